This design comes from an exercise in tuning for small area on the open sky130 flow, not from production work.
The RTL was checked by simulation tests, not by an equivalence proof against the original design.
Order is by start time. A run may have started before the one above it ended, and the first run may already hold edits.
Not every run is shown, and edits may drop behaviour that the tests do not exercise.
Power is estimated from default activity; no workload was simulated.

==> flow/design.v <==
module key( key_num, clk, rst, signal );
	input key_num;
	input clk;
	input rst;
	output signal;
	reg flag;
	reg signal;
	always @ ( posedge clk ) begin
		if ( rst ) begin
			signal <= 1'b0;
			flag <= 1'b0;
		end
		else if ( key_num == 1'b0 ) begin
			signal <= ~flag;
			flag <= 1'b1;
		end
		else begin
			flag <= 1'b0;
		end
	end
endmodule
module Audio( oAUD_LRCK, oAUD_BCK, oLRCK_RISE, oBCK_RISE, oPHASE, oSTART, iCLK, iRST );
	input iCLK;
	input iRST;
	output oAUD_LRCK;
	output oAUD_BCK;
	output oLRCK_RISE;	 
	output oBCK_RISE;	 
	output [4:0] oPHASE;
	output oSTART;		 
	reg [4:0] d;
	reg [5:0] h;
	wire wrap = d[4] & d[0];
	always @ ( posedge iCLK ) begin
		if (iRST) begin
			d <= 5'd0;
			h <= 6'd0;
		end
		else if (wrap) begin
			d <= 5'd0;
			h <= h + 6'd1;
		end
		else begin
			d <= d + 5'd1;
		end
	end
	assign oAUD_BCK = h[0];
	assign oAUD_LRCK = h[5];
	assign oPHASE = h[4:0];
	assign oBCK_RISE = ~iRST & wrap & ~h[0];
	assign oLRCK_RISE = ~iRST & wrap & ( &h[4:0] ) & ~h[5];
	assign oSTART = ( d == 5'd0 ) & ( h[4:0] == 5'd0 );
endmodule
module xpt3( CLK, RST, KEY, SW, I2C_RDY,
				  AUD_ADCDAT, AUD_DACDAT, AUD_BCLK, AUD_LRCK,
				  SRAM_DQ_IN, SRAM_DQ_OUT, SRAM_DQ_OE, SRAM_ADDR, SRAM_WE_N,
				  MODE, PLAY_SPEED, PLAY_SECONDS, PLAY_FRAMES
				  );
	input CLK;
	input RST;
	input [3:0] KEY;
	input [1:0] SW;
	input I2C_RDY;
	input AUD_ADCDAT;
	output AUD_DACDAT;
	output AUD_BCLK;
	output AUD_LRCK;
	input [15:0] SRAM_DQ_IN;
	output [15:0] SRAM_DQ_OUT;
	output SRAM_DQ_OE;
	output [19:0] SRAM_ADDR;
	output SRAM_WE_N;
	output [2:0] MODE;
	output [3:0] PLAY_SPEED;
	output [6:0] PLAY_SECONDS;
	output [13:0] PLAY_FRAMES;
	parameter IDLE = 3'd0;
	parameter PLAY = 3'd1;
	parameter REC = 3'd2;
	parameter REC_PAUSE = 3'd3;
	parameter PLAY_PAUSE = 3'd4;
	parameter x1    = 4'd8 ;
	parameter x2    = 4'd9 ;
	parameter x3    = 4'd10;
	parameter x4    = 4'd11;
	parameter x5    = 4'd12;
	parameter x6    = 4'd13;
	parameter x7    = 4'd14;
	parameter x8    = 4'd15;
	parameter x1_2  = 4'd1;
	parameter x1_3  = 4'd2;
	parameter x1_4  = 4'd3;
	parameter x1_5  = 4'd4;
	parameter x1_6  = 4'd5;
	parameter x1_7  = 4'd6;
	parameter x1_8  = 4'd7;
	wire reset = RST;
	wire play, rec, stop, spdctrl;
	wire lrck_rise, bclk_rise, start;
	wire [4:0] phase;
	reg [2:0] state;
	reg [2:0] state_next;
	reg [3:0] speed;
	reg [3:0] speed_next;
	reg [2:0] counter;
	reg [13:0] time_div;
	reg [6:0] time_sec;
	reg [19:0] SRAM_ADDR;
	reg [19:0] full_addr;
	reg full_r;
	reg [1:0] op;		 
	reg [3:0] op_step;
	reg [15:0] sdata_now;
	reg [15:0] sdata_past;
	reg [15:0] tsd;		 
	reg tsd_zero;
	reg [15:0] sdata;
	reg dq_valid;		 
	reg SRAM_DQ_OE;
	reg AUD_DACDAT;
	wire [2:0] counter_limit = speed[2:0];
	wire lrck = AUD_LRCK;
	wire win = ( phase == 5'd0 );	 
	assign SRAM_WE_N = ~( ( state == REC ) | reset );
	assign MODE = state;
	assign PLAY_SPEED = speed;
	assign PLAY_SECONDS = time_sec;
	assign PLAY_FRAMES = time_div;
	assign SRAM_DQ_OUT = tsd & {16{dq_valid}};
	key key_0( KEY[0], CLK, reset, play );
	key key_1( KEY[1], CLK, reset, rec );
	key key_2( KEY[2], CLK, reset, stop );
	key key_3( KEY[3], CLK, reset, spdctrl );
	Audio Audio_setting( .oAUD_LRCK(AUD_LRCK), .oAUD_BCK(AUD_BCLK), .oLRCK_RISE(lrck_rise), .oBCK_RISE(bclk_rise),
	                     .oPHASE(phase), .oSTART(start), .iCLK(CLK), .iRST(reset) );
	wire tdiv_end = &{ time_div[13:10], time_div[7:6], time_div[4:3] };
	always @ ( posedge CLK ) begin
		if (reset) begin
			time_div <= 14'b0;
			time_sec <= 7'b0;
		end
		else if (lrck_rise) begin
			case(state)
				PLAY, REC: begin
					if ( ~tdiv_end ) time_div <= time_div + 14'd1;
					else begin
						time_div <= 14'b0;
						time_sec <= time_sec + 7'b1;
					end
				end
				PLAY_PAUSE, REC_PAUSE: ;
				default: begin
					time_div <= 14'b0;
					time_sec <= 7'b0;
				end
			endcase
		end
	end
	wire pend = start & ( lrck | ( op == 2'd0 ) );
	wire [3:0] inc = reset ? 4'd1 : ( pend ? op_step : 4'd0 );
	wire [19:0] addr_sum = SRAM_ADDR + {16'd0, inc};
	wire [19:0] temp_addr = ( pend & ( op == 2'd0 ) ) ? 20'd0 : addr_sum;
	wire full_new = ( op == 2'd1 ) ? ( ( &temp_addr ) | ( temp_addr >= full_addr ) ) :
	                ( op == 2'd2 ) ? ( &temp_addr ) : 1'b0;
	wire full = pend ? full_new : full_r;
	wire [3:0] play_step = speed[3] ? ( {1'b0, speed[2:0]} + 4'd1 ) : { 3'd0, ( counter == counter_limit ) };
	always @ ( posedge CLK ) begin
		SRAM_ADDR <= reset ? addr_sum : temp_addr;
		full_r <= ~reset & full;
		if (reset) full_addr <= 20'd0;
		else if ( ( state == REC ) & lrck ) full_addr <= temp_addr;
		if (reset) begin
			op <= 2'd0;
			counter <= 3'd0;
		end
		else if (lrck_rise) begin
			case(state)
				PLAY: begin op <= 2'd1; op_step <= play_step; counter <= ( counter == counter_limit ) ? 3'd0 : counter + 3'd1; end
				REC: begin op <= 2'd2; op_step <= 4'd1; end
				PLAY_PAUSE, REC_PAUSE: begin op <= 2'd3; op_step <= 4'd0; end
				default: op <= 2'd0;
			endcase
		end
	end
	always @ ( posedge CLK ) begin
		state <= ( reset || ( I2C_RDY == 0 ) ) ? IDLE : state_next;
	end
	always @ (*) begin
		case(state)
			IDLE: begin
				if ( play & ~rec & ~stop ) state_next = PLAY;
				else if ( ~play & rec & ~stop ) state_next = REC;
				else state_next = IDLE;
			end
			PLAY: begin
				if ( play & ~rec & ~stop ) state_next = PLAY_PAUSE;
				else if ( ( ~play & ~rec & stop ) | full ) state_next = IDLE;
				else state_next = PLAY;
			end
			REC: begin
				if ( ~play & rec & ~stop ) state_next = REC_PAUSE;
				else if ( ( ~play & ~rec & stop ) | full ) state_next = IDLE;
				else state_next = REC;
			end
			PLAY_PAUSE: begin
				if ( play & ~rec & ~stop ) state_next = PLAY;
				else if ( ~play & ~rec & stop ) state_next = IDLE;
				else state_next = PLAY_PAUSE;
			end
			REC_PAUSE: begin
				if ( ~play & rec & ~stop ) state_next = REC;
				else if ( ~play & ~rec & stop ) state_next = IDLE;
				else state_next = REC_PAUSE;
			end
			default: state_next = IDLE;
		endcase
	end
	always @ ( posedge CLK ) begin
		speed <= (reset) ? x1 : speed_next;
	end
	wire up = ~SW[1] & spdctrl;
	wire dn = SW[1] & spdctrl;
	always @ (*) begin
		if (~SW[0]) speed_next = x1;
		else begin
			case(speed)
				x1: speed_next = up ? x2 : dn ? x1_2 : x1;
				x2: speed_next = up ? x3 : dn ? x1 : x2;
				x3: speed_next = up ? x4 : dn ? x2 : x3;
				x4: speed_next = up ? x5 : dn ? x3 : x4;
				x5: speed_next = up ? x6 : dn ? x4 : x5;
				x6: speed_next = up ? x7 : dn ? x5 : x6;
				x7: speed_next = up ? x8 : dn ? x6 : x7;
				x8: speed_next = up ? x1 : dn ? x7 : x8;
				x1_2: speed_next = up ? x1 : dn ? x1_3 : x1_2;
				x1_3: speed_next = up ? x1_2 : dn ? x1_4 : x1_3;
				x1_4: speed_next = up ? x1_3 : dn ? x1_5 : x1_4;
				x1_5: speed_next = up ? x1_4 : dn ? x1_6 : x1_5;
				x1_6: speed_next = up ? x1_5 : dn ? x1_7 : x1_6;
				x1_7: speed_next = up ? x1_6 : dn ? x1_8 : x1_7;
				x1_8: speed_next = up ? x1_7 : dn ? x1 : x1_8;
				default: speed_next = x1;
			endcase
		end
	end
	wire c_zero = ( counter == 3'd0 );
	wire c_lim = ( counter == counter_limit );
	wire [15:0] n_now = c_zero ? SRAM_DQ_IN : sdata_now;
	wire [15:0] n_past = c_lim ? n_now : sdata_past;
	wire [15:0] interp;
	interp u_interp( .p(n_past), .n(sdata_now), .c(counter), .s(speed[2:0]), .q(interp) );
	wire [15:0] play_data = win ? ( speed[3] ? SRAM_DQ_IN : interp ) : { sdata[14:0], 1'b0 };
	wire [3:0] rpos = 4'd15 - ( ( phase - 5'd1 ) >> 1 );
	reg [15:0] rec_data;
	integer i;
	always @ (*) begin
		for ( i = 0; i < 16; i = i + 1 )
			rec_data[i] = ( ~win && ( rpos == i ) ) ? AUD_ADCDAT : sdata[i];
	end
	always @ ( posedge CLK ) begin
		if (reset) begin
			sdata_now <= 16'd0;
			sdata_past <= 16'd0;
		end
		else if ( ( state == PLAY ) & win ) begin
			sdata_now <= n_now;
			sdata_past <= n_past;
		end
	end
	always @ ( posedge CLK ) begin
		if (reset) sdata <= 16'd0;
		else if (bclk_rise) sdata <= tsd_zero ? 16'd0 : tsd;
	end
	always @ ( posedge CLK ) begin
		if (reset) begin
			tsd_zero <= 1'b1;
			dq_valid <= 1'b0;
			SRAM_DQ_OE <= 1'b1;
			AUD_DACDAT <= 1'b0;
		end
		else begin
			case(state)
				PLAY: begin
					tsd <= play_data;
					tsd_zero <= 1'b0;
					SRAM_DQ_OE <= 1'b0;
					AUD_DACDAT <= play_data[15];
				end
				REC: begin
					if (lrck) begin
						tsd <= rec_data;
						tsd_zero <= 1'b0;
						dq_valid <= ( phase == 5'd31 );
						SRAM_DQ_OE <= 1'b1;
					end
					AUD_DACDAT <= 1'b0;
				end
				PLAY_PAUSE, REC_PAUSE: ;
				default: begin
					tsd_zero <= 1'b1;
					AUD_DACDAT <= 1'b0;
				end
			endcase
		end
	end
endmodule
module interp( p, n, c, s, q );
	input [15:0] p;
	input [15:0] n;
	input [2:0] c;
	input [2:0] s;
	output [15:0] q;
	wire [3:0] k = {1'b0, s} + 4'd1;
	wire [16:0] dl = {1'b0, n} - {1'b0, p};
	wire [19:0] P = ( {20{c[0]}} & {{3{dl[16]}}, dl} ) + ( {20{c[1]}} & {{2{dl[16]}}, dl, 1'b0} ) + ( {20{c[2]}} & {dl[16], dl, 2'b0} );
	wire sg = P[19];
	reg [18:0] qq;
	reg [3:0] r;
	reg [4:0] v;
	integer i;
	always @ (*) begin
		r = sg ? k - 4'd1 : 4'd0;
		for ( i = 18; i >= 0; i = i - 1 ) begin
			v = {r, P[i]};
			if ( v >= {1'b0, k} ) begin qq[i] = 1'b1; r = v - {1'b0, k}; end
			else begin qq[i] = 1'b0; r = v[3:0]; end
		end
	end
	wire [19:0] sum = {4'b0, p} + {1'b0, qq};
	wire neg = sg & ~sum[19];
	reg [15:0] qk;
	reg cy;
	always @ (*) begin
		case(s)
			3'd2: begin qk = 16'h5555; cy = ( r == 4'd2 ); end
			3'd4: begin qk = 16'h3333; cy = ( r == 4'd4 ); end
			3'd5: begin qk = 16'hAAAA; cy = ( r >= 4'd2 ); end
			3'd6: begin qk = 16'h4924; cy = ( r >= 4'd3 ); end
			default: begin qk = 16'd0; cy = 1'b0; end
		endcase
	end
	assign q = sum[15:0] + ( neg ? qk + {15'd0, cy} : 16'd0 );
endmodule
==> flow/run.sh <==
#!/bin/bash
# synth_recipe.tcl (not shown) runs the flow's synth.tcl, then flattens the netlist and writes it again
# the make line also repeats each setting of config.mk as NAME=value (left out here)
make -C /OpenROAD-flow-scripts/flow DESIGN_CONFIG=/design/flow/config.mk WORK_HOME=/design/flow/orfs CLKGATE_MAP_FILE= SYNTH_SCRIPT=/design/flow/synth_recipe.tcl finish
==> flow/config.mk <==
export PLATFORM = sky130hd
export DESIGN_NAME = xpt3
export DESIGN_NICKNAME = xpt3
export VERILOG_FILES = /design/flow/design.v
export SDC_FILE = /design/flow/constraint.sdc
export NUM_CORES = 4
export LEC_CHECK = 0
export ABC_AREA = 1
export CAP_MARGIN = 20
export CORE_MARGIN = 2
export CORE_UTILIZATION = 40
export SLEW_MARGIN = 20
==> flow/constraint.sdc <==
create_clock -name core_clock -period 120.0 [get_ports {CLK}]
set_input_delay 24.0000 -clock core_clock [delete_from_list [all_inputs] [get_ports {CLK}]]
set_output_delay 24.0000 -clock core_clock [all_outputs]
set_load 0.01 [all_outputs]
==> results of run 1 <==
-- final cells by class --
cell class	count	area (sq um)	share of cell area, %
Clock inverter	14	144	0.764
Sequential cell	165	3500	18.6
Tap cell	532	666	3.53
Clock buffer	18	429	2.28
Multi-Input combinational cell	1810	11300	59.9
Timing Repair Buffer	109	1050	5.56
Inverter	471	1770	9.38
-- per-layer routing --
| metal | vias to the layer above | global-route usage, % | wire length (um) |
|---|---|---|---|
| met4 | 0 | 7.61 | 1340 |
| met2 | 366 | 36.7 | 21500 |
| li1 | 8261 | - | - |
| met1 | 7363 | 27.6 | 21400 |
| met5 | - | 0 | 0 |
| met3 | 75 | 2.43 | 1810 |
-- state kept, by name (all words and copies together) (netlist names), 2 cells and up --
| register | cells |
|---|---|
| Audio_setting.d | 5 |
| Audio_setting.h | 6 |
| SRAM_ADDR | 20 |
| counter | 3 |
| full_addr | 20 |
| op | 2 |
| op_step | 4 |
| sdata | 16 |
| sdata_now | 16 |
| sdata_past | 16 |
| speed | 4 |
| state | 3 |
| time_div | 14 |
| time_sec | 7 |
| tsd | 16 |
-- placed cells by master, fill, tap and decap left out, types with 24 or more instances in the layout --
cell type,n
nand2_1,478
inv_1,462
nor2_1,281
ha_1,180
a21oi_1,169
dfxtp_1,145
o21ai_0,120
nand3_1,117
clkdlybuf4s50_1,93
xor2_1,71
nor3_1,69
fa_1,40
a211oi_1,33
xnor2_1,30
nand4_1,24
-- path summary, 6_finish.rpt --
path	slack (ns)	start	to	cells past startpoint
worst max-delay path	55.18	SRAM_DQ_IN[0]	tsd[15]	256
worst max register to register	77.09	counter[2]	tsd[15]	257
worst min-delay path	0.47	full_addr[7]	full_addr[7]	2
worst min register to register	0.47	full_addr[7]	full_addr[7]	2
-- logic make-up (layout without fill, tap and decap cells) --
kind of cell / Yosys count / in the layout / synth area share (%)
AND/OR/NAND/NOR: 1056 / 1056 / 28.5
buffers and inverters: 524 / 612 / 11.8
AO/OA/AOI/OAI: 419 / 419 / 14.4
adder cells (fa/ha/maj): 220 / 220 / 18.2
flip-flops: 165 / 165 / 20.9
XOR/XNOR: 101 / 101 / 5.28
multiplexers: 14 / 14 / 0.844
-- metrics by stage --
stage          hold WS (ns)  utilization, %  cells  worst slack (ns)  cell area (sq um)
2_1_floorplan         0.445               -   2499             60.77              16700
3_3_place_gp          0.455            44.4   3087             56.44              18300
3_5_place_dp          0.456            44.4   3087             55.06              18300
4_1_cts               0.468            45.8   3119             55.48              18800
5_1_grt               0.495            45.8   3119             50.23              18800
6_report              0.469            45.8   3119             55.18              18800
-- critical path, delay by kind of cell --
kind	cells	cell delay, ns
AND/OR/NAND/NOR	135	20.12
AO/OA/AOI/OAI	58	9.86
adder cells (fa/ha/maj)	25	7.42
buffers and inverters	36	3.18
XOR/XNOR	2	0.41
==> impl_metrics.json, run 1 <==
{
  "status": "timing/DRC/antenna clean",
  "synth_edf_count": 20,
  "worstPathArrival_ns": 65.03,
  "wl_mm": 46.1,
  "wl_per_cell_um": 14.8,
  "nets": 2820,
  "fin_skew_ns": 0.0154,
  "hold_viol": 0,
  "postCtsSetupBuffers": 0,
  "ioPinCount": 95,
  "clock_latency_ns": 0.46,
  "start_kind": "input port",
  "cts_root_buf": "clkbuf_16",
  "holdCritPathClass": "reg -> reg",
  "worst-setup-path-type": "in -> reg",
  "grt_pass1_wl_mm": 76.0,
  "fin_setup_tns_ns": 0,
  "synth.most_common_cell": "nand2_1",
  "antenna_found_initial": 0,
  "slew_headroom_pct": 31.4,
  "synth_top_cell_by_area": "dfxtp_1",
  "yosysTopAreaCellShare_pct": 17.3,
  "synth_nets": 2745,
  "synth.distinct_cells": 57,
  "period_share_pct": 54.0,
  "cts_buffers": 17,
  "dieHeight_um": 209,
  "vias": 16100,
  "crit_path_end_kind": "flip-flop",
  "core-area_sq_mm": 0.0411,
  "postSynth.asyncResetShare_pct": 0,
  "clk_pin_slew_ns": 0.07,
  "worst_slew_pin_slew_ns": 1.03,
  "hpwlAfterDp_mm": 37.0,
  "drive_gt1_share_pct": 4.48,
  "cts.path.max_buffers": 2,
  "ys_seq_area_share_pct": 20.9,
  "min_period_ns": 64.82,
  "syn_to_final_growth_pct": 12.6,
  "setup-violations-final": 0,
  "die_width_um": 209,
  "synth_seq_cells": 165,
  "rsz0062_at_grt": "no",
  "slowest_delay_ns": 0.61,
  "synth_flop_cell": "dfxtp_1",
  "post_cts_resized": 0,
  "initialDrtViolationCount": 1064,
  "syn-cell-area_sq_mm": 0.0167,
  "yosysWarnings": 4,
  "grt_usage_pct": 21.3,
  "grt_max_degree": 62,
  "num-fill-cells": 4220,
  "rows": 74,
  "place_congestion": 0.949,
  "fmax_mhz": 15.4,
  "avgSynthCellArea_sq_um": 6.70,
  "first_pass_iters": 6,
  "grt-ovfl-total": 0,
  "portBuffers": 94,
  "cap_violations": 0,
  "ant_nets": 0,
  "cp_max_fo": 14,
  "num_antenna_cells": 0,
  "cts_sinks": 165,
  "syn_inst": 2499,
  "start_util_pct": 40.7,
  "worstPathRequired_ns": 120.21,
  "htreeDepth": 4,
  "drv_slew": 0,
  "cp_slowest_cell": "nor3_1",
  "dieArea_sq_mm": 0.0435,
  "vias_per_cell": 5.15,
  "synth.area.top_cells": "dfxtp_1, ha_1, nand2_1",
  "tritoncts": "yes",
  "synth_commonest_cells": "nand2_1, inv_1, nor2_1",
  "ctsHoldBuffers": 0,
  "crit_path_frequent_cell": "nor2_1",
  "drc": 0,
  "grt_pass1_vias": 15600
}
Power of run 1 is not shown: default switching activity piles up to over one toggle a cycle in this logic, so the estimate is an artifact.
==> run 2, diff against run 1 <==
==> flow/flow/run.sh (new file) <==
#!/bin/bash
# Layout flow: the standard flow, except that synthesis maps the logic with
# a stronger ABC area script and without the full/half-adder extraction, and the
# port buffers use the smallest buffer cell.
set -euo pipefail
rm -rf scripts_custom
cp -r "$FLOW_HOME/scripts" scripts_custom
cp flow/abc_area.script scripts_custom/abc_area.script
bash standard.sh SCRIPTS_DIR="$PWD/scripts_custom" ADDER_MAP_FILE= synth > synth.log 2>&1
bash standard.sh "BUFFER_PORTS_ARGS=-buffer_cell sky130_fd_sc_hd__buf_1" finish > finish.log 2>&1
==> flow/flow/abc_area.script (new file) <==
strash
&get -n
&fraig -x
&put
dc2
strash
&get -n
&dch -f
&nf -R 1000
&put
==> flow/standard.sh (new file) <==
#!/bin/bash
# synth_recipe.tcl (not shown) runs the flow's synth.tcl, then flattens the netlist and writes it again
# the make line also repeats each setting of config.mk as NAME=value (left out here)
make -C /OpenROAD-flow-scripts/flow DESIGN_CONFIG=/design/flow/config.mk WORK_HOME=/design/flow/orfs CLKGATE_MAP_FILE= SYNTH_SCRIPT=/design/flow/synth_recipe.tcl "${@:-finish}"
removed: flow/run.sh
==> run 2 against run 1 <==
Against the previous run: first-iteration DRC count shrank 22%; maximum frequency increased by 6.6%; area after synthesis decreased by 27%; largest cell class unchanged.
==> impl_metrics.json, run 2 <==
{
  "synth.area.top_cells": "dfxtp_1, xnor2_1, nor2_1",
  "fin_setup_tns_ns": 0,
  "drc": 0,
  "grt_usage_pct": 21.2,
  "start_util_pct": 40.4,
  "synth.distinct_cells": 54,
  "seqCellArea_sq_mm": 0.00350,
  "cts_buffers": 17,
  "cap_violations": 0,
  "cp_max_fo": 9,
  "multi_input_area_sq_mm": 0.00864,
  "hp-start": "sdata[15]",
  "rows": 64,
  "synth.most_common_cell": "nor2_1",
  "worst_slew_pin_slew_ns": 0.992,
  "ctsHoldBuffers": 0,
  "slowest_delay_ns": 0.84,
  "slew_headroom_pct": 33.3,
  "core-area_sq_mm": 0.0304,
  "status": "timing/DRC/antenna clean",
  "synth_commonest_cells": "nor2_1, nand2_1, xnor2_1",
  "crit_path_frequent_cell": "maj3_1",
  "antenna_found_initial": 0,
  "grt_pass1_vias": 10600,
  "synth_nets": 1649,
  "cts_sinks": 165,
  "portBuffers": 94,
  "vias_per_cell": 5.41,
  "hold-worst-slack_ns": 0.477,
  "grt_pass1_wl_mm": 54.4,
  "nets": 1783,
  "yosysWarnings": 4,
  "ioPinCount": 95,
  "start_kind": "input port",
  "worstPathRequired_ns": 120.17,
  "clock_latency_ns": 0.44,
  "synth_top_cell_by_area": "dfxtp_1",
  "fin_skew_ns": 0.0107,
  "dieArea_sq_mm": 0.0322,
  "syn_to_final_growth_pct": 13.6,
  "place_congestion": 0.890,
  "worstPathArrival_ns": 60.96,
  "cts.path.max_buffers": 2,
  "htreeDepth": 4,
  "wl_mm": 34.1,
  "reg2reg_slack_ns": 81.41,
  "min_period_ns": 60.79,
  "hold_viol": 0,
  "synth_edf_count": 20,
  "drive_gt1_share_pct": 3.28,
  "grt-ovfl-total": 0,
  "syn-cell-area_sq_mm": 0.0123,
  "initialDrtViolationCount": 834,
  "tritoncts": "yes",
  "rsz0062_at_grt": "no",
  "clk_pin_slew_ns": 0.06,
  "avgSynthCellArea_sq_um": 7.58,
  "holdPathEnd": "sdata[15]",
  "wl_per_cell_um": 15.8,
  "holdCritPathClass": "reg -> reg",
  "grt_max_degree": 66,
  "worst-setup-path-type": "in -> reg",
  "cp_slowest_cell": "o31ai_1",
  "final_common_cell": "nor2_1",
  "period_share_pct": 50.7,
  "ant_nets": 0,
  "post_cts_resized": 0,
  "ys_seq_area_share_pct": 28.5,
  "drv_slew": 0,
  "layout_common_cells": "nor2_1, nand2_1, xnor2_1",
  "synth_flop_cell": "dfxtp_1",
  "rr_worst_depth": 171,
  "setup-violations-final": 0,
  "hpwlAfterDp_mm": 25.1,
  "syn_inst": 1623,
  "cts_root_buf": "clkbuf_16",
  "vias": 11700,
  "num-fill-cells": 3071,
  "die_width_um": 179,
  "yosysTopAreaCellShare_pct": 23.6,
  "fmax_mhz": 16.5,
  "postCtsSetupBuffers": 0,
  "postSynth.asyncResetShare_pct": 0,
  "reg_top3": "SRAM_ADDR: 20 flops, full_addr: 20 flops",
  "num_antenna_cells": 0,
  "dieHeight_um": 179,
  "synth_seq_cells": 165,
  "first_pass_iters": 5,
  "r2r_end": "tsd[15]",
  "holdPathStages": 2,
  "crit_path_end_kind": "flip-flop",
  "regToRegStartpoint": "counter[2]"
}
run 2: changes by cell type after synthesis, sizes merged, moves of 57 or more:
cell	previous run	this run
xnor2	30	170
ha	180	0
inv	465	0
a21oi	171	114
nand2	501	170
nand3	143	22
run 2: routing by layer:
| metal | up-vias | wire [um] | GRT usage (%) |
|---|---|---|---|
| li1 | 6037 | - | - |
| met1 | 5423 | 16300 | 28.8 |
| met2 | 219 | 15900 | 35.3 |
| met3 | 41 | 1360 | 3.04 |
| met4 | 0 | 591 | 5.44 |
| met5 | - | 0 | 0 |
run 2: layout make-up:
cell class,instances,area share (%)
multi-input cells,1402,61.8
flip-flops and latches,165,25.1
repair buffers,115,3.68
well taps,396,3.55
clock buffers,22,3.40
inverters,56,1.50
clock inverters,10,0.949
run 2: through the flow:
| step | utilization (%) | setup WS [ns] | cells | cell area, sq um |
|---|---|---|---|---|
| 2_1_floorplan | - | 63.12 | 1623 | 12300 |
| 6_report | 45.9 | 59.21 | 2166 | 14000 |
| 3_5_place_dp | 43.9 | 59.24 | 2134 | 13400 |
| 4_1_cts | 45.9 | 59.53 | 2166 | 14000 |
| 5_1_grt | 45.9 | 55.78 | 2166 | 14000 |
| 3_3_place_gp | 43.9 | 60.44 | 2134 | 13400 |
run 2: cells by family (layout without fill, tap and decap cells):
logic type / Yosys count / count (layout) / share of synthesized area, %
buffers and inverters: 56 / 203 / 1.71
AO/OA/AOI/OAI: 411 / 411 / 21.3
flip-flops: 165 / 165 / 28.5
XOR/XNOR: 237 / 237 / 17.2
adder cells (fa/ha/maj): 51 / 51 / 4.15
multiplexers: 31 / 31 / 2.55
AND/OR/NAND/NOR: 672 / 672 / 24.6
run 2: worst max path at each step:
stage | slack (ns) | endpoint | start | depth (start not counted)
floorplan | 63.12 | tsd[15] | SRAM_DQ_IN[0] | 171
global placement | 60.44 | tsd[15] | SRAM_DQ_IN[2] | 171
detailed placement | 59.24 | tsd[15] | SRAM_DQ_IN[2] | 171
CTS | 59.53 | tsd[15] | SRAM_DQ_IN[2] | 171
global route | 55.78 | tsd[15] | SRAM_DQ_IN[2] | 171
finish | 59.21 | tsd[15] | SRAM_DQ_IN[2] | 171
run 2: critical path, delay by kind of cell:
kind | cells | cell delay, ns
buffers and inverters | 10 | 1.26
AO/OA/AOI/OAI | 63 | 14.23
adder cells (fa/ha/maj) | 30 | 10.85
XOR/XNOR | 19 | 3.80
AND/OR/NAND/NOR | 48 | 6.52
multiplexers | 1 | 0.20
Power of run 2 is left out for the same reason.
==> run 3, diff against run 2 <==
--- a/flow/design.v
+++ b/flow/design.v
@@ -107,6 +107,7 @@
 	reg [6:0] time_sec;
 	reg [19:0] SRAM_ADDR;
 	reg [19:0] full_addr;
+	reg fa_zero;
 	reg full_r;
 	reg [1:0] op;		 
 	reg [3:0] op_step;
@@ -134,6 +135,22 @@
 	Audio Audio_setting( .oAUD_LRCK(AUD_LRCK), .oAUD_BCK(AUD_BCLK), .oLRCK_RISE(lrck_rise), .oBCK_RISE(bclk_rise),
 	                     .oPHASE(phase), .oSTART(start), .iCLK(CLK), .iRST(reset) );
 	wire tdiv_end = &{ time_div[13:10], time_div[7:6], time_div[4:3] };
+	reg [13:0] tdiv_inc;
+	reg [6:0] tsec_inc;
+	reg tc;
+	integer m;
+	always @ (*) begin
+		tc = 1'b1;
+		for ( m = 0; m < 14; m = m + 1 ) begin
+			tdiv_inc[m] = time_div[m] ^ tc;
+			tc = time_div[m] & tc;
+		end
+		tc = 1'b1;
+		for ( m = 0; m < 7; m = m + 1 ) begin
+			tsec_inc[m] = time_sec[m] ^ tc;
+			tc = time_sec[m] & tc;
+		end
+	end
 	always @ ( posedge CLK ) begin
 		if (reset) begin
 			time_div <= 14'b0;
@@ -142,10 +159,10 @@
 		else if (lrck_rise) begin
 			case(state)
 				PLAY, REC: begin
-					if ( ~tdiv_end ) time_div <= time_div + 14'd1;
+					if ( ~tdiv_end ) time_div <= tdiv_inc;
 					else begin
 						time_div <= 14'b0;
-						time_sec <= time_sec + 7'b1;
+						time_sec <= tsec_inc;
 					end
 				end
 				PLAY_PAUSE, REC_PAUSE: ;
@@ -158,17 +175,41 @@
 	end
 	wire pend = start & ( lrck | ( op == 2'd0 ) );
 	wire [3:0] inc = reset ? 4'd1 : ( pend ? op_step : 4'd0 );
-	wire [19:0] addr_sum = SRAM_ADDR + {16'd0, inc};
+	reg [19:0] addr_sum;
+	reg ac;
+	integer j;
+	always @ (*) begin
+		ac = 1'b0;
+		for ( j = 0; j < 20; j = j + 1 ) begin
+			if ( j < 4 ) begin
+				addr_sum[j] = SRAM_ADDR[j] ^ inc[j] ^ ac;
+				ac = ( SRAM_ADDR[j] & inc[j] ) | ( SRAM_ADDR[j] & ac ) | ( inc[j] & ac );
+			end
+			else begin
+				addr_sum[j] = SRAM_ADDR[j] ^ ac;
+				ac = SRAM_ADDR[j] & ac;
+			end
+		end
+	end
 	wire [19:0] temp_addr = ( pend & ( op == 2'd0 ) ) ? 20'd0 : addr_sum;
-	wire full_new = ( op == 2'd1 ) ? ( ( &temp_addr ) | ( temp_addr >= full_addr ) ) :
+	reg ge;
+	always @ (*) begin
+		ge = 1'b1;
+		for ( j = 0; j < 20; j = j + 1 )
+			ge = ( temp_addr[j] & ~full_addr[j] ) | ( temp_addr[j] & ge ) | ( ~full_addr[j] & ge );
+	end
+	wire full_new = ( op == 2'd1 ) ? ( ( &temp_addr ) | ge | fa_zero ) :
 	                ( op == 2'd2 ) ? ( &temp_addr ) : 1'b0;
 	wire full = pend ? full_new : full_r;
 	wire [3:0] play_step = speed[3] ? ( {1'b0, speed[2:0]} + 4'd1 ) : { 3'd0, ( counter == counter_limit ) };
 	always @ ( posedge CLK ) begin
 		SRAM_ADDR <= reset ? addr_sum : temp_addr;
-		full_r <= ~reset & full;
-		if (reset) full_addr <= 20'd0;
-		else if ( ( state == REC ) & lrck ) full_addr <= temp_addr;
+		full_r <= full;
+		if (reset) fa_zero <= 1'b1;
+		else if ( ( state == REC ) & lrck ) begin
+			full_addr <= temp_addr;
+			fa_zero <= 1'b0;
+		end
 		if (reset) begin
 			op <= 2'd0;
 			counter <= 3'd0;
@@ -268,8 +309,7 @@
 		end
 	end
 	always @ ( posedge CLK ) begin
-		if (reset) sdata <= 16'd0;
-		else if (bclk_rise) sdata <= tsd_zero ? 16'd0 : tsd;
+		if (bclk_rise) sdata <= tsd_zero ? 16'd0 : tsd;
 	end
 	always @ ( posedge CLK ) begin
 		if (reset) begin
@@ -310,23 +350,63 @@
 	input [2:0] c;
 	input [2:0] s;
 	output [15:0] q;
-	wire [3:0] k = {1'b0, s} + 4'd1;
-	wire [16:0] dl = {1'b0, n} - {1'b0, p};
-	wire [19:0] P = ( {20{c[0]}} & {{3{dl[16]}}, dl} ) + ( {20{c[1]}} & {{2{dl[16]}}, dl, 1'b0} ) + ( {20{c[2]}} & {dl[16], dl, 2'b0} );
+	integer i;
+	reg [16:0] dl;
+	reg cr;
+	always @ (*) begin
+		cr = 1'b1;
+		for ( i = 0; i < 16; i = i + 1 ) begin
+			dl[i] = n[i] ^ ~p[i] ^ cr;
+			cr = ( n[i] & ~p[i] ) | ( n[i] & cr ) | ( ~p[i] & cr );
+		end
+		dl[16] = ~cr;
+	end
+	reg [19:0] a0, a1, a2, s1, c1, P;
+	reg cc;
+	always @ (*) begin
+		a0 = {20{c[0]}} & {{3{dl[16]}}, dl};
+		a1 = {20{c[1]}} & {{2{dl[16]}}, dl, 1'b0};
+		a2 = {20{c[2]}} & {dl[16], dl, 2'b0};
+		for ( i = 0; i < 20; i = i + 1 ) begin
+			s1[i] = a0[i] ^ a1[i] ^ a2[i];
+			c1[i] = ( a0[i] & a1[i] ) | ( a0[i] & a2[i] ) | ( a1[i] & a2[i] );
+		end
+		P[0] = s1[0];
+		cc = 1'b0;
+		for ( i = 1; i < 20; i = i + 1 ) begin
+			P[i] = s1[i] ^ c1[i-1] ^ cc;
+			cc = ( s1[i] & c1[i-1] ) | ( s1[i] & cc ) | ( c1[i-1] & cc );
+		end
+	end
 	wire sg = P[19];
+	wire [3:0] k = {1'b0, s} + 4'd1;
 	reg [18:0] qq;
 	reg [3:0] r;
 	reg [4:0] v;
-	integer i;
 	always @ (*) begin
-		r = sg ? k - 4'd1 : 4'd0;
+		r = sg ? {1'b0, s} : 4'd0;
 		for ( i = 18; i >= 0; i = i - 1 ) begin
 			v = {r, P[i]};
 			if ( v >= {1'b0, k} ) begin qq[i] = 1'b1; r = v - {1'b0, k}; end
 			else begin qq[i] = 1'b0; r = v[3:0]; end
 		end
 	end
-	wire [19:0] sum = {4'b0, p} + {1'b0, qq};
+	reg [19:0] sum;
+	reg cs;
+	always @ (*) begin
+		cs = 1'b0;
+		for ( i = 0; i < 19; i = i + 1 ) begin
+			if ( i < 16 ) begin
+				sum[i] = p[i] ^ qq[i] ^ cs;
+				cs = ( p[i] & qq[i] ) | ( p[i] & cs ) | ( qq[i] & cs );
+			end
+			else begin
+				sum[i] = qq[i] ^ cs;
+				cs = qq[i] & cs;
+			end
+		end
+		sum[19] = cs;
+	end
 	wire neg = sg & ~sum[19];
 	reg [15:0] qk;
 	reg cy;
@@ -335,9 +415,18 @@
 			3'd2: begin qk = 16'h5555; cy = ( r == 4'd2 ); end
 			3'd4: begin qk = 16'h3333; cy = ( r == 4'd4 ); end
 			3'd5: begin qk = 16'hAAAA; cy = ( r >= 4'd2 ); end
-			3'd6: begin qk = 16'h4924; cy = ( r >= 4'd3 ); end
 			default: begin qk = 16'd0; cy = 1'b0; end
 		endcase
 	end
-	assign q = sum[15:0] + ( neg ? qk + {15'd0, cy} : 16'd0 );
+	reg [15:0] qo;
+	reg co, ai;
+	always @ (*) begin
+		co = neg & cy;
+		for ( i = 0; i < 16; i = i + 1 ) begin
+			ai = neg & qk[i];
+			qo[i] = sum[i] ^ ai ^ co;
+			co = ( sum[i] & ai ) | ( sum[i] & co ) | ( ai & co );
+		end
+	end
+	assign q = qo;
 endmodule
==> flow/flow/run.sh (replaced) <==
#!/bin/bash
# Layout flow: the standard flow, except that synthesis maps the logic with
# a stronger ABC area script and without the full/half-adder extraction, the
# port buffers use the smallest buffer cell, and the clock tree uses small
# clock buffers without dummy loads.
set -euo pipefail
rm -rf scripts_custom
cp -r "$FLOW_HOME/scripts" scripts_custom
cp flow/abc_area.script scripts_custom/abc_area.script
bash standard.sh SCRIPTS_DIR="$PWD/scripts_custom" ADDER_MAP_FILE= synth > synth.log 2>&1
bash standard.sh "BUFFER_PORTS_ARGS=-buffer_cell sky130_fd_sc_hd__buf_1" \
  "CTS_ARGS=-sink_clustering_enable -repair_clock_nets -dont_use_dummy_load -buf_list sky130_fd_sc_hd__clkbuf_8 -root_buf sky130_fd_sc_hd__clkbuf_16 -sink_clustering_size 20 -sink_clustering_max_diameter 60" \
  finish > finish.log 2>&1
==> flow/flow/abc_area.script (replaced) <==
strash
&get -n
&fraig -x
&put
dc2
strash
&get -n
&deepsyn -T 30
&put
strash
&get -n
&dch -f
&nf -R 1000 -p
&put
==> run 3 against run 2 <==
Against the previous run: sequential share of layout area is 5.9 points higher; critical path depth is 1 higher; maximum frequency is 0.60% lower; die area is 8.1% lower; via count is 7.9% lower; global-route usage is 1.6 points higher; flip-flop and latch count is 1 higher; worst setup slack worse by 0.36 ns; wire length is 2.4% lower; synthesized cell count is 12% lower; final cell count is 11% lower; clock-buffer cell count is 5 lower; critical path type unchanged; highest routed layer unchanged.
==> impl_metrics.json, run 3 <==
{
  "num-fill-cells": 2856,
  "period_share_pct": 51.0,
  "power_w": 0.000183,
  "worst-setup-path-type": "in -> reg",
  "drive_gt1_share_pct": 2.95,
  "worst_slew_pin_slew_ns": 1.03,
  "clock_latency_ns": 0.41,
  "synth_edf_count": 56,
  "synth_flop_cell": "dfxtp_1",
  "tritoncts": "yes",
  "yosysTopAreaCellShare_pct": 19.5,
  "portBuffers": 94,
  "rows": 61,
  "die_width_um": 172,
  "grt_max_degree": 39,
  "htreeDepth": 4,
  "synth.most_common_cell": "nor2_1",
  "antenna_found_initial": 0,
  "clk_pin_slew_ns": 0.07,
  "fin_skew_ns": 0.0504,
  "synth_top_cell_by_area": "dfxtp_1",
  "rsz0062_at_grt": "no",
  "postSynth.asyncResetShare_pct": 0,
  "avgSynthCellArea_sq_um": 7.92,
  "cts_sinks": 166,
  "grt_pass1_vias": 9987,
  "cts.path.max_buffers": 2,
  "path_buf_inv": 4,
  "reg_top3": "SRAM_ADDR: 20 flops, full_addr: 20 flops",
  "place_ws_ns": 58.74,
  "syn-cell-area_sq_mm": 0.0113,
  "setup-violations-final": 0,
  "slew_headroom_pct": 31.5,
  "dieHeight_um": 172,
  "syn_to_final_growth_pct": 11.3,
  "start_kind": "input port",
  "cap_violations": 0,
  "wl_mm": 33.3,
  "postCtsSetupBuffers": 0,
  "cts_buffers": 17,
  "vias": 10800,
  "cp_top_family": "compound AO/OA/AOI/OAI gates",
  "initialDrtViolationCount": 781,
  "worstPathArrival_ns": 61.27,
  "cts_root_buf": "clkbuf_16",
  "p_leak_nw": 4.26,
  "slowest_delay_ns": 0.80,
  "ctsHoldBuffers": 0,
  "synth.area.top_cells": "dfxtp_1, edfxtp_1, xnor2_1",
  "ant_nets": 0,
  "core-area_sq_mm": 0.0278,
  "place_congestion": 0.855,
  "cp_slowest_cell": "nor3_1",
  "first_pass_iters": 5,
  "grt_pass1_wl_mm": 52.6,
  "final_common_cell": "nor2_1",
  "synth_nets": 1450,
  "post_cts_resized": 0,
  "worstPathRequired_ns": 120.12,
  "layout_common_cells": "nor2_1, nand2_1, a21oi_1",
  "crit_path_end_kind": "flip-flop",
  "yosysWarnings": 4,
  "drv_slew": 0,
  "grt_usage_pct": 22.8,
  "dieArea_sq_mm": 0.0296,
  "grt-ovfl-total": 0,
  "fin_area_sq_mm": 0.0126,
  "synth_seq_cells": 166,
  "synth.distinct_cells": 52,
  "synth_commonest_cells": "nor2_1, nand2_1, a21oi_1",
  "vias_per_cell": 5.57,
  "fmax_mhz": 16.4,
  "cp_max_fo": 7,
  "start_util_pct": 40.6,
  "hpwlAfterDp_mm": 25.4,
  "ioPinCount": 95,
  "nets": 1588,
  "ys_seq_area_share_pct": 34.4,
  "hold_viol": 0,
  "crit_path_frequent_cell": "maj3_1",
  "syn_inst": 1424,
  "holdCritPathClass": "reg -> reg",
  "ir_drop_mv": 0.00802,
  "drc": 0,
  "place_area_sq_mm": 0.0123,
  "fin_setup_tns_ns": 0,
  "status": "timing/DRC/antenna clean",
  "pwr_density_cell_mw_per_mm2": 14.5,
  "num_antenna_cells": 0,
  "wl_per_cell_um": 17.2,
  "setup_slack_ns": 58.85,
  "min_period_ns": 61.15
}
## run 3: cell count changes after synthesis, moves of 16 or more
cell	delta
a211oi_1	-46
a22o_1	+16
dfxtp_1	-35
edfxtp_1	+36
mux2i_1	-25
nor2_1	-81
o221ai_1	+20
o32ai_1	-18
xnor2_1	-55
## run 3: logic make-up after synthesis
group           share of synthesized area (%)
buf+inv                                  1.40
flops                                    34.4
compound gates                           20.7
simple gates                             25.0
mux                                     0.566
fa+ha+maj                                4.08
xor+xnor                                 13.8
## run 3: layer usage
layer  GRT usage (%)  part of all wire [%]  vias up
li1                -                     -     5369
met1            31.0                    47     5088
met2            37.0                    46      285
met3            3.59                   5.7       50
met4            7.27                   2.3        0
met5               0                     0        -
## run 3: layout make-up
class                      instances  area (sq um)  share of cell area, %
tap                              378           473                   3.77
clock buffer                      17           245                   1.95
multi-input combinational       1216          7250                   57.8
inverter                          42           158                   1.26
sequential                       166          3880                   30.9
timing repair buffer             119           542                   4.32
## run 3: tightest hold or removal path: cells and delay by family, from the launching register on
| family | cells | cell delay, ns |
|---|---|---|
| compound gates | 1 | 0.06 |
| flops | 1 | 0.34 |
| simple gates | 1 | 0.05 |
## run 3: worst paths after layout
check	startpoint	to	slack, ns	cells after the start
min reg2reg	sdata_past[3]	sdata_past[3]	0.47	2
max	SRAM_DQ_IN[3]	tsd[15]	58.85	172
min	sdata_past[3]	sdata_past[3]	0.47	2
max reg2reg	speed[0]	tsd[15]	81.06	176
## run 3: stage by stage
step / hold WS, ns / util [%] / std cells
after floorplan: 0.425 / - / 1424
after global placement: 0.440 / 44.3 / 1921
after detailed placement: 0.451 / 44.3 / 1921
after CTS: 0.472 / 45.2 / 1938
after global routing: 0.498 / 45.2 / 1938
final: 0.472 / 45.2 / 1938
## run 3: power breakdown
part	total (W)	internal [W]	switching, W
clock	0.0000315	0.0000134	0.0000181
sequential	0.0000623	0.0000604	0.00000194
combinational	0.0000887	0.0000347	0.0000540
==> run 4, diff against run 3 <==
--- a/flow/flow/run.sh
+++ b/flow/flow/run.sh
@@ -9,5 +9,5 @@
 cp flow/abc_area.script scripts_custom/abc_area.script
 bash standard.sh SCRIPTS_DIR="$PWD/scripts_custom" ADDER_MAP_FILE= synth > synth.log 2>&1
 bash standard.sh "BUFFER_PORTS_ARGS=-buffer_cell sky130_fd_sc_hd__buf_1" \
-  "CTS_ARGS=-sink_clustering_enable -repair_clock_nets -dont_use_dummy_load -buf_list sky130_fd_sc_hd__clkbuf_8 -root_buf sky130_fd_sc_hd__clkbuf_16 -sink_clustering_size 20 -sink_clustering_max_diameter 60" \
+  "CTS_ARGS=-sink_clustering_enable -repair_clock_nets -dont_use_dummy_load -buf_list sky130_fd_sc_hd__clkbuf_16 -root_buf sky130_fd_sc_hd__clkbuf_16 -sink_clustering_size 20 -sink_clustering_max_diameter 60" \
   finish > finish.log 2>&1
==> flow/flow/abc_area.script (replaced) <==
strash
&get -n
&fraig -x
&put
dc2
strash
&get -n
&deepsyn -T 120
&put
strash
&get -n
&dch -f
&nf -R 1000 -p
&put
--- a/flow/config.mk
+++ b/flow/config.mk
@@ -8,5 +8,5 @@
 export ABC_AREA = 1
 export CAP_MARGIN = 20
 export CORE_MARGIN = 2
-export CORE_UTILIZATION = 40
+export CORE_UTILIZATION = 65
 export SLEW_MARGIN = 20
==> run 4 against run 3 <==
Against the previous run: still clean on timing, DRC and antenna; total power rose by 1.4%; area after synthesis fell by 0.89%; sequential share of layout area rose by 0.38 points; critical endpoint unchanged; largest power group unchanged; highest routed layer unchanged.
==> impl_metrics.json, run 4 <==
{
  "status": "timing/DRC/antenna clean",
  "grt_pass1_vias": 10100,
  "postCtsSetupBuffers": 0,
  "place_ws_ns": 67.18,
  "slowest_delay_ns": 0.50,
  "synth.area.top_cells": "dfxtp_1, edfxtp_1, xnor2_1",
  "grt_usage_pct": 34.4,
  "place_area_sq_mm": 0.0120,
  "cp_slowest_cell": "a211oi_1",
  "grt_pass1_wl_mm": 50.2,
  "ir_drop_mv": 0.0112,
  "drc": 0,
  "worst_slew_pin_slew_ns": 0.808,
  "setup-violations-final": 0,
  "worstPathRequired_ns": 120.15,
  "drt-met1-wl_mm": 12.9,
  "hold_viol": 0,
  "post_cts_resized": 0,
  "dieHeight_um": 135,
  "top_layer_used": "met4",
  "syn_inst": 1398,
  "dieArea_sq_mm": 0.0183,
  "vias": 10900,
  "core-area_sq_mm": 0.0167,
  "synth_edf_count": 56,
  "pwr_density_cell_mw_per_mm2": 14.9,
  "rows": 47,
  "cts_sinks": 166,
  "wl_met3_mm": 2.20,
  "synth_commonest_cells": "nor2_1, nand2_1, xnor2_1",
  "clock_latency_ns": 0.43,
  "syn-cell-area_sq_mm": 0.0112,
  "htreeDepth": 4,
  "avgSynthCellArea_sq_um": 8.00,
  "start_util_pct": 66.9,
  "worst-setup-path-type": "in -> reg",
  "ioPinCount": 95,
  "hpwlAfterDp_mm": 22.4,
  "postSynth.asyncResetShare_pct": 0,
  "place_congestion": 0.978,
  "num_antenna_cells": 0,
  "fin_skew_ns": 0.0217,
  "cp_max_fo": 8,
  "first_pass_iters": 6,
  "power_w": 0.000185,
  "min_period_ns": 53.18,
  "reg_top3": "SRAM_ADDR: 20 flops, full_addr: 20 flops",
  "cts_buffers": 17,
  "syn_to_final_growth_pct": 10.9,
  "synth_nets": 1424,
  "synth.most_common_cell": "nor2_1",
  "synth_top_cell_by_area": "dfxtp_1",
  "worstPathArrival_ns": 53.33,
  "cap_violations": 0,
  "dp_cells": 1731,
  "holdCritPathClass": "reg -> reg",
  "synth_flop_cell": "dfxtp_1",
  "antenna_found_initial": 0,
  "vias_per_cell": 6.23,
  "instances_no_fill": 1748,
  "grt_max_degree": 52,
  "yosysTopAreaCellShare_pct": 19.7,
  "portBuffers": 94,
  "cts.path.max_buffers": 2,
  "slew_headroom_pct": 45.7,
  "tritoncts": "yes",
  "yosysWarnings": 4,
  "fin_area_sq_mm": 0.0124,
  "grt-ovfl-total": 0,
  "layout_common_cells": "nor2_1, nand2_1, xnor2_1",
  "rsz0062_at_grt": "no",
  "ys_seq_area_share_pct": 34.7,
  "fmax_mhz": 18.8,
  "ant_nets": 0,
  "synth_seq_cells": 166,
  "start_kind": "input port",
  "nets": 1556,
  "ctsHoldBuffers": 0,
  "die_width_um": 135,
  "wl_mm": 30.8,
  "drv_slew": 0,
  "initialDrtViolationCount": 1111,
  "wl_per_cell_um": 17.6,
  "final_common_cell": "nor2_1",
  "synth.distinct_cells": 60,
  "clk_pin_slew_ns": 0.06,
  "setup_slack_ns": 66.82,
  "drive_gt1_share_pct": 2.62,
  "p_leak_nw": 4.22,
  "crit_path_frequent_cell": "nor2_1",
  "crit_path_end_kind": "flip-flop",
  "period_share_pct": 44.3,
  "fin_setup_tns_ns": 0,
  "met2_length_mm": 14.7,
  "cts_root_buf": "clkbuf_16"
}
## run 4: through the flow
step           util, %  hold WS, ns
3_5_place_dp      71.7        0.434
4_1_cts           74.2        0.444
2_1_floorplan        -        0.423
3_3_place_gp      71.7        0.433
6_report          74.2        0.442
5_1_grt           74.2        0.482
## run 4: worst max-delay path, delay by kind of cell
kind            cells  cell delay, ns
buf+inv             3            0.35
simple gates       51            7.84
fa+ha+maj          10            3.59
compound gates     66           13.63
xor+xnor           19            3.88
## run 4: metal layers
| metal | up-vias | track usage, % |
|---|---|---|
| met4 | 0 | 12.0 |
| met5 | - | 0 |
| met2 | 467 | 59.1 |
| li1 | 5240 | - |
| met1 | 5110 | 44.0 |
| met3 | 78 | 5.61 |
## run 4: layout make-up
class / instances / area, sq um
clock buffers: 17 / 425
fillers: 1369 / 4300
inverters: 52 / 195
multi-input cells: 1180 / 7120
flip-flops and latches: 166 / 3880
well taps: 220 / 275
repair buffers: 113 / 495
## run 4: path summary, 6_finish.rpt
| path | start | slack (ns) | endpoint | depth (start not counted) |
|---|---|---|---|---|
| min reg2reg | fa_zero | 0.44 | fa_zero | 2 |
| min | fa_zero | 0.44 | fa_zero | 2 |
| max reg2reg | speed[2] | 84.64 | tsd[15] | 166 |
| max | SRAM_DQ_IN[15] | 66.82 | tsd[15] | 149 |
## run 4: logic make-up after synthesis
| kind of cell | Yosys count | synth area share, % |
|---|---|---|
| AND/OR/NAND/NOR | 616 | 26.5 |
| AO/OA/AOI/OAI | 349 | 19.8 |
| XOR/XNOR | 179 | 14.0 |
| flip-flops | 166 | 34.7 |
| buffers and inverters | 52 | 1.75 |
| adder cells (fa/ha/maj) | 34 | 3.04 |
| multiplexers | 2 | 0.190 |
## run 4: power breakdown
part / total, W / internal (W) / switching (W)
registers: 0.0000615 / 0.0000597 / 0.00000179
logic: 0.0000788 / 0.0000312 / 0.0000476
clock network: 0.0000448 / 0.0000246 / 0.0000202
==> run 5, diff against run 4 <==
--- a/flow/flow/run.sh
+++ b/flow/flow/run.sh
@@ -9,5 +9,5 @@
 cp flow/abc_area.script scripts_custom/abc_area.script
 bash standard.sh SCRIPTS_DIR="$PWD/scripts_custom" ADDER_MAP_FILE= synth > synth.log 2>&1
 bash standard.sh "BUFFER_PORTS_ARGS=-buffer_cell sky130_fd_sc_hd__buf_1" \
-  "CTS_ARGS=-sink_clustering_enable -repair_clock_nets -dont_use_dummy_load -buf_list sky130_fd_sc_hd__clkbuf_16 -root_buf sky130_fd_sc_hd__clkbuf_16 -sink_clustering_size 20 -sink_clustering_max_diameter 60" \
+  "CTS_ARGS=-sink_clustering_enable -repair_clock_nets -dont_use_dummy_load -buf_list sky130_fd_sc_hd__clkbuf_8 -root_buf sky130_fd_sc_hd__clkbuf_16 -sink_clustering_size 20 -sink_clustering_max_diameter 60" \
   finish > finish.log 2>&1
==> run 5 against run 4 <==
Against the previous run: still clean; non-clock buffer count is the same; worst setup slack gained 0.046 ns; clock skew grew 0.018 ns; clock power shrank 29%; sequential share of layout area grew 0.46 points; wire length is essentially flat; register-to-register slack gained 0.09 ns; first-iteration DRC count shrank 11%; final cell count is the same; cell area shrank 1.5%; combinational power shrank 0.6%; critical endpoint unchanged.
==> impl_metrics.json, run 5 <==
{
  "initialDrtViolationCount": 992,
  "pwr-share-comb_pct": 45.6,
  "vias_per_cell": 6.20,
  "grt_pass1_vias": 10100,
  "synth_top_cell_by_area": "dfxtp_1",
  "synth.distinct_cells": 60,
  "syn_to_final_growth_pct": 9.28,
  "cts.path.max_buffers": 2,
  "place_area_sq_mm": 0.0120,
  "hold-worst-slack_ns": 0.445,
  "setup-violations-final": 0,
  "ir_drop_mv": 0.00978,
  "num_antenna_cells": 0,
  "p_leak_nw": 4.14,
  "ioPinCount": 95,
  "pwr-share-clk_pct": 18.6,
  "slowest_delay_ns": 0.51,
  "fin_skew_ns": 0.0392,
  "final_common_cell": "nor2_1",
  "crit_path_frequent_cell": "nor2_1",
  "cp_max_fo": 8,
  "fmax_mhz": 18.8,
  "post_cts_resized": 0,
  "crit_path_end_kind": "flip-flop",
  "postCtsSetupBuffers": 0,
  "ant_nets": 0,
  "clk_pin_slew_ns": 0.08,
  "drv_slew": 0,
  "synth_flop_cell": "dfxtp_1",
  "place_congestion": 0.978,
  "synth_edf_count": 56,
  "avgSynthCellArea_sq_um": 8.00,
  "synth_seq_cells": 166,
  "start_util_pct": 66.9,
  "synth.most_common_cell": "nor2_1",
  "yosysTopAreaCellShare_pct": 19.7,
  "swShare_pct": 39.3,
  "drive_gt1_share_pct": 2.62,
  "syn-cell-area_sq_mm": 0.0112,
  "min_period_ns": 53.13,
  "pwr_density_cell_mw_per_mm2": 14.1,
  "yosysWarnings": 4,
  "fin_setup_tns_ns": 0,
  "portBuffers": 94,
  "vias": 10800,
  "syn_inst": 1398,
  "ys_seq_area_share_pct": 34.7,
  "wl_mm": 30.8,
  "use_met2_pct": 58.2,
  "period_share_pct": 44.3,
  "layout_common_cells": "nor2_1, nand2_1, xnor2_1",
  "nets": 1556,
  "seqPwrFrac_pct": 35.8,
  "die_width_um": 135,
  "fin_area_sq_mm": 0.0122,
  "synth_nets": 1424,
  "postSynth.asyncResetShare_pct": 0,
  "tritoncts": "yes",
  "start_kind": "input port",
  "drc": 0,
  "cts_root_buf": "clkbuf_16",
  "synth.area.top_cells": "dfxtp_1, edfxtp_1, xnor2_1",
  "grt_usage_pct": 34.3,
  "worstPathRequired_ns": 120.11,
  "p_sw_w": 0.0000675,
  "place_ws_ns": 67.18,
  "dieHeight_um": 135,
  "grt_use_met3_pct": 5.39,
  "holdCritPathClass": "reg -> reg",
  "grt_max_degree": 52,
  "worst_slew_pin_slew_ns": 0.917,
  "internal_power_w": 0.000104,
  "grt-busiest-layer": "met2",
  "synth_commonest_cells": "nor2_1, nand2_1, xnor2_1",
  "rsz0062_at_grt": "no",
  "gr-usage-met1_pct": 43.8,
  "rows": 47,
  "grt_pass1_wl_mm": 50.1,
  "first_pass_iters": 6,
  "worstPathArrival_ns": 53.24,
  "slew_headroom_pct": 38.4,
  "wl_per_cell_um": 17.6,
  "status": "timing/DRC/antenna clean",
  "clock_latency_ns": 0.40,
  "hold_viol": 0,
  "dieArea_sq_mm": 0.0183,
  "grt-ovfl-total": 0,
  "cts_sinks": 166,
  "core-area_sq_mm": 0.0167,
  "cp_slowest_cell": "a211oi_1",
  "hpwlAfterDp_mm": 22.4,
  "cap_violations": 0,
  "ctsHoldBuffers": 0,
  "setup_slack_ns": 66.87,
  "cts_buffers": 17,
  "antenna_found_initial": 0,
  "htreeDepth": 4,
  "worst-setup-path-type": "in -> reg",
  "reg_top3": "SRAM_ADDR: 20 flops, full_addr: 20 flops"
}
## run 5: stage by stage
stage	power, W	std cells	utilization [%]
6_report	0.000172	1748	73.2
5_1_grt	0.000182	1748	73.2
4_1_cts	0.000171	1748	73.2
3_5_place_dp	0.000139	1731	71.7
3_3_place_gp	0.000137	1731	71.7
2_1_floorplan	0.000124	1398	-
## run 5: kinds of logic after synthesis
family / synth area share [%]
buf+inv: 1.75
xor+xnor: 14.0
simple gates: 26.5
flops: 34.7
compound gates: 19.8
fa+ha+maj: 3.04
mux: 0.190
## run 5: cell type report
type	instances	area, sq um
repair buffers	113	495
well taps	220	275
clock buffers	17	245
fillers	1411	4480
inverters	52	195
multi-input cells	1180	7120
flip-flops and latches	166	3880
## run 5: critical path: cells and delay by family
kind / cells / cell delay [ns]
xor+xnor: 19 / 3.80
fa+ha+maj: 10 / 3.56
buf+inv: 3 / 0.35
compound gates: 67 / 13.87
simple gates: 51 / 7.66
## run 5: power by group through the flow
stage	clock, W	combinational [W]	sequential, W
6_report	0.0000319	0.0000783	0.0000614
5_1_grt	0.0000341	0.0000864	0.0000616
4_1_cts	0.0000320	0.0000774	0.0000613
3_5_place_dp	0	0.0000765	0.0000626
3_3_place_gp	0	0.0000748	0.0000625
2_1_floorplan	0	0.0000613	0.0000626
## run 5: worst paths after layout
kind	start	endpoint	slack, ns	cells past startpoint
worst max-delay path	SRAM_DQ_IN[15]	tsd[15]	66.87	150
worst min-delay path	fa_zero	fa_zero	0.45	2
worst max register to register	speed[2]	tsd[15]	84.73	167
worst min register to register	fa_zero	fa_zero	0.45	2
## run 5: layer usage
layer	routed length [um]	vias to the layer above
met2	14500	477
met1	12700	5050
li1	-	5229
met3	2500	76
met4	1050	0
met5	0	-
==> run 6, diff against run 5 <==
==> flow/flow/abc_area.script (replaced) <==
strash
&get -n
&fraig -x
&put
dc2
strash
&get -n
&deepsyn -T 240
&put
strash
&get -n
&dch -f
&nf -R 1000 -p
&put
--- a/flow/config.mk
+++ b/flow/config.mk
@@ -8,5 +8,5 @@
 export ABC_AREA = 1
 export CAP_MARGIN = 20
 export CORE_MARGIN = 2
-export CORE_UTILIZATION = 65
+export CORE_UTILIZATION = 75
 export SLEW_MARGIN = 20
==> run 6 against run 5 <==
Against the previous run: critical path type unchanged; total power down 10%; clock-buffer cell count unchanged; register-to-register slack worse by 0.51 ns; critical path depth up 1; via count up 0.14%; core utilization up 11 points; combinational power down 21%; wire length down 5.0%; highest routed layer unchanged; still clean on timing, DRC and antenna; flip-flop and latch count unchanged; synthesized cell count down 0.57%.
==> impl_metrics.json, run 6 <==
{
  "pwr-share-clk_pct": 20.4,
  "setup-violations-final": 0,
  "cts_sinks": 166,
  "cap_violations": 0,
  "crit_cells": 151,
  "syn_to_final_growth_pct": 8.95,
  "cp_slowest_cell": "nor2b_1",
  "cp_top_family": "compound AO/OA/AOI/OAI gates",
  "grt_max_degree": 57,
  "final_common_cell": "nor2_1",
  "slowest_delay_ns": 0.61,
  "internal_power_w": 0.0000977,
  "crit_path_end_kind": "flip-flop",
  "fin_skew_ns": 0.0361,
  "clk_pin_slew_ns": 0.07,
  "hold_viol": 0,
  "hpwlAfterDp_mm": 21.1,
  "tritoncts": "yes",
  "wl_mm": 29.2,
  "ctsHoldBuffers": 0,
  "grt_usage_pct": 36.1,
  "period_share_pct": 45.0,
  "synth.most_common_cell": "nor2_1",
  "wl_per_cell_um": 17.2,
  "synth_commonest_cells": "nor2_1, nand2_1, xnor2_1",
  "synth_edf_count": 56,
  "yosysTopAreaCellShare_pct": 19.6,
  "cts.path.max_buffers": 2,
  "drv_slew": 0,
  "synth_nets": 1416,
  "start_util_pct": 76.9,
  "drc": 0,
  "ant_nets": 0,
  "worstPathArrival_ns": 54.18,
  "p_leak_nw": 4.06,
  "reg2reg_slack_ns": 84.22,
  "reg_top3": "SRAM_ADDR: 20 flops, full_addr: 20 flops",
  "dieArea_sq_mm": 0.0160,
  "holdCritPathClass": "reg -> reg",
  "status": "timing/DRC/antenna clean",
  "postCtsSetupBuffers": 0,
  "worst-setup-path-type": "in -> reg",
  "syn_inst": 1390,
  "core-area_sq_mm": 0.0146,
  "min_period_ns": 53.97,
  "swShare_pct": 36.7,
  "grt_pass1_wl_mm": 47.3,
  "fin_setup_tns_ns": 0,
  "syn-cell-area_sq_mm": 0.0112,
  "synth_seq_cells": 166,
  "synth_top_cell_by_area": "dfxtp_1",
  "pwr-share-comb_pct": 40.1,
  "layout_common_cells": "nor2_1, nand2_1, xnor2_1",
  "avgSynthCellArea_sq_um": 8.07,
  "vias_per_cell": 6.37,
  "rows": 44,
  "worstPathRequired_ns": 120.21,
  "grt-ovfl-total": 0,
  "postSynth.asyncResetShare_pct": 0,
  "dieHeight_um": 126,
  "portBuffers": 94,
  "p_sw_w": 0.0000565,
  "cts_buffers": 17,
  "instances_no_fill": 1704,
  "num_antenna_cells": 0,
  "rsz0062_at_grt": "no",
  "ys_seq_area_share_pct": 34.6,
  "synth.area.top_cells": "dfxtp_1, edfxtp_1, xnor2_1",
  "initialDrtViolationCount": 1079,
  "cp_max_fo": 10,
  "ioPinCount": 95,
  "yosysWarnings": 4,
  "seqPwrFrac_pct": 39.5,
  "worst_slew_pin_slew_ns": 0.954,
  "pwr_density_cell_mw_per_mm2": 12.6,
  "antenna_found_initial": 0,
  "clock_latency_ns": 0.38,
  "htreeDepth": 4,
  "post_cts_resized": 0,
  "place_congestion": 0.956,
  "dp_cells": 1687,
  "nets": 1548,
  "start_kind": "input port",
  "cts_root_buf": "clkbuf_16",
  "fmax_mhz": 18.5,
  "slew_headroom_pct": 36.1,
  "drive_gt1_share_pct": 2.70,
  "die_width_um": 126,
  "vias": 10800,
  "first_pass_iters": 9,
  "holdPathStages": 2,
  "rr_worst_depth": 165,
  "ir_drop_mv": 0.0101,
  "crit_path_frequent_cell": "nor2_1",
  "path_buf_inv": 5,
  "grt_pass1_vias": 9905,
  "synth.distinct_cells": 60,
  "synth_flop_cell": "dfxtp_1"
}
[run 6: area by class of cell]
class / instances / area, sq um
Multi-Input combinational cell: 1165 / 7150
Sequential cell: 166 / 3880
Fill cell: 978 / 2360
Timing Repair Buffer: 113 / 495
Clock buffer: 17 / 245
Tap cell: 184 / 230
Inverter: 59 / 221
[run 6: cells by family after synthesis]
group | count (synthesis) | share of synthesized area, %
simple gates | 600 | 26.0
compound gates | 340 | 19.3
xor+xnor | 183 | 14.3
flops | 166 | 34.6
buf+inv | 59 | 1.97
fa+ha+maj | 40 | 3.57
mux | 2 | 0.190
[run 6: final timing paths]
kind / from / end
min: fa_zero / fa_zero
min reg2reg: fa_zero / fa_zero
max: SRAM_DQ_IN[15] / tsd[15]
max reg2reg: speed[0] / tsd[15]
[run 6: power by group through the flow]
stage               registers, W  clock network [W]   logic, W
floorplan              0.0000623                  0  0.0000469
global placement       0.0000621                  0  0.0000578
detailed placement     0.0000622                  0  0.0000589
CTS                    0.0000609          0.0000316  0.0000601
global route           0.0000611          0.0000334  0.0000674
finish                 0.0000610          0.0000315  0.0000618
[run 6: worst min-delay path: cells and delay by family (launching register included)]
family	cells	cell delay [ns]
flip-flops	1	0.31
AND/OR/NAND/NOR	2	0.09
[run 6: stage by stage]
stage	hold WS, ns	setup WS (ns)	instance area (sq um)	power, W	util [%]
2_1_floorplan	0.423	69.77	11200	0.000109	-
3_3_place_gp	0.431	68.32	12000	0.000120	82.1
3_5_place_dp	0.444	66.57	12000	0.000121	82.1
4_1_cts	0.456	66.74	12200	0.000153	83.8
5_1_grt	0.474	63.07	12200	0.000162	83.8
6_report	0.450	66.03	12200	0.000154	83.8
[run 6: layer usage]
metal / wire length, um / track usage [%] / vias up
met3: 2730 / 7.21 / 86
met4: 824 / 13.2 / 0
met5: 0 / 0 / -
met1: 12600 / 50.1 / 5020
li1: - / - / 5210
met2: 13000 / 56.7 / 531
==> run 7, diff against run 6 <==
--- a/flow/design.v
+++ b/flow/design.v
@@ -118,7 +118,6 @@
 	reg [15:0] sdata;
 	reg dq_valid;		 
 	reg SRAM_DQ_OE;
-	reg AUD_DACDAT;
 	wire [2:0] counter_limit = speed[2:0];
 	wire lrck = AUD_LRCK;
 	wire win = ( phase == 5'd0 );	 
@@ -128,6 +127,7 @@
 	assign PLAY_SECONDS = time_sec;
 	assign PLAY_FRAMES = time_div;
 	assign SRAM_DQ_OUT = tsd & {16{dq_valid}};
+	assign AUD_DACDAT = tsd[15] & ~tsd_zero & ~SRAM_DQ_OE;
 	key key_0( KEY[0], CLK, reset, play );
 	key key_1( KEY[1], CLK, reset, rec );
 	key key_2( KEY[2], CLK, reset, stop );
@@ -316,7 +316,6 @@
 			tsd_zero <= 1'b1;
 			dq_valid <= 1'b0;
 			SRAM_DQ_OE <= 1'b1;
-			AUD_DACDAT <= 1'b0;
 		end
 		else begin
 			case(state)
@@ -324,7 +323,6 @@
 					tsd <= play_data;
 					tsd_zero <= 1'b0;
 					SRAM_DQ_OE <= 1'b0;
-					AUD_DACDAT <= play_data[15];
 				end
 				REC: begin
 					if (lrck) begin
@@ -333,12 +331,10 @@
 						dq_valid <= ( phase == 5'd31 );
 						SRAM_DQ_OE <= 1'b1;
 					end
-					AUD_DACDAT <= 1'b0;
 				end
 				PLAY_PAUSE, REC_PAUSE: ;
 				default: begin
 					tsd_zero <= 1'b1;
-					AUD_DACDAT <= 1'b0;
 				end
 			endcase
 		end
==> flow/flow/abc_area.script (replaced) <==
strash
&get -n
&fraig -x
&put
dc2
strash
&get -n
&deepsyn -T 120
&put
strash
&get -n
&dch -f
&nf -R 1000 -p
&put
--- a/flow/config.mk
+++ b/flow/config.mk
@@ -8,5 +8,5 @@
 export ABC_AREA = 1
 export CAP_MARGIN = 20
 export CORE_MARGIN = 2
-export CORE_UTILIZATION = 75
+export CORE_UTILIZATION = 65
 export SLEW_MARGIN = 20
==> run 7 against run 6 <==
Against the previous run: global-route usage down 3.1 points; combinational power rose by 140%; core utilization down 10 points; non-clock buffer count rose by 3; maximum frequency is 11% higher; flip-flop and latch count is 1 lower; largest cell class unchanged; worst hold slack barely moved; sequential power barely moved; first-iteration DRC count shrank 6.4%; total power up 58%; worst setup slack improved by 5.3 ns; cell area is 0.13% higher.
==> impl_metrics.json, run 7 <==
{
  "status": "timing/DRC/antenna clean",
  "rsz0062_at_grt": "no",
  "worstPathArrival_ns": 24.62,
  "reg_top3": "SRAM_ADDR: 20 flops, full_addr: 20 flops",
  "clk_pin_slew_ns": 0.07,
  "ioPinCount": 95,
  "synth_seq_cells": 165,
  "synth_nets": 1437,
  "drv_slew": 0,
  "avgSynthCellArea_sq_um": 7.93,
  "seqPwrFrac_pct": 25.1,
  "ctsHoldBuffers": 0,
  "ir_drop_mv": 0.0333,
  "slowest_delay_ns": 0.32,
  "synth_edf_count": 56,
  "fin_skew_ns": 0.0298,
  "num_antenna_cells": 0,
  "fin_area_sq_mm": 0.0122,
  "cp_slowest_cell": "buf_4",
  "nets": 1572,
  "start_kind": "input port",
  "hold-worst-slack_ns": 0.450,
  "slew_headroom_pct": 45.0,
  "rows": 47,
  "place_congestion": 0.918,
  "syn_inst": 1411,
  "crit_chain": "buf_1 > buf_4 > nor2_1 > buf_1",
  "pwr-share-comb_pct": 62.0,
  "yosysWarnings": 4,
  "hold_viol": 0,
  "cts_root_buf": "clkbuf_16",
  "crit_path_end_kind": "primary output",
  "pwr-share-clk_pct": 13.0,
  "layout_common_cells": "nor2_1, nand2_1, dfxtp_1",
  "num-fill-cells": 1388,
  "postSynth.asyncResetShare_pct": 0,
  "min_period_ns": 48.62,
  "hpwlAfterDp_mm": 22.1,
  "grt_usage_pct": 33.0,
  "synth_top_cell_by_area": "dfxtp_1",
  "crit_path_frequent_cell": "buf_1",
  "dieArea_sq_mm": 0.0183,
  "setup_slack_ns": 71.38,
  "synth.distinct_cells": 53,
  "htreeDepth": 4,
  "drc": 0,
  "initialDrtViolationCount": 1010,
  "vias": 10800,
  "swShare_pct": 44.9,
  "die_width_um": 135,
  "clock_latency_ns": 0.39,
  "multi_input_area_sq_mm": 0.00712,
  "start_util_pct": 67.0,
  "period_share_pct": 40.5,
  "p_sw_w": 0.000109,
  "place_area_sq_mm": 0.0120,
  "first_pass_iters": 6,
  "antenna_found_initial": 1,
  "setup-violations-final": 0,
  "internal_power_w": 0.000134,
  "grt-ovfl-total": 0,
  "p_leak_nw": 4.19,
  "dieHeight_um": 135,
  "cts_buffers": 17,
  "portBuffers": 94,
  "seqCellArea_sq_mm": 0.00386,
  "fin_setup_tns_ns": 0,
  "ys_seq_area_share_pct": 34.5,
  "drive_gt1_share_pct": 2.72,
  "grt_pass1_vias": 9659,
  "tritoncts": "yes",
  "place_ws_ns": 71.38,
  "syn_to_final_growth_pct": 9.39,
  "synth_commonest_cells": "nor2_1, nand2_1, dfxtp_1",
  "yosysTopAreaCellShare_pct": 19.5,
  "worst-setup-path-type": "in -> out",
  "grt-busiest-layer": "met2",
  "cp_max_fo": 29,
  "final_common_cell": "nor2_1",
  "cts_sinks": 165,
  "synth.area.top_cells": "dfxtp_1, edfxtp_1, xnor2_1",
  "cap_violations": 0,
  "ant_nets": 0,
  "pwr_density_cell_mw_per_mm2": 19.9,
  "core-area_sq_mm": 0.0167,
  "vias_per_cell": 6.11,
  "synth_flop_cell": "dfxtp_1",
  "fmax_mhz": 20.6,
  "holdCritPathClass": "reg -> reg",
  "syn-cell-area_sq_mm": 0.0112,
  "grt_use_met3_pct": 5.05,
  "gr-usage-met1_pct": 47.4,
  "wl_per_cell_um": 16.9,
  "worstPathRequired_ns": 96.00,
  "post_cts_resized": 0,
  "worst_slew_pin_slew_ns": 0.819,
  "cts.path.max_buffers": 2,
  "wl_mm": 29.9,
  "use_met2_pct": 51.4,
  "postCtsSetupBuffers": 0,
  "synth.most_common_cell": "nor2_1",
  "grt_max_degree": 51,
  "grt_pass1_wl_mm": 47.8
}
-- run 7: changes by cell type after synthesis, sizes merged, moves of 7 or more --
cell,change
mux2i,+8
or3,+7
xnor2,-22
nor2,+29
nor2b,-7
a21oi,-8
or2,-19
and2,+16
o21ai,+18
and3,+12
maj3,-8
-- run 7: logic make-up after synthesis --
logic type / Yosys count / share of synthesized area, %
and+or+nand+nor: 619 / 26.2
DFF: 165 / 34.5
buffers and inverters: 58 / 1.95
adders and majority gates: 32 / 2.86
muxes: 9 / 0.805
AOI/OAI and AO/OA: 363 / 20.8
xor gates and xnor gates: 165 / 12.9
-- run 7: layer usage --
metal  routed length [um]  share of wire [%]
met1                13500                 45
met2                13100                 44
met3                 2540                8.5
met4                  708                2.4
met5                   13              0.044
-- run 7: final cells by class --
| type | instances | share of cell area, % |
|---|---|---|
| clock buffer | 17 | 2.00 |
| sequential | 165 | 31.6 |
| timing repair buffer | 116 | 4.23 |
| inverter | 58 | 1.78 |
| tap | 220 | 2.25 |
| multi-input combinational | 1188 | 58.2 |
-- run 7: metrics by stage --
| step | cells | util [%] | total power, W |
|---|---|---|---|
| 2_1_floorplan | 1411 | - | 0.000184 |
| 3_3_place_gp | 1747 | 71.8 | 0.000206 |
| 3_5_place_dp | 1747 | 71.8 | 0.000209 |
| 4_1_cts | 1764 | 73.3 | 0.000241 |
| 5_1_grt | 1764 | 73.3 | 0.000264 |
| 6_report | 1764 | 73.3 | 0.000244 |
-- run 7: critical path, delay by kind of cell --
family	cells	cell delay [ns]
buffers and inverters	3	0.53
AND/OR/NAND/NOR	1	0.09
-- run 7: power by group through the flow --
stage / combinational (W) / sequential [W] / clock (W)
2_1_floorplan: 0.000121 / 0.0000626 / 0
3_3_place_gp: 0.000144 / 0.0000623 / 0
3_5_place_dp: 0.000147 / 0.0000624 / 0
4_1_cts: 0.000148 / 0.0000611 / 0.0000320
5_1_grt: 0.000169 / 0.0000614 / 0.0000341
6_report: 0.000151 / 0.0000611 / 0.0000317
-- run 7: path summary, 6_finish.rpt --
| check | startpoint | end | slack, ns | depth (start not counted) |
|---|---|---|---|---|
| worst max-delay path | RST | SRAM_WE_N | 71.38 | 4 |
| worst min-delay path | fa_zero | fa_zero | 0.45 | 2 |
| worst max register to register | sdata_now[0] | tsd[15] | 84.02 | 165 |
| worst min register to register | fa_zero | fa_zero | 0.45 | 2 |

-- separate check: timing with driven ports --
No port has a modelled driver above. Below, the same layouts with a new extraction and two added sets of constraints. Step 1: set_driving_cell puts a clkbuf_16 on CLK and a buf_2 on each other input, an assumption about the parent block. Step 2 moves the port delays by t, midway between the first and last clock arrival at a register: inputs arrive t later, outputs are due t later. That takes back most of the time a late clock gives input paths. Three values: ideal ports, drivers, drivers and shift; two values: the first two.
run	t, ns	setup WS [ns]	worst register clock-pin slew, ns
run 1	0.498	55.178 / 55.196 / 54.698	0.07 / 0.07
run 2	0.483	59.214 / 59.240 / 58.757	0.07 / 0.07
run 3	0.435	58.849 / 58.876 / 58.441	0.12 / 0.12
run 4	0.467	66.820 / 66.841 / 66.374	0.07 / 0.07
run 5	0.424	66.865 / 66.885 / 66.461	0.10 / 0.10
run 6	0.412	66.033 / 66.055 / 65.643	0.10 / 0.10
run 7	0.422	71.380 / 71.356 / 71.356	0.10 / 0.10
After both steps setup and hold are still met in every run listed. For run 1, which loses most, drivers alone change the setup slack by +0.018 ns; drivers and shift together by -0.480 ns.
